Source: an optimization exercise on an open RTL-to-GDS flow (aim: a short achievable clock period and few clock cycles). Production flows keep margins and buffers that such runs may drop. The RTL was checked by simulation tests, not by an equivalence proof against the original design. Order is by start time. A run may have started before the one above it ended, and the first run may already hold edits. The series may have gaps, and a smaller design here may also do less where the tests do not look. Power is estimated from default activity; no workload was simulated.

[flow/config.mk]
export PLATFORM = sky130hd
export DESIGN_NAME = mips_cpu
export DESIGN_NICKNAME = mips_cpu
export VERILOG_FILES = /design/flow/design.v
export SDC_FILE = /design/flow/constraint.sdc
export NUM_CORES = 8
export LEC_CHECK = 0
export CAP_MARGIN = 20
export CORE_MARGIN = 2
export CORE_UTILIZATION = 40
export SETUP_SLACK_MARGIN = 0.5
export SLEW_MARGIN = 20
[flow/run.sh]
#!/bin/bash
# synth_recipe.tcl (not shown) runs the flow's synth.tcl, then flattens the netlist and writes it again
# the make line also repeats each setting of config.mk as NAME=value (left out here)
make -C /OpenROAD-flow-scripts/flow DESIGN_CONFIG=/design/flow/config.mk WORK_HOME=/design/flow/orfs CLKGATE_MAP_FILE= SYNTH_SCRIPT=/design/flow/synth_recipe.tcl finish
[flow/constraint.sdc]
create_clock -name core_clock -period 12.0 [get_ports {clk}]
set_input_delay 2.4000 -clock core_clock [delete_from_list [all_inputs] [get_ports {clk}]]
set_output_delay 2.4000 -clock core_clock [all_outputs]
set_load 0.01 [all_outputs]
[flow/design.v]
module pc(rst, clk, newpc, pc);
input rst, clk;
input [31:0] newpc;
output reg [31:0] pc;
always@(negedge rst or posedge clk)
begin
if (!rst)
	pc <= 0 ;
else
	pc <= newpc ;
end
endmodule
module sign_extend(unextend,extended);
    input  [15:0] unextend;
    output [31:0] extended;
    assign extended = {{16{unextend[15]}}, unextend};
endmodule
module mux_32(m1,m2,sel,out);
    input [31:0] m1,m2;
    input sel;
    output [31:0] out;
    assign out=sel? m2 : m1;
endmodule 
module mux_5(rt,rd,sel,wrt_reg);
    input [4:0] rt,rd;
    input sel;
    output [4:0]wrt_reg;
    assign wrt_reg=sel? rd : rt;
endmodule 
module jump_concat(inst,pc,out_adr);
    input [25:0] inst;
    input [3:0] pc;
    output [31:0] out_adr;
    assign out_adr = {pc,inst <<2};
endmodule
module alu_mips(reg_data1, reg_data2,shamt, control, aluout, zero);
input [31:0] reg_data1,reg_data2;
input [4:0] shamt;
input [3:0] control;
output reg [31:0] aluout;
output zero;
always@(control, reg_data1, reg_data2, shamt)
begin
	case(control)
		4'b0010: aluout=reg_data1+reg_data2;
		4'b0110: aluout=reg_data1-reg_data2;
		4'b0000: aluout=reg_data1&reg_data2;
		4'b0001: aluout=reg_data1|reg_data2;
		4'b1001: aluout=reg_data1^reg_data2;
		4'b1010: aluout=reg_data2<<shamt;
		4'b1100: aluout=reg_data2>>shamt;
		4'b0111: aluout={31'b0, reg_data1<reg_data2};
		default: aluout=reg_data1+reg_data2;
	endcase
end
assign zero=aluout==0?1:0;
endmodule
module control(inst,func,RegWrite,RegDst,AluSrc,Branch,MemWrite,MemRead,MemtoReg,AluOp,jump);
input [5:0] inst;
input [5:0] func;
output RegWrite,RegDst,AluSrc,Branch,MemWrite,MemRead,MemtoReg,jump;
output [3:0] AluOp;
reg [11:0] out;
always@(inst,func)begin
    if(inst==6'b000000)begin  
        if(func==6'b100000) out=12'b110001000100; 
        else if(func==6'b000000)out=12'b110000010100; 
        else if(func==6'b000010)out=12'b110000011000; 
        else if(func==6'b100010)out=12'b110000001100; 
        else if(func==6'b100100)out=12'b110000000000; 
        else if(func==6'b100101)out=12'b110000000010; 
        else if(func==6'b101011)out=12'b110000001110; 
        else out=12'b000000000000;
    end
    else if(inst== 6'b100011) out=12'b101001100100; 
    else if(inst==6'b101011) out=12'b001010000100; 
    else if(inst==6'b000100) out=12'b000100001100; 
    else if (inst==6'b001000) out=12'b101000000100; 
    else if(inst==6'b001101) out=12'b101000000010; 
    else if(inst==6'b000010) out=12'b000000000101; 
    else out=12'b000000000000;
end
assign RegWrite=out[11];
assign RegDst=out[10];
assign AluSrc=out[9];
assign Branch=out[8];
assign MemWrite=out[7];
assign MemRead=out[6];
assign MemtoReg=out[5];
assign AluOp=out[4:1];
assign jump=out[0];
endmodule
module register_mips(rst,clk,regwrite,read_adr1,read_adr2,dst_adr,write_data,readout1,readout2);
    input rst,clk;  
    input regwrite;  
    input [4:0] read_adr1,read_adr2,dst_adr;  
    input [31:0] write_data;  
    output [31:0] readout1, readout2;  
    reg[31:0] register_memory [31:1];  
    parameter size=32;
    integer i;
    always @ (negedge rst or posedge clk)
    begin
        if (!rst) begin
            for (i = 1; i < size; i = i + 1)
                register_memory[i] <= 32'b0;
        end
        else if (regwrite == 1'b1 && dst_adr != 5'd0) begin
            register_memory[dst_adr] <= write_data;
        end
    end
    assign readout1 = (read_adr1 == 5'd0) ? 32'b0 : register_memory[read_adr1];
    assign readout2 = (read_adr2 == 5'd0) ? 32'b0 : register_memory[read_adr2];
endmodule
module mips_cpu(rst,clk,imem_addr,imem_rdata,dmem_addr,dmem_wdata,dmem_we,dmem_rdata);
    input rst,clk;
    output [31:0] imem_addr;    
    input  [31:0] imem_rdata;   
    output [31:0] dmem_addr;    
    output [31:0] dmem_wdata;   
    output        dmem_we;      
    input  [31:0] dmem_rdata;   
    wire[4:0] reg_wrtadr;
    wire [31:0] instruction,read_data1,read_data2,sign_extended,alu_scr2,alu_result,reg_wrtdata,mem_readdata;
    wire [31:0] new_pc,now_pc,next_pc,branced_pc,jump_pc,branch_selected;
    wire alu_zero,is_branced;
    wire RegWrite,RegDst,AluSrc,Branch,MemWrite,MemRead,MemtoReg,jump;
    wire [3:0] AluOp;
    pc p1(rst,clk,new_pc,now_pc);
    jump_concat jcon(instruction[25:0],next_pc[31:28],jump_pc);
    control c1(instruction[31:26],instruction[5:0],RegWrite,RegDst,AluSrc,Branch,MemWrite,MemRead,MemtoReg,AluOp,jump);
    assign imem_addr=now_pc;
    assign instruction=imem_rdata;
    mux_5 regmux(instruction[20:16],instruction[15:11],RegDst,reg_wrtadr);
    register_mips r1(rst,clk,RegWrite,instruction[25:21],instruction[20:16],reg_wrtadr,reg_wrtdata,read_data1,read_data2);
    sign_extend se(instruction[15:0],sign_extended);
    mux_32 alscr(read_data2,sign_extended,AluSrc,alu_scr2);
    alu_mips ALU(read_data1,alu_scr2,instruction[10:6],AluOp,alu_result,alu_zero);
    assign dmem_addr=alu_result;
    assign dmem_wdata=read_data2;
    assign dmem_we=MemWrite;
    assign mem_readdata=dmem_rdata;
    mux_32 memmux(alu_result,mem_readdata,MemtoReg,reg_wrtdata);
    mux_32 bmux(next_pc,branced_pc,is_branced,branch_selected);
    mux_32 jmux(branch_selected,jump_pc,jump,new_pc);
    assign next_pc=now_pc+4;
    assign is_branced=alu_zero&Branch;
    assign branced_pc=(sign_extended<<2)+next_pc;
endmodule
==> results of run 1 <==
worst min-delay path, stage by stage (launching register included):
cell,delay [ns]
dfrtp_1,0.36
nand2_1,0.05
o21ai_0,0.06
state kept, by name, indices dropped and copies added (netlist names):
signal / flops
r1.register_memory: 992
p1.pc: 30
layout by cell type (no fill, tap or decap), drive strengths merged, types with 76 or more instances in the layout:
cell,n
buf,647
a21oi,231
nand2,1262
ha,126
nor3,76
a22oi,362
nor2,364
clkbuf,162
clkdlybuf4s50,145
and3,464
a221oi,129
inv,127
nand4,106
o21ai,1140
dfrtp,1022
a2111oi,121
nand3,209
path summary, 6_finish.rpt:
check | cells after the start | slack [ns] | endpoint | start
max | 31 | 0.38 | dmem_addr[28] | imem_rdata[18]
min | 2 | 0.50 | r1.register_memory[8][12] | r1.register_memory[8][12]
max in group asynchronous | 3 | 8.03 | r1.register_memory[12][25] | rst
min reg2reg | 2 | 0.50 | r1.register_memory[8][12] | r1.register_memory[8][12]
min in group asynchronous | 1 | 1.59 | r1.register_memory[4][3] | rst
max reg2reg | 35 | 3.96 | p1.pc[6] | r1.register_memory[27][0]
power groups by stage:
stage / registers (mW) / clock network [mW] / logic, mW
after floorplan: 3.68 / 0 / 0.814
after global placement: 3.72 / 0 / 1.63
after detailed placement: 3.72 / 0 / 1.63
after CTS: 3.66 / 3.54 / 1.65
after global routing: 3.67 / 3.69 / 1.80
final: 3.67 / 3.55 / 1.72
kinds of logic (layout without fill, tap and decap cells):
group	Yosys count	in the layout
other	1	41
buffers and inverters	817	1131
DFF	1022	1022
and+or+nand+nor	2778	2778
AOI/OAI and AO/OA	2604	2604
adders and majority gates	130	130
muxes	67	67
xor gates and xnor gates	67	67
layout make-up:
type / instances / area, sq um
Antenna cell: 39 / 97.6
Fill cell: 15100 / 80300
Clock buffer: 162 / 3180
Multi-Input combinational cell: 5648 / 34300
Clock inverter: 42 / 524
Tap cell: 2044 / 2560
Inverter: 128 / 480
Timing Repair Buffer: 799 / 7020
Sequential cell: 1022 / 25600
through the flow:
stage	power, mW	worst slack (ns)	cells
3_5_place_dp	5.35	-0.437	9631
3_3_place_gp	5.34	-0.878	9630
4_1_cts	8.84	0.331	9840
5_1_grt	9.15	0.347	9847
6_report	8.93	0.382	9884
2_1_floorplan	4.50	1.62	7487
metal layers:
layer / wire length, um / GRT usage (%) / vias to the layer above / share of wire [%]
met5: 183 / 0.151 / - / 0.045
met1: 151000 / 63.5 / 34600 / 37
met4: 36200 / 35.3 / 26 / 8.8
met2: 165000 / 70.9 / 6407 / 40
met3: 58600 / 19.7 / 1869 / 14
li1: - / - / 28100 / -
repair_timing:
item / CTS / global route
buffers inserted: 5 / 3
hold endpoints to repair: 0 / 0
endpoints found under the setup margin: 13 / 14
pin swaps: 5 / 9
hold buffers: 0 / 0
resized for setup: 26 / 42
==> impl_metrics.env, run 1 <==
export IMPL_synth_xor_area_share_pct=0.946
export IMPL_stdcell_area_sq_um=73700
export IMPL_synth_simple_area_share_pct=21.4
export IMPL_synth_top_family_by_area="compound AO/OA/AOI/OAI gates"
export IMPL_placed_area_sq_um=69600
export IMPL_io_pins=163
export IMPL_avgSynthCellArea_sq_um=8.29
export IMPL_synthArstFlopShare_pct=100
export IMPL_hold_violations=0
export IMPL_final_antenna_net_count=0
export IMPL_synth_edf_count=0
export IMPL_gp_congestion=1.08
export IMPL_startpoint_type="input pin"
export IMPL_setup_viol=0
export IMPL_yosysSeqAreaShare_pct=41.2
export IMPL_cap_violations=0
export IMPL_p_sw_share_pct=32.1
export IMPL_vdd_drop_max_uv=117
export IMPL_critPathCaptureType="primary output"
export IMPL_path_max_fanout=20
export IMPL_drt_iter0_drc=12900
export IMPL_power_internal_mw=6.06
export IMPL_synthAdderAreaFrac_pct=2.65
export IMPL_cp_data_arrival_time_ns=9.22
export IMPL_crit_type="in -> out"
export IMPL_synth_cells=7486
export IMPL_critical_path_top_delay_family="buffers and inverters"
export IMPL_drive_above_1_share_pct=14.1
export IMPL_vias=71000
export IMPL_slew_headroom_pct=13.4
export IMPL_rows=144
export IMPL_worst_pin_slew_ns=1.29
export IMPL_grt_pass1_wl_um=555000
export IMPL_fin_setup_tns_ns=0
export IMPL_ys_flop_type="dfrtp_1"
export IMPL_worst_skew_pair_late_latency_ns=0.83
export IMPL_clockBufferDepth=3
export IMPL_sequentialPowerShare_pct=41.0
export IMPL_pwr_density_cell_nw_per_um2=121
export IMPL_dpl_hpwl_um=285000
export IMPL_synthesis_area_sq_um=62100
export IMPL_nets=7905
export IMPL_synth_seq_cells=1022
export IMPL_die_x_um=398
export IMPL_synth_compound_area_share_pct=27.4
export IMPL_yosysTopAreaCell="dfrtp_1"
export IMPL_coreArea_sq_um=154000
export IMPL_clkSinkCount=1022
export IMPL_cts_tree="done"
export IMPL_critPathMostFrequentCell="buf_4"
export IMPL_p_sw_mw=2.87
export IMPL_synth_most_common_cell="nand2_1"
export IMPL_min_period_over_period_pct=96.8
export IMPL_grt_overflow_total=0
export IMPL_final_util_pct=47.9
export IMPL_synth_area_top_cells="dfrtp_1 (41%), o21ai_0 (9.1%), nand2_1 (7.6%)"
export IMPL_period_needed_ns=11.62
export IMPL_totalWireLength_um=411000
export IMPL_clkPwrFrac_pct=39.7
export IMPL_finalMaxSlewViolations=0
export IMPL_grt_total_usage_pct=50.6
export IMPL_synthTopCellsByCount="nand2_1 (1262), o21ai_0 (1123), dfrtp_1 (1022), clkbuf_1 (607), and3_1 (464)"
export IMPL_cts_max_level=3
export IMPL_cts_made_buffers=111
export IMPL_cts_clk_slew_worst_paths_ns=0.06
export IMPL_min_path_type="reg -> reg"
export IMPL_fmax_mhz=86.1
export IMPL_start_util_pct=40.3
export IMPL_post_route_drc_count=0
export IMPL_muxShareOfSynthArea_pct=1.28
export IMPL_combinationalPowerShare_pct=19.3
export IMPL_synth_top_area_share_pct=41.2
export IMPL_cpPeakStageDelay_ns=0.57
export IMPL_drt_pre_antenna_iters=8
export IMPL_yosysWarnings=5
export IMPL_antenna_found_initial=42
export IMPL_root_buffer="clkbuf_16"
export IMPL_critPathBufInv=13
export IMPL_synthToLayoutAreaGrowth_pct=18.8
export IMPL_cp_slowest_cell="nor3b_4"
export IMPL_holdWs_ns=0.502
export IMPL_portBuffers=160
export IMPL_grt_pass1_vias=64900
export IMPL_synth_cell_types=105
export IMPL_clock_skew_ns=0.103
export IMPL_power_leakage_nw=33.1
export IMPL_via_per_inst=7.18
export IMPL_grt_start_max_net_pins=168
export IMPL_status="timing/DRC/antenna clean"
export IMPL_routedWlPerCell_um=41.6
export IMPL_cp_required_ns=9.60
export IMPL_rsz0062_at_grt="yes"
export IMPL_fp_dieArea_sq_um=158000
export IMPL_die_h_um=398
Testbench counts, summed over its fixed seeds: cycles 55,417.
==> inputs of run 2 (changes only) <==
--- a/flow/design.v
+++ b/flow/design.v
@@ -34,25 +34,36 @@
     assign out_adr = {pc,inst <<2};
 endmodule
-module alu_mips(reg_data1, reg_data2,shamt, control, aluout, zero);
-input [31:0] reg_data1,reg_data2;
-input [4:0] shamt;
-input [3:0] control;
-output reg [31:0] aluout;
-output zero;
-always@(control, reg_data1, reg_data2, shamt)
-begin
-	case(control)
-		4'b0010: aluout=reg_data1+reg_data2;
-		4'b0110: aluout=reg_data1-reg_data2;
-		4'b0000: aluout=reg_data1&reg_data2;
-		4'b0001: aluout=reg_data1|reg_data2;
-		4'b1001: aluout=reg_data1^reg_data2;
-		4'b1010: aluout=reg_data2<<shamt;
-		4'b1100: aluout=reg_data2>>shamt;
-		4'b0111: aluout={31'b0, reg_data1<reg_data2};
-		default: aluout=reg_data1+reg_data2;
-	endcase
-end
-assign zero=aluout==0?1:0;
+module ks_add #(parameter W = 32, parameter L = 5) (a, b, ci, s, co);
+    input  [W-1:0] a, b;
+    input          ci;
+    output [W-1:0] s;
+    output         co;
+    wire [W-1:0] g [0:L];
+    wire [W-1:0] p [0:L];
+    assign g[0] = (a & b);
+    assign p[0] = (a | b);
+    genvar i, k;
+    generate
+        for (k = 0; k < L; k = k + 1) begin : lvl
+            for (i = 0; i < W; i = i + 1) begin : bt
+                if (i >= (1 << k)) begin : comb
+                    assign g[k+1][i] = g[k][i] | (p[k][i] & g[k][i - (1 << k)]);
+                    assign p[k+1][i] = p[k][i] & p[k][i - (1 << k)];
+                end else begin : ps
+                    assign g[k+1][i] = g[k][i];
+                    assign p[k+1][i] = p[k][i];
+                end
+            end
+        end
+    endgenerate
+    wire [W:0] c;
+    assign c[0] = ci;
+    generate
+        for (i = 1; i <= W; i = i + 1) begin : cy
+            assign c[i] = g[L][i-1] | (p[L][i-1] & ci);
+        end
+    endgenerate
+    assign s  = (a ^ b) ^ c[W-1:0];
+    assign co = c[W];
 endmodule
 module control(inst,func,RegWrite,RegDst,AluSrc,Branch,MemWrite,MemRead,MemtoReg,AluOp,jump);
@@ -121,29 +132,190 @@
     output        dmem_we;      
     input  [31:0] dmem_rdata;   
-    wire[4:0] reg_wrtadr;
-    wire [31:0] instruction,read_data1,read_data2,sign_extended,alu_scr2,alu_result,reg_wrtdata,mem_readdata;
-    wire [31:0] new_pc,now_pc,next_pc,branced_pc,jump_pc,branch_selected;
-    wire alu_zero,is_branced;
-    wire RegWrite,RegDst,AluSrc,Branch,MemWrite,MemRead,MemtoReg,jump;
-    wire [3:0] AluOp;
-    pc p1(rst,clk,new_pc,now_pc);
-    jump_concat jcon(instruction[25:0],next_pc[31:28],jump_pc);
-    control c1(instruction[31:26],instruction[5:0],RegWrite,RegDst,AluSrc,Branch,MemWrite,MemRead,MemtoReg,AluOp,jump);
-    assign imem_addr=now_pc;
-    assign instruction=imem_rdata;
-    mux_5 regmux(instruction[20:16],instruction[15:11],RegDst,reg_wrtadr);
-    register_mips r1(rst,clk,RegWrite,instruction[25:21],instruction[20:16],reg_wrtadr,reg_wrtdata,read_data1,read_data2);
-    sign_extend se(instruction[15:0],sign_extended);
-    mux_32 alscr(read_data2,sign_extended,AluSrc,alu_scr2);
-    alu_mips ALU(read_data1,alu_scr2,instruction[10:6],AluOp,alu_result,alu_zero);
-    assign dmem_addr=alu_result;
-    assign dmem_wdata=read_data2;
-    assign dmem_we=MemWrite;
-    assign mem_readdata=dmem_rdata;
-    mux_32 memmux(alu_result,mem_readdata,MemtoReg,reg_wrtdata);
-    mux_32 bmux(next_pc,branced_pc,is_branced,branch_selected);
-    mux_32 jmux(branch_selected,jump_pc,jump,new_pc);
-    assign next_pc=now_pc+4;
-    assign is_branced=alu_zero&Branch;
-    assign branced_pc=(sign_extended<<2)+next_pc;
-endmodule
+    reg [29:0] pc;              
+    reg [29:0] pcn;             
+    reg        e_kill;          
+    reg        e_wen, e_lw, e_sw, e_beq, e_pred, e_fok, e_addi;
+    reg [31:0] e_nimm;          
+    reg [4:0]  e_rd;
+    reg [31:0] e_rsl, e_rsh, e_rtl, e_rth, e_bl, e_bh;
+    reg        e_rs4, e_rt4;
+    reg [15:0] e_imm;
+    reg [4:0]  e_sh;
+    reg        e_fb_l;
+    reg        s_add, s_sub, s_and, s_or, s_slt, s_sll, s_srl;
+    reg [29:0] e_npc;
+    reg        m_wen, m_lw;
+    reg [4:0]  m_rd;
+    reg [31:0] m_res;
+    reg [31:0] m_addr, m_wdata;
+    reg        m_we;
+    reg        w_wen;
+    reg [4:0]  w_rd;
+    reg [31:0] w_val;
+    reg [31:0] rf [1:31];
+    wire [31:0] ins = imem_rdata;
+    wire [5:0]  op = ins[31:26];
+    wire [5:0]  fn = ins[5:0];
+    wire [4:0]  rs = ins[25:21];
+    wire [4:0]  rt = ins[20:16];
+    wire [4:0]  rd = ins[15:11];
+    wire rtype  = (op == 6'h00);
+    wire f_add  = rtype & (fn == 6'h20);
+    wire f_sub  = rtype & (fn == 6'h22);
+    wire f_and  = rtype & (fn == 6'h24);
+    wire f_or   = rtype & (fn == 6'h25);
+    wire f_slt  = rtype & (fn == 6'h2B);
+    wire f_sll  = rtype & (fn == 6'h00);
+    wire f_srl  = rtype & (fn == 6'h02);
+    wire f_lw   = (op == 6'h23);
+    wire f_sw   = (op == 6'h2B);
+    wire f_beq  = (op == 6'h04);
+    wire f_addi = (op == 6'h08);
+    wire f_ori  = (op == 6'h0D);
+    wire f_j    = (op == 6'h02);
+    wire f_r3   = f_add | f_sub | f_and | f_or | f_slt;    
+    wire f_sh   = f_sll | f_srl;                            
+    wire f_ri   = f_addi | f_ori | f_lw;                    
+    wire [4:0] f_dst = f_ri ? rt : rd;
+    wire f_wen  = ((f_r3 | f_sh) & (rd != 5'd0)) | (f_ri & (rt != 5'd0));
+    wire use_rs = f_r3 | f_ri | f_sw | f_beq;
+    wire use_rt = f_r3 | f_sh | f_sw | f_beq;
+    wire [31:0] rsl = (rs[3:0] == 4'd0) ? 32'd0 : rf[{1'b0, rs[3:0]}];
+    wire [31:0] rsh = rf[{1'b1, rs[3:0]}];
+    wire [31:0] rtl = (rt[3:0] == 4'd0) ? 32'd0 : rf[{1'b0, rt[3:0]}];
+    wire [31:0] rth = rf[{1'b1, rt[3:0]}];
+    wire ev_wen = e_wen & ~e_kill;
+    wire ev_lw  = e_lw  & ~e_kill;
+    wire fa_m = ev_wen & (e_rd == rs);
+    wire fb_m = ev_wen & (e_rd == rt);
+    wire fa_w = m_wen & (m_rd == rs);
+    wire fb_w = m_wen & (m_rd == rt);
+    wire stall = ev_lw & (fa_m | (fb_m & ~op[5] & ~op[3]));
+    wire [29:0] pci = ~pcn;
+    wire [29:0] npc = pci + 30'd1;
+    wire [29:0] jt  = {2'b00, npc[29:26], ins[23:0]};
+    wire [10:0] bt_lo = {1'b0, npc[9:0]} + {1'b0, ins[9:0]};
+    wire [29:0] bt  = {npc[29:10], bt_lo[9:0]};
+    wire        fok = bt_lo[10] ? (ins[15:10] == 6'h3F) : (ins[15:10] == 6'h00);
+    wire e_az   = e_addi & ~e_kill & (e_rs4 ? (e_rsh == e_nimm) : (e_rsl == e_nimm));
+    wire zknown = e_addi & ~e_kill & (((rt == 5'd0) & fa_m) | ((rs == 5'd0) & fb_m));
+    wire f_pred = f_beq & (zknown ? e_az : ((rs == rt) | ins[15]));
+    wire        mispredict;
+    wire [29:0] redirect;
+    wire [31:0] res;
+    wire [31:0] a, bf, b;    
+    wire [31:0] wb;
+    wire [31:0] fva = fa_m ? res : wb;
+    wire [31:0] fvb = fb_m ? res : wb;
+    wire        fa  = fa_m | fa_w;
+    wire        fb  = fb_m | fb_w;
+    wire [31:0] imm32 = {{16{ins[15]}}, ins[15:0]};
+    wire        isrc  = f_ri | f_sw;
+    wire [29:0] pc_next = mispredict ? redirect :
+                          stall      ? pci :
+                          f_j        ? jt :
+                          f_pred     ? bt : npc;
+    always @(negedge rst or posedge clk) begin
+        if (!rst) begin
+            pc  <= 30'd0;
+            pcn <= {30{1'b1}};
+            e_kill <= 1'b0;
+            e_wen <= 1'b0; e_lw <= 1'b0; e_sw <= 1'b0; e_beq <= 1'b0;
+        end else begin
+            pc  <= pc_next;
+            pcn <= ~pc_next;
+            e_kill <= mispredict | stall;
+            e_wen  <= f_wen;
+            e_lw   <= f_lw;
+            e_sw   <= f_sw;
+            e_beq  <= f_beq & (ins[15:0] != 16'd0);
+        end
+    end
+    always @(posedge clk) begin
+        e_pred <= f_pred;
+        e_addi <= f_addi & f_wen;
+        e_nimm <= 32'd0 - {{16{ins[15]}}, ins[15:0]};
+        e_fok  <= fok;
+        e_rd   <= f_dst;
+        e_rs4  <= rs[4];
+        e_rt4  <= rt[4];
+        e_rsl  <= fa ? fva : rsl;
+        e_rsh  <= fa ? fva : rsh;
+        e_rtl  <= fb ? fvb : rtl;
+        e_rth  <= fb ? fvb : rth;
+        e_bl   <= isrc ? imm32 : fb ? fvb : rtl;
+        e_bh   <= isrc ? imm32 : fb ? fvb : rth;
+        e_imm  <= ins[15:0];
+        e_sh   <= ins[10:6];
+        e_fb_l <= fb_m & ev_lw;
+        s_add  <= f_add | f_addi | f_lw | f_sw;
+        s_sub  <= f_sub;
+        s_and  <= f_and;
+        s_or   <= f_or | f_ori;
+        s_slt  <= f_slt;
+        s_sll  <= f_sll;
+        s_srl  <= f_srl;
+        e_npc  <= npc;
+    end
+    assign a  = e_rs4 ? e_rsh : e_rsl;
+    assign bf = e_rt4 ? e_rth : e_rtl;
+    assign b  = e_rt4 ? e_bh : e_bl;
+    wire [31:0] sum, diff;
+    wire        nborrow;
+    ks_add #(32) add0 (.a(a), .b(b), .ci(1'b0), .s(sum), .co());
+    ks_add #(32) sub0 (.a(a), .b(~bf), .ci(1'b1), .s(diff), .co(nborrow));
+    assign res = ({32{s_add}} & sum)
+                    | ({32{s_sub}} & diff)
+                    | ({32{s_and}} & (a & bf))
+                    | ({32{s_or}}  & (a | b))
+                    | ({32{s_slt}} & {31'd0, ~nborrow})
+                    | ({32{s_sll}} & (bf << e_sh))
+                    | ({32{s_srl}} & (bf >> e_sh));
+    wire eq_ll = (e_rsl == e_rtl), eq_lh = (e_rsl == e_rth);
+    wire eq_hl = (e_rsh == e_rtl), eq_hh = (e_rsh == e_rth);
+    wire taken = e_rs4 ? (e_rt4 ? eq_hh : eq_hl) : (e_rt4 ? eq_lh : eq_ll);
+    wire ev_beq = e_beq & ~e_kill;
+    assign mispredict = ev_beq & (taken ? ~(e_pred & e_fok) : e_pred);
+    wire [29:0] e_bt = e_npc + {{14{e_imm[15]}}, e_imm};
+    assign redirect = taken ? e_bt : e_npc;
+    always @(negedge rst or posedge clk) begin
+        if (!rst) begin
+            m_wen <= 1'b0; m_lw <= 1'b0; m_we <= 1'b0;
+        end else begin
+            m_wen <= ev_wen;
+            m_lw  <= ev_lw;
+            m_we  <= e_sw & ~e_kill;
+        end
+    end
+    always @(posedge clk) begin
+        m_rd    <= e_rd;
+        m_res   <= res;
+        m_addr  <= sum;
+        m_wdata <= e_fb_l ? dmem_rdata : bf;
+    end
+    assign wb = m_lw ? dmem_rdata : m_res;
+    always @(negedge rst or posedge clk) begin
+        if (!rst) begin
+            w_wen <= 1'b0;
+        end else begin
+            w_wen <= m_wen;
+        end
+    end
+    always @(posedge clk) begin
+        w_rd  <= m_rd;
+        w_val <= wb;
+    end
+    integer i;
+    always @(negedge rst or posedge clk) begin
+        if (!rst) begin
+            for (i = 1; i < 32; i = i + 1)
+                rf[i] <= 32'd0;
+        end else if (m_wen) begin
+            rf[m_rd] <= wb;
+        end
+    end
+    assign imem_addr  = {pc, 2'b00};
+    assign dmem_addr  = m_addr;
+    assign dmem_wdata = m_wdata;
+    assign dmem_we    = m_we;
+endmodule
==> flow/flow/run.sh (new file) <==
#!/bin/bash
set -euo pipefail
bash standard.sh SETUP_SLACK_MARGIN=8.5 TNS_END_PERCENT=100 \
  "BUFFER_PORTS_ARGS=-buffer_cell sky130_fd_sc_hd__buf_8" finish > flow_make.log 2>&1
==> flow/standard.sh (new file) <==
#!/bin/bash
# synth_recipe.tcl (not shown) runs the flow's synth.tcl, then flattens the netlist and writes it again
# the make line also repeats each setting of config.mk as NAME=value (left out here)
make -C /OpenROAD-flow-scripts/flow DESIGN_CONFIG=/design/flow/config.mk WORK_HOME=/design/flow/orfs CLKGATE_MAP_FILE= SYNTH_SCRIPT=/design/flow/synth_recipe.tcl "${@:-finish}"
--- a/flow/config.mk
+++ b/flow/config.mk
@@ -6,7 +6,7 @@
 export NUM_CORES = 8
 export LEC_CHECK = 0
+export ABC_CLOCK_PERIOD_IN_PS = 3000
 export CAP_MARGIN = 20
 export CORE_MARGIN = 2
 export CORE_UTILIZATION = 40
-export SETUP_SLACK_MARGIN = 0.5
 export SLEW_MARGIN = 20
removed: flow/run.sh
==> impl_metrics.env, run 2 <==
export IMPL_min_period_over_period_pct=34.6
export IMPL_final_common_cell="dfrtp_1"
export IMPL_drt_pre_antenna_iters=14
export IMPL_grt_pass1_wl_um=576000
export IMPL_fmax_mhz=241
export IMPL_rows=160
export IMPL_ys_flop_type="dfrtp_1"
export IMPL_hold_end="m_rd[0]"
export IMPL_power_internal_mw=10.7
export IMPL_p_sw_share_pct=34.9
export IMPL_synth_xor_area_share_pct=1.89
export IMPL_dpl_hpwl_um=225000
export IMPL_portBuffers=160
export IMPL_largest_reg_flops=992
export IMPL_place_inst=10400
export IMPL_layout_cells_non_filler=11500
export IMPL_synth_simple_area_share_pct=13.3
export IMPL_worst_skew_pair_late_latency_ns=0.86
export IMPL_min_path_type="reg -> reg"
export IMPL_muxShareOfSynthArea_pct=6.83
export IMPL_grt_pass1_vias=73500
export IMPL_critical_path_top_delay_family="compound AO/OA/AOI/OAI gates"
export IMPL_cpPeakStageDelay_ns=0.48
export IMPL_synth_seq_cells=1433
export IMPL_timing_rr_end="e_bl[26]"
export IMPL_die_x_um=440
export IMPL_crit_type="reg -> reg"
export IMPL_yosysTopAreaCell="dfrtp_1"
export IMPL_synth_compound_area_share_pct=25.1
export IMPL_hold_violations=0
export IMPL_io_pins=163
export IMPL_start_util_pct=40.1
export IMPL_combinationalPowerShare_pct=30.9
export IMPL_dp_slack_ns=6.06
export IMPL_synth_most_common_cell="dfrtp_1"
export IMPL_critPathCaptureType="flop"
export IMPL_final_cell_mix="dfrtp_1 (1028), nor2_1 (868), a21oi_1 (788), nand2_1 (593), buf_4 (448)"
export IMPL_synthToLayoutAreaGrowth_pct=37.3
export IMPL_period_needed_ns=4.15
export IMPL_yosysWarnings=3
export IMPL_p_sw_mw=5.72
export IMPL_synth_top_family_by_area="compound AO/OA/AOI/OAI gates"
export IMPL_vias=79400
export IMPL_cp_data_arrival_time_ns=4.89
export IMPL_cts_made_buffers=157
export IMPL_fin_ws_ns=7.85
export IMPL_cp_slowest_cell="a221o_2"
export IMPL_path_max_fanout=6
export IMPL_fp_dieArea_sq_um=194000
export IMPL_sequentialPowerShare_pct=37.2
export IMPL_totalWireLength_um=430000
export IMPL_regMostFlops="rf"
export IMPL_nets=9107
export IMPL_synth_cell_types=102
export IMPL_post_route_drc_count=0
export IMPL_final_util_pct=55.1
export IMPL_routedWlPerCell_um=37.5
export IMPL_synthesis_area_sq_um=76200
export IMPL_grt_start_max_net_pins=165
export IMPL_die_h_um=440
export IMPL_worstRegToRegCells=17
export IMPL_setup_viol=0
export IMPL_synth_edf_count=0
export IMPL_antenna_found_initial=30
export IMPL_power_mw=16.4
export IMPL_cap_violations=0
export IMPL_synth_cells=8262
export IMPL_clock_skew_ns=0.0384
export IMPL_root_buffer="clkbuf_16"
export IMPL_slew_headroom_pct=14.0
export IMPL_clkPwrFrac_pct=31.8
export IMPL_pwr_density_cell_nw_per_um2=157
export IMPL_synth_area_top_cells="dfrtp_1 (34%), dfxtp_1 (9.8%), a21oi_1 (5.6%)"
export IMPL_hold_buffers=0
export IMPL_hold_path_depth=0
export IMPL_clockBufferDepth=3
export IMPL_cp_required_ns=12.74
export IMPL_power_leakage_nw=41.6
export IMPL_synthAdderAreaFrac_pct=3.59
export IMPL_rrSetupSlack_ns=7.85
export IMPL_cts_clk_slew_worst_paths_ns=0.06
export IMPL_critPathBufInv=6
export IMPL_cts_max_level=4
export IMPL_synthTopCellsByCount="dfrtp_1 (1030), nor2_1 (952), a21oi_1 (854), nand2_1 (635), clkbuf_1 (596)"
export IMPL_stdcell_area_sq_um=105000
export IMPL_critPathMostFrequentCell="buf_12"
export IMPL_grt_total_usage_pct=41.8
export IMPL_seqCellArea_sq_um=34100
export IMPL_synth_top_area_share_pct=33.8
export IMPL_fin_setup_tns_ns=0
export IMPL_rsz0062_at_grt="yes"
export IMPL_startpoint_type="flop"
export IMPL_r2r_start="e_rs4"
export IMPL_cts_tree="done"
export IMPL_finalMaxSlewViolations=0
export IMPL_synthArstFlopShare_pct=74.0
export IMPL_gp_congestion=1.03
export IMPL_avgSynthCellArea_sq_um=9.22
export IMPL_num_fill_cells=16100
export IMPL_status="timing/DRC/antenna clean"
export IMPL_drive_above_1_share_pct=28.8
export IMPL_grt_overflow_total=0
export IMPL_via_per_inst=6.91
export IMPL_final_antenna_net_count=0
export IMPL_worstPathCellList="buf_12 -> mux2i_1 -> buf_4 -> inv_4 -> ha_4 -> inv_2 -> fa_2 -> or3_4 -> a311oi_4 -> a2111o_2 -> a31oi_4 -> o31ai_4 -> buf_12 -> buf_8 -> o22ai_4 -> a221o_2 -> a221o_1"
export IMPL_min_from="e_rd[0]"
export IMPL_clkSinkCount=1433
export IMPL_drt_iter0_drc=13800
export IMPL_holdWs_ns=0.403
export IMPL_coreArea_sq_um=190000
export IMPL_placed_area_sq_um=82300
export IMPL_worst_pin_slew_ns=1.28
export IMPL_vdd_drop_max_uv=162
export IMPL_multiInputGateArea_sq_um=45300
export IMPL_yosysSeqAreaShare_pct=44.7
[run 2: cell count changes after synthesis, moves of 81 or more]
cell	delta
nand2_1	-627
a221oi_1	+121
a21oi_1	+624
o21ai_0	-608
a22o_1	+156
a22oi_1	+103
nor2_1	+588
a2111oi_0	-110
mux2i_1	+143
and3_1	-414
ha_1	+88
dfxtp_1	+373
mux4_2	+81
mux2_2	+96
[run 2: final cells by class]
class                           instances  area share, %
Clock buffer                          217           4.26
Inverter                              206          0.768
Tap cell                             2511           3.00
Sequential cell                      1433           32.6
Antenna cell                           22         0.0526
Timing Repair Buffer                 1089           15.0
Multi-Input combinational cell       5937           43.3
Clock inverter                         71          0.953
[run 2: worst max-delay path by stage]
| stage | startpoint | to | slack, ns | cells past startpoint |
|---|---|---|---|---|
| 4_1_cts | e_rs4 | e_bl[30] | 7.92 | 17 |
| 3_5_place_dp | imem_rdata[17] | e_bh[8] | 6.06 | 13 |
| 6_report | e_rs4 | e_bl[26] | 7.85 | 17 |
| 3_3_place_gp | imem_rdata[17] | e_bh[8] | 6.01 | 13 |
| 2_1_floorplan | e_rt4 | e_bl[30] | 7.24 | 23 |
| 5_1_grt | e_rs4 | e_bl[26] | 7.84 | 13 |
[run 2: cells by family (layout without fill, tap and decap cells)]
family                     Yosys count  after routing
other                                1             24
AOI/OAI and AO/OA                 2871           2871
adders and majority gates          217            217
and+or+nand+nor                   2287           2290
buffers and inverters              896           1583
xor gates and xnor gates           164            164
muxes                              393            393
DFF                               1433           1433
[run 2: power by group through the flow]
stage	sequential (mW)	combinational (mW)	clock, mW
2_1_floorplan	5.86	2.26	0
3_3_place_gp	6.08	3.74	0
3_5_place_dp	6.09	3.77	0
4_1_cts	6.04	4.57	5.20
5_1_grt	6.13	5.29	5.42
6_report	6.10	5.07	5.22
[run 2: per-layer routing]
layer	routed length (um)	GRT usage, %	vias to the layer above
li1	-	-	31700
met1	146000	48.8	38500
met2	179000	60.5	6829
met3	59100	16.0	2324
met4	45600	35.1	24
met5	422	0.546	-
[run 2: timing repair]
action                                  in CTS  in global routing
endpoints found under the setup margin     901                525
endpoints found under the hold margin        0                  0
gates cloned                               111                 23
pin swaps                                  308                347
setup buffers                              385                223
gates resized for setup                   1125                465
Testbench counts for the RTL of run 2, summed over its fixed seeds: cycles 56,620.
==> inputs of run 3 (changes only) <==
--- a/flow/design.v
+++ b/flow/design.v
@@ -140,4 +140,5 @@
     reg [31:0] e_rsl, e_rsh, e_rtl, e_rth, e_bl, e_bh;
     reg        e_rs4, e_rt4;
+    reg        e_rs4n, e_rt4n;   
     reg [15:0] e_imm;
     reg [4:0]  e_sh;
@@ -206,8 +207,4 @@
     wire [31:0] a, bf, b;    
     wire [31:0] wb;
-    wire [31:0] fva = fa_m ? res : wb;
-    wire [31:0] fvb = fb_m ? res : wb;
-    wire        fa  = fa_m | fa_w;
-    wire        fb  = fb_m | fb_w;
     wire [31:0] imm32 = {{16{ins[15]}}, ins[15:0]};
     wire        isrc  = f_ri | f_sw;
@@ -240,10 +237,12 @@
         e_rs4  <= rs[4];
         e_rt4  <= rt[4];
-        e_rsl  <= fa ? fva : rsl;
-        e_rsh  <= fa ? fva : rsh;
-        e_rtl  <= fb ? fvb : rtl;
-        e_rth  <= fb ? fvb : rth;
-        e_bl   <= isrc ? imm32 : fb ? fvb : rtl;
-        e_bh   <= isrc ? imm32 : fb ? fvb : rth;
+        e_rs4n <= ~rs[4];
+        e_rt4n <= ~rt[4];
+        e_rsl  <= fa_m ? res : fa_w ? wb : rsl;
+        e_rsh  <= fa_m ? res : fa_w ? wb : rsh;
+        e_rtl  <= fb_m ? res : fb_w ? wb : rtl;
+        e_rth  <= fb_m ? res : fb_w ? wb : rth;
+        e_bl   <= (fb_m & ~isrc) ? res : isrc ? imm32 : fb_w ? wb : rtl;
+        e_bh   <= (fb_m & ~isrc) ? res : isrc ? imm32 : fb_w ? wb : rth;
         e_imm  <= ins[15:0];
         e_sh   <= ins[10:6];
@@ -258,7 +257,7 @@
         e_npc  <= npc;
     end
-    assign a  = e_rs4 ? e_rsh : e_rsl;
+    assign a  = {e_rs4n ? e_rsl[31:16] : e_rsh[31:16], e_rs4 ? e_rsh[15:0] : e_rsl[15:0]};
     assign bf = e_rt4 ? e_rth : e_rtl;
-    assign b  = e_rt4 ? e_bh : e_bl;
+    assign b  = e_rt4n ? e_bl : e_bh;
     wire [31:0] sum, diff;
     wire        nborrow;
==> flow/flow/run.sh (replaced) <==
#!/bin/bash
set -euo pipefail
here=$(cd "$(dirname "$0")" && pwd)
plat=$(sed -n '/^export DONT_USE_CELLS/,/^#/p' "$FLOW_HOME/platforms/sky130hd/config.mk" \
       | grep -o 'sky130_fd_sc_hd__[a-z0-9_]*' | tr '\n' ' ')
extra=$(tr '\n' ' ' < "$here/extra_dont_use.txt")
bash standard.sh SETUP_SLACK_MARGIN=8.5 TNS_END_PERCENT=100 \
  "BUFFER_PORTS_ARGS=-buffer_cell sky130_fd_sc_hd__buf_8" \
  "DONT_USE_CELLS=$plat $extra" finish > flow_make.log 2>&1
==> flow/flow/extra_dont_use.txt (new file) <==
sky130_fd_sc_hd__a2111o_1 sky130_fd_sc_hd__a2111o_2 sky130_fd_sc_hd__a2111o_4 sky130_fd_sc_hd__a2111oi_0 sky130_fd_sc_hd__a2111oi_1 sky130_fd_sc_hd__a2111oi_2 sky130_fd_sc_hd__a2111oi_4 sky130_fd_sc_hd__a41o_1 sky130_fd_sc_hd__a41o_2 sky130_fd_sc_hd__a41o_4 sky130_fd_sc_hd__a41oi_1 sky130_fd_sc_hd__a41oi_2 sky130_fd_sc_hd__a41oi_4 sky130_fd_sc_hd__nor4_1 sky130_fd_sc_hd__nor4_2 sky130_fd_sc_hd__nor4_4 sky130_fd_sc_hd__nor4b_1 sky130_fd_sc_hd__nor4b_2 sky130_fd_sc_hd__nor4b_4 sky130_fd_sc_hd__nor4bb_1 sky130_fd_sc_hd__nor4bb_2 sky130_fd_sc_hd__nor4bb_4 sky130_fd_sc_hd__o2111a_1 sky130_fd_sc_hd__o2111a_2 sky130_fd_sc_hd__o2111a_4 sky130_fd_sc_hd__o2111ai_1 sky130_fd_sc_hd__o2111ai_2 sky130_fd_sc_hd__o2111ai_4 sky130_fd_sc_hd__o41a_1 sky130_fd_sc_hd__o41a_2 sky130_fd_sc_hd__o41a_4 sky130_fd_sc_hd__o41ai_1 sky130_fd_sc_hd__o41ai_2 sky130_fd_sc_hd__o41ai_4 sky130_fd_sc_hd__or4_1 sky130_fd_sc_hd__or4_2 sky130_fd_sc_hd__or4_4 sky130_fd_sc_hd__or4b_1 sky130_fd_sc_hd__or4b_2 sky130_fd_sc_hd__or4b_4 sky130_fd_sc_hd__or4bb_1 sky130_fd_sc_hd__or4bb_2 sky130_fd_sc_hd__or4bb_4 
==> impl_metrics.env, run 3 <==
export IMPL_met1_length_um=142000
export IMPL_yosysWarnings=3
export IMPL_ys_flop_type="dfrtp_1"
export IMPL_synthToLayoutAreaGrowth_pct=35.6
export IMPL_die_h_um=439
export IMPL_cap_violations=1
export IMPL_fin_setup_tns_ns=0
export IMPL_synthArstFlopShare_pct=73.9
export IMPL_worst_skew_pair_late_latency_ns=0.84
export IMPL_clockBufferDepth=3
export IMPL_combinationalPowerShare_pct=31.1
export IMPL_min_period_over_period_pct=34.3
export IMPL_regMostFlops="rf"
export IMPL_fmax_mhz=243
export IMPL_dp_slack_ns=6.24
export IMPL_synth_seq_cells=1435
export IMPL_synth_area_top_cells="dfrtp_1 (34%), dfxtp_1 (9.9%), a22oi_1 (8.6%)"
export IMPL_critPathCaptureType="flop"
export IMPL_min_from="e_rd[2]"
export IMPL_worst_pin_slew_ns=1.62
export IMPL_synth_cells=8318
export IMPL_crit_type="in -> reg"
export IMPL_io_pins=163
export IMPL_portBuffers=160
export IMPL_avgSynthCellArea_sq_um=9.11
export IMPL_clkPwrFrac_pct=31.5
export IMPL_clock_skew_ns=0.0380
export IMPL_largest_reg_flops=992
export IMPL_dpl_hpwl_um=214000
export IMPL_via_per_inst=6.93
export IMPL_p_sw_share_pct=34.3
export IMPL_yosysSeqAreaShare_pct=45.0
export IMPL_startpoint_type="input pin"
export IMPL_cts_max_level=4
export IMPL_p_sw_mw=5.56
export IMPL_worstRegToRegCells=13
export IMPL_nets=9111
export IMPL_post_route_drc_count=0
export IMPL_power_leakage_nw=39.3
export IMPL_drt_iter0_drc=15200
export IMPL_rsz0062_at_grt="yes"
export IMPL_totalWireLength_um=417000
export IMPL_status="failed layout checks"
export IMPL_hold_buffers=0
export IMPL_gp_congestion=1.01
export IMPL_r2r_start="e_rs4"
export IMPL_die_x_um=439
export IMPL_fin_ws_ns=7.89
export IMPL_final_cell_mix="nor2_1 (1122), dfrtp_1 (1027), a21oi_1 (1019), a22oi_1 (766), buf_4 (393)"
export IMPL_grt_overflow_total=0
export IMPL_yosysTopAreaCell="dfrtp_1"
export IMPL_finalMaxSlewViolations=14
export IMPL_final_common_cell="nor2_1"
export IMPL_rows=159
export IMPL_drt_pre_antenna_iters=15
export IMPL_final_util_pct=54.7
export IMPL_timing_rr_end="pcn[9]"
export IMPL_synthesis_area_sq_um=75800
export IMPL_start_util_pct=40.3
export IMPL_vdd_drop_max_uv=117
export IMPL_power_internal_mw=10.6
export IMPL_grt_pass1_vias=72900
export IMPL_antenna_found_initial=31
export IMPL_drive_above_1_share_pct=28.0
export IMPL_clkSinkCount=1435
export IMPL_cts_made_buffers=156
export IMPL_holdWs_ns=0.419
export IMPL_grt_start_max_net_pins=151
export IMPL_violations="capacitance limit, slew limit"
export IMPL_slew_headroom_pct=-8.33
export IMPL_fp_dieArea_sq_um=193000
export IMPL_vias=79500
export IMPL_path_max_fanout=12
export IMPL_cts_tree="done"
export IMPL_wl_met2_um=168000
export IMPL_coreArea_sq_um=188000
export IMPL_cts_clk_slew_worst_paths_ns=0.06
export IMPL_grt_total_usage_pct=39.5
export IMPL_rrSetupSlack_ns=7.98
export IMPL_final_antenna_net_count=0
export IMPL_min_path_type="reg -> reg"
export IMPL_top_layer="met5"
export IMPL_setup_viol=0
export IMPL_hold_end="m_rd[2]"
export IMPL_hold_violations=0
export IMPL_routedWlPerCell_um=36.3
export IMPL_root_buffer="clkbuf_16"
export IMPL_hold_path_depth=0
export IMPL_sequentialPowerShare_pct=37.3
export IMPL_synth_top_area_share_pct=34.0
export IMPL_synth_edf_count=0
export IMPL_period_needed_ns=4.11
export IMPL_grt_pass1_wl_um=549000
export IMPL_wl_met3_um=63600
export IMPL_pwr_density_cell_nw_per_um2=158
export IMPL_synth_most_common_cell="nor2_1"
export IMPL_synth_cell_types=91
export IMPL_cp_required_ns=12.69
export IMPL_synthTopCellsByCount="nor2_1 (1195), a21oi_1 (1070), dfrtp_1 (1030), a22oi_1 (867), clkbuf_1 (582)"
export IMPL_cp_data_arrival_time_ns=4.81
[run 3: changes by cell type after synthesis, sizes merged, moves of 40 or more]
cell / delta
a21oi: +216
a221oi: -203
a22o: -204
a22oi: +402
inv: +44
nand2: -255
nand3: -40
nand4: +127
nor2: +244
nor3: +71
o21ai: -183
[run 3: kinds of logic (layout without fill, tap and decap cells)]
family	Yosys count	count (layout)	synth area share (%)
compound gates	2849	2856	24.2
xor+xnor	176	176	2.03
fa+ha+maj	215	215	3.58
buf+inv	925	1553	4.85
flops	1435	1435	45.0
mux	387	388	6.67
other cells	1	31	0.00495
simple gates	2330	2333	13.7
[run 3: layout make-up]
type	instances	area, sq um
inverters	249	961
clock buffers	247	4820
flip-flops and latches	1435	34200
repair buffers	1018	14300
diodes	29	72.6
clock inverters	39	514
well taps	2495	3120
multi-input cells	5970	44800
fillers	15900	85200
[run 3: critical path, cell delays in order]
cell	delay, ns
buf_12	0.12
xnor2_1	0.20
nand4_1	0.23
nor3_4	0.24
buf_12	0.23
a32oi_4	0.09
o311ai_4	0.42
buf_6	0.22
mux2i_1	0.19
a21oi_1	0.10
a221o_1	0.36
[run 3: worst max path at each step]
stage	start	to	slack, ns	cells after the start
final	imem_rdata[21]	pc[8]	7.89	11
after global routing	imem_rdata[21]	pc[0]	7.84	11
after CTS	imem_rdata[20]	pc[8]	8.02	12
after detailed placement	e_rt4	e_bl[23]	6.24	13
after global placement	imem_rdata[19]	e_bh[28]	6.23	10
after floorplan	imem_rdata[16]	pc[8]	7.41	11
[run 3: timing repair]
| action | CTS | global route |
|---|---|---|
| buffers inserted | 324 | 247 |
| setup endpoints to repair | 1077 | 814 |
| pin swaps | 242 | 385 |
| cloned | 80 | 39 |
| gates resized for setup | 1100 | 588 |
[run 3: power by group through the flow]
stage,clock network [mW],logic (mW),registers [mW]
2_1_floorplan,0,2.29,5.87
3_3_place_gp,0,3.76,6.03
3_5_place_dp,0,3.78,6.04
4_1_cts,5.09,4.47,6.00
5_1_grt,5.29,5.28,6.09
6_report,5.11,5.04,6.05
[run 3: per-stage QoR]
stage | cells | power (mW) | cell area (sq um)
2_1_floorplan | 8319 | 8.16 | 77000
3_3_place_gp | 10500 | 9.79 | 81400
3_5_place_dp | 10500 | 9.82 | 81400
4_1_cts | 11200 | 15.6 | 97100
5_1_grt | 11500 | 16.7 | 103000
6_report | 11500 | 16.2 | 103000
[run 3: routing by layer]
layer	up-vias	GRT usage, %
met4	24	29.8
met3	2416	15.3
met2	7305	56.6
li1	31600	-
met5	-	0.298
met1	38200	47.9
Testbench counts for the RTL of run 3, summed over its fixed seeds: cycles 56,620.
==> inputs of run 4 (changes only) <==
==> flow/flow/extra_dont_use.txt (replaced) <==
sky130_fd_sc_hd__a2111o_1
sky130_fd_sc_hd__a2111o_2
sky130_fd_sc_hd__a2111o_4
sky130_fd_sc_hd__a2111oi_0
sky130_fd_sc_hd__a2111oi_1
sky130_fd_sc_hd__a2111oi_2
sky130_fd_sc_hd__a2111oi_4
sky130_fd_sc_hd__a41o_1
sky130_fd_sc_hd__a41o_2
sky130_fd_sc_hd__a41o_4
sky130_fd_sc_hd__a41oi_1
sky130_fd_sc_hd__a41oi_2
sky130_fd_sc_hd__a41oi_4
sky130_fd_sc_hd__nor4_1
sky130_fd_sc_hd__nor4_2
sky130_fd_sc_hd__nor4_4
sky130_fd_sc_hd__nor4b_1
sky130_fd_sc_hd__nor4b_2
sky130_fd_sc_hd__nor4b_4
sky130_fd_sc_hd__nor4bb_1
sky130_fd_sc_hd__nor4bb_2
sky130_fd_sc_hd__nor4bb_4
sky130_fd_sc_hd__o2111a_1
sky130_fd_sc_hd__o2111a_2
sky130_fd_sc_hd__o2111a_4
sky130_fd_sc_hd__o2111ai_1
sky130_fd_sc_hd__o2111ai_2
sky130_fd_sc_hd__o2111ai_4
sky130_fd_sc_hd__o41a_1
sky130_fd_sc_hd__o41a_2
sky130_fd_sc_hd__o41a_4
sky130_fd_sc_hd__o41ai_1
sky130_fd_sc_hd__o41ai_2
sky130_fd_sc_hd__o41ai_4
sky130_fd_sc_hd__or4_1
sky130_fd_sc_hd__or4_2
sky130_fd_sc_hd__or4_4
sky130_fd_sc_hd__or4b_1
sky130_fd_sc_hd__or4b_2
sky130_fd_sc_hd__or4b_4
sky130_fd_sc_hd__or4bb_1
sky130_fd_sc_hd__or4bb_2
sky130_fd_sc_hd__or4bb_4
sky130_fd_sc_hd__a311o_1
sky130_fd_sc_hd__a311o_2
sky130_fd_sc_hd__a311o_4
sky130_fd_sc_hd__a311oi_1
sky130_fd_sc_hd__a311oi_2
sky130_fd_sc_hd__a311oi_4
sky130_fd_sc_hd__nor3_1
sky130_fd_sc_hd__nor3_2
sky130_fd_sc_hd__nor3_4
sky130_fd_sc_hd__nor3b_1
sky130_fd_sc_hd__nor3b_2
sky130_fd_sc_hd__nor3b_4
sky130_fd_sc_hd__o311a_1
sky130_fd_sc_hd__o311a_2
sky130_fd_sc_hd__o311a_4
sky130_fd_sc_hd__o311ai_0
sky130_fd_sc_hd__o311ai_1
sky130_fd_sc_hd__o311ai_2
sky130_fd_sc_hd__o311ai_4
sky130_fd_sc_hd__o31a_1
sky130_fd_sc_hd__o31a_2
sky130_fd_sc_hd__o31a_4
sky130_fd_sc_hd__o31ai_1
sky130_fd_sc_hd__o31ai_2
sky130_fd_sc_hd__o31ai_4
sky130_fd_sc_hd__o32a_1
sky130_fd_sc_hd__o32a_2
sky130_fd_sc_hd__o32a_4
sky130_fd_sc_hd__o32ai_1
sky130_fd_sc_hd__o32ai_2
sky130_fd_sc_hd__o32ai_4
sky130_fd_sc_hd__or3_1
sky130_fd_sc_hd__or3_2
sky130_fd_sc_hd__or3_4
sky130_fd_sc_hd__or3b_1
sky130_fd_sc_hd__or3b_2
sky130_fd_sc_hd__or3b_4
==> impl_metrics.env, run 4 <==
export IMPL_vias=79600
export IMPL_nets=9139
export IMPL_synth_cells=8336
export IMPL_coreArea_sq_um=188000
export IMPL_drive_above_1_share_pct=27.4
export IMPL_p_sw_share_pct=34.3
export IMPL_path_max_fanout=8
export IMPL_critical_path_top_delay_family="simple AND/OR/NAND/NOR gates"
export IMPL_r2r_start="e_rt4n"
export IMPL_met1_length_um=140000
export IMPL_die_x_um=440
export IMPL_synthToLayoutAreaGrowth_pct=33.5
export IMPL_cts_max_level=4
export IMPL_synthTopCellsByCount="nor2_1 (1293), a21oi_1 (1075), dfrtp_1 (1030), a22oi_1 (793), clkbuf_1 (585)"
export IMPL_synth_compound_area_share_pct=24.0
export IMPL_min_period_over_period_pct=33.3
export IMPL_gp_congestion=0.984
export IMPL_yosysWarnings=3
export IMPL_avgSynthCellArea_sq_um=9.12
export IMPL_fmax_mhz=251
export IMPL_ys_flop_type="dfrtp_1"
export IMPL_synth_edf_count=0
export IMPL_regMostFlops="rf"
export IMPL_yosysTopAreaCell="dfrtp_1"
export IMPL_worst_pin_slew_ns=1.32
export IMPL_via_per_inst=6.92
export IMPL_grt_start_max_net_pins=168
export IMPL_finalMaxSlewViolations=0
export IMPL_power_leakage_nw=39.3
export IMPL_sequentialPowerShare_pct=38.4
export IMPL_synth_area_top_cells="dfrtp_1 (34%), dfxtp_1 (9.9%), a22oi_1 (7.8%)"
export IMPL_clkSinkCount=1435
export IMPL_period_needed_ns=3.99
export IMPL_worst_skew_pair_late_latency_ns=0.84
export IMPL_power_mw=15.7
export IMPL_totalWireLength_um=421000
export IMPL_final_antenna_net_count=0
export IMPL_fin_setup_tns_ns=0
export IMPL_slew_headroom_pct=12.2
export IMPL_top_layer="met5"
export IMPL_muxShareOfSynthArea_pct=7.12
export IMPL_synthArstFlopShare_pct=73.9
export IMPL_drt_iter0_drc=15500
export IMPL_synthesis_area_sq_um=76000
export IMPL_synth_top_family_by_area="compound AO/OA/AOI/OAI gates"
export IMPL_synth_most_common_cell="nor2_1"
export IMPL_pwr_density_cell_nw_per_um2=155
export IMPL_synth_cell_types=73
export IMPL_crit_type="in -> reg"
export IMPL_final_util_pct=53.9
export IMPL_cp_data_arrival_time_ns=4.76
export IMPL_timing_critical_path_from="imem_rdata[17]"
export IMPL_grt_pass1_wl_um=537000
export IMPL_routedWlPerCell_um=36.6
export IMPL_clkPwrFrac_pct=31.2
export IMPL_grt_overflow_total=0
export IMPL_cap_violations=0
export IMPL_cts_made_buffers=153
export IMPL_drt_pre_antenna_iters=14
export IMPL_synth_top_area_share_pct=33.9
export IMPL_grt_total_usage_pct=38.6
export IMPL_wl_met3_um=64400
export IMPL_critPathMostFrequentCell="buf_12"
export IMPL_dp_slack_ns=6.09
export IMPL_rows=159
export IMPL_largest_reg_flops=992
export IMPL_wl_met2_um=168000
export IMPL_power_internal_mw=10.3
export IMPL_die_h_um=440
export IMPL_cts_clk_slew_worst_paths_ns=0.06
export IMPL_synthAdderAreaFrac_pct=3.57
export IMPL_final_common_cell="nor2_1"
export IMPL_critPathCaptureType="flop"
export IMPL_fin_ws_ns=8.01
export IMPL_fp_dieArea_sq_um=193000
export IMPL_critPathBufInv=4
export IMPL_combinationalPowerShare_pct=30.4
export IMPL_synth_simple_area_share_pct=13.6
export IMPL_final_cell_mix="nor2_1 (1142), a21oi_1 (1029), dfrtp_1 (1025), a22oi_1 (649), buf_4 (464)"
export IMPL_min_path_type="reg -> reg"
export IMPL_yosysSeqAreaShare_pct=44.8
export IMPL_post_route_drc_count=0
export IMPL_start_util_pct=40.4
export IMPL_dpl_hpwl_um=217000
export IMPL_grt_pass1_vias=72200
export IMPL_io_pins=163
export IMPL_clockBufferDepth=3
export IMPL_rsz0062_at_grt="yes"
export IMPL_holdWs_ns=0.404
export IMPL_setup_viol=0
export IMPL_synth_xor_area_share_pct=2.07
export IMPL_portBuffers=160
export IMPL_cpPeakStageDelay_ns=0.60
export IMPL_vdd_drop_max_uv=105
export IMPL_cp_required_ns=12.77
export IMPL_startpoint_type="input pin"
export IMPL_p_sw_mw=5.40
export IMPL_hold_violations=0
export IMPL_min_from="e_rd[4]"
export IMPL_root_buffer="clkbuf_16"
export IMPL_synth_seq_cells=1435
export IMPL_hold_buffers=0
export IMPL_clock_skew_ns=0.0329
export IMPL_status="timing/DRC/antenna clean"
export IMPL_antenna_found_initial=26
export IMPL_cp_slowest_cell="nor2_4"
export IMPL_worstPathCellList="buf_12 -> buf_6 -> nand2b_4 -> nor2_4 -> buf_12 -> buf_16 -> a22oi_1 -> and3_1 -> a31oi_4 -> a21oi_1 -> o21ai_2"
export IMPL_num_fill_cells=16200
export IMPL_cts_tree="done"
[run 4: changes by cell type after synthesis, sizes merged, moves of 40 or more]
cell	delta
nor2	+99
nand3	-45
a22oi	-73
a22o	+40
a221oi	+42
nor3	-177
[run 4: path summary, 6_finish.rpt]
kind,to,slack [ns],cells past startpoint
max,e_bl[29],8.01,11
min,m_rd[4],0.40,0
max reg2reg,m_res[30],8.15,16
min reg2reg,m_rd[4],0.40,0
max in group asynchronous,rf[11][26],8.69,3
min in group asynchronous,pc[13],1.57,1
[run 4: repair_timing]
item / in CTS / in global routing
cloned: 69 / 62
pin swaps: 207 / 371
endpoints found under the hold margin: 0 / 0
gates resized for setup: 899 / 509
endpoints found under the setup margin: 1072 / 775
buffers inserted: 284 / 284
[run 4: worst reg2reg max path, delay by kind of cell, from the launching register on]
family	cells	cell delay, ns
compound gates	4	1.19
buf+inv	6	0.79
mux	2	0.63
simple gates	3	0.42
flops	1	0.37
fa+ha+maj	1	0.36
[run 4: cell families after synthesis]
| logic type | count (synthesis) |
|---|---|
| AO/OA/AOI/OAI | 2834 |
| multiplexers | 422 |
| XOR/XNOR | 180 |
| other | 1 |
| adder cells (fa/ha/maj) | 215 |
| buffers and inverters | 925 |
| flip-flops | 1435 |
| AND/OR/NAND/NOR | 2324 |
[run 4: through the flow]
stage | instance area, sq um | cells
floorplan | 78000 | 8337
global placement | 81900 | 10500
detailed placement | 81900 | 10500
CTS | 95400 | 11100
global route | 101000 | 11500
finish | 101000 | 11500
[run 4: per-layer routing]
layer / up-vias / track usage, %
li1: 31500 / -
met1: 38100 / 45.7
met2: 7286 / 56.4
met3: 2683 / 15.4
met4: 38 / 28.5
met5: - / 0.273
[run 4: area by class of cell]
type / instances / area (sq um) / area share [%]
Antenna cell: 26 / 65.1 / 0.0641
Sequential cell: 1435 / 34200 / 33.7
Multi-Input combinational cell: 5986 / 44000 / 43.3
Tap cell: 2495 / 3120 / 3.08
Inverter: 258 / 972 / 0.958
Clock buffer: 237 / 4560 / 4.49
Clock inverter: 41 / 487 / 0.480
Timing Repair Buffer: 1024 / 14100 / 13.9
[run 4: power by group through the flow]
stage               combinational [mW]  sequential (mW)  clock, mW
floorplan                         2.28             5.85          0
finish                            4.78             6.03       4.91
CTS                               4.27             5.98       4.88
global placement                  3.65             6.02          0
detailed placement                3.70             6.03          0
global route                      5.01             6.07       5.09
==> inputs of run 5 (changes only) <==
--- a/flow/flow/run.sh
+++ b/flow/flow/run.sh
@@ -7,3 +7,3 @@
 bash standard.sh SETUP_SLACK_MARGIN=8.5 TNS_END_PERCENT=100 \
   "BUFFER_PORTS_ARGS=-buffer_cell sky130_fd_sc_hd__buf_8" \
-  "DONT_USE_CELLS=$plat $extra" finish > flow_make.log 2>&1
+  "DONT_USE_CELLS=$plat $extra" "POST_GLOBAL_ROUTE_TCL=$here/post_grt.tcl" finish > flow_make.log 2>&1
==> flow/flow/post_grt.tcl (new file) <==
# After the global-route timing repair: repair any max slew / max capacitance
# violations its moves (cloning, resizing) left, with global-route parasitics,
# then legalize and update the global routes of the changed nets.
log_cmd estimate_parasitics -global_routing
log_cmd global_route -start_incremental
repair_design_helper
log_cmd detailed_placement
log_cmd global_route -end_incremental
log_cmd estimate_parasitics -global_routing
==> impl_metrics.env, run 5 <==
export IMPL_cap_violations=0
export IMPL_synth_edf_count=0
export IMPL_via_per_inst=6.92
export IMPL_final_cell_mix="nor2_1 (1142), a21oi_1 (1029), dfrtp_1 (1025), a22oi_1 (649), buf_4 (464)"
export IMPL_avgSynthCellArea_sq_um=9.12
export IMPL_portBuffers=160
export IMPL_totalWireLength_um=421000
export IMPL_start_util_pct=40.4
export IMPL_die_x_um=440
export IMPL_clockBufferDepth=3
export IMPL_timing_rr_end="m_res[30]"
export IMPL_hold_buffers=0
export IMPL_grt_total_usage_pct=38.6
export IMPL_final_antenna_net_count=0
export IMPL_root_buffer="clkbuf_16"
export IMPL_cts_made_buffers=153
export IMPL_status="timing/DRC/antenna clean"
export IMPL_clock_skew_ns=0.0329
export IMPL_yosysSeqAreaShare_pct=44.8
export IMPL_cts_resized_gates=899
export IMPL_synthesis_area_sq_um=76000
export IMPL_pwr_density_cell_nw_per_um2=155
export IMPL_fmax_mhz=251
export IMPL_hold_end="m_rd[4]"
export IMPL_hold_violations=0
export IMPL_met1_length_um=140000
export IMPL_period_needed_ns=3.99
export IMPL_min_path_type="reg -> reg"
export IMPL_cts_clk_slew_worst_paths_ns=0.06
export IMPL_layout_cells_non_filler=11500
export IMPL_seqCellArea_sq_um=34200
export IMPL_yosysTopAreaCell="dfrtp_1"
export IMPL_clkSinkCount=1435
export IMPL_synth_seq_cells=1435
export IMPL_grt_pass1_vias=72200
export IMPL_final_common_cell="nor2_1"
export IMPL_wl_met3_um=64400
export IMPL_nets=9139
export IMPL_place_inst=10500
export IMPL_synth_most_common_cell="nor2_1"
export IMPL_synthArstFlopShare_pct=73.9
export IMPL_setup_viol=0
export IMPL_cts_max_level=4
export IMPL_r2r_start="e_rt4n"
export IMPL_crit_type="in -> reg"
export IMPL_routedWlPerCell_um=36.6
export IMPL_min_from="e_rd[4]"
export IMPL_wl_met2_um=168000
export IMPL_drive_above_1_share_pct=27.4
export IMPL_slew_headroom_pct=12.2
export IMPL_cp_required_ns=12.77
export IMPL_rrSetupSlack_ns=8.15
export IMPL_cts_tree="done"
export IMPL_worstRegToRegCells=16
export IMPL_drt_iter0_drc=15500
export IMPL_critPathCaptureType="flop"
export IMPL_antenna_found_initial=26
export IMPL_dpl_hpwl_um=217000
export IMPL_post_route_drc_count=0
export IMPL_top_layer="met5"
export IMPL_vdd_drop_max_uv=105
export IMPL_die_h_um=440
export IMPL_startpoint_type="input pin"
export IMPL_coreArea_sq_um=188000
export IMPL_power_leakage_nw=39.3
export IMPL_synthToLayoutAreaGrowth_pct=33.5
export IMPL_vias=79600
export IMPL_path_max_fanout=8
export IMPL_post_cts_buffers=284
export IMPL_fin_setup_tns_ns=0
export IMPL_synth_area_top_cells="dfrtp_1 (34%), dfxtp_1 (9.9%), a22oi_1 (7.8%)"
export IMPL_num_fill_cells=16200
export IMPL_finalMaxSlewViolations=0
export IMPL_regMostFlops="rf"
export IMPL_fp_dieArea_sq_um=193000
export IMPL_multiInputGateArea_sq_um=44000
export IMPL_min_period_over_period_pct=33.3
export IMPL_synth_cell_types=73
export IMPL_largest_reg_flops=992
export IMPL_grt_pass1_wl_um=537000
export IMPL_synth_cells=8336
export IMPL_drt_pre_antenna_iters=14
export IMPL_final_util_pct=53.9
export IMPL_hold_path_depth=0
export IMPL_io_pins=163
export IMPL_power_mw=15.7
export IMPL_grt_overflow_total=0
export IMPL_yosysWarnings=3
export IMPL_ys_flop_type="dfrtp_1"
export IMPL_gp_congestion=0.984
export IMPL_rows=159
export IMPL_synth_top_area_share_pct=33.9
export IMPL_synthTopCellsByCount="nor2_1 (1293), a21oi_1 (1075), dfrtp_1 (1030), a22oi_1 (793), clkbuf_1 (585)"
export IMPL_cp_data_arrival_time_ns=4.76
export IMPL_worst_skew_pair_late_latency_ns=0.84
export IMPL_worst_pin_slew_ns=1.32
export IMPL_grt_start_max_net_pins=168
-- run 5: cell counts after synthesis --
Identical to the previous run, type by type.
-- run 5: logic make-up after synthesis --
logic type               after synthesis  share of synthesized area (%)
AO/OA/AOI/OAI                       2834                           24.0
XOR/XNOR                             180                           2.07
adder cells (fa/ha/maj)              215                           3.57
buffers and inverters                925                           4.76
flip-flops                          1435                           44.8
multiplexers                         422                           7.12
other                                  1                        0.00493
AND/OR/NAND/NOR                     2324                           13.6
-- run 5: stage by stage --
step | hold WS, ns | worst slack (ns) | instance area, sq um
after floorplan | 0.375 | 7.46 | 78000
after global placement | 0.397 | 6.08 | 81900
after detailed placement | 0.395 | 6.09 | 81900
after CTS | 0.405 | 8.14 | 95400
final | 0.404 | 8.01 | 101000
-- run 5: final cells by class --
| cell class | count | share of cell area [%] |
|---|---|---|
| antenna | 26 | 0.0641 |
| clock buffer | 237 | 4.49 |
| clock inverter | 41 | 0.480 |
| inverter | 258 | 0.958 |
| multi-input combinational | 5986 | 43.3 |
| sequential | 1435 | 33.7 |
| tap | 2495 | 3.08 |
| timing repair buffer | 1024 | 13.9 |
-- run 5: how the worst max path moves through the flow --
stage                               from            end
final                     imem_rdata[17]       e_bl[29]
after floorplan           imem_rdata[16]          pc[1]
after detailed placement  imem_rdata[17]       e_bh[16]
after global placement    imem_rdata[17]       e_bh[16]
after CTS                          pc[9]  imem_addr[11]
-- run 5: where the power goes --
group          switching (mW)  internal (mW)  total [mW]
clock                    2.12           2.79        4.91
sequential              0.597           5.44        6.03
combinational            2.68           2.10        4.78
total                    5.40           10.3        15.7
-- run 5: critical path: stages --
cell and delay, ns:
buf_12 0.11, buf_6 0.13, nand2b_4 0.18, nor2_4 0.60, buf_12 0.25, buf_16 0.19
a22oi_1 0.11, and3_1 0.22, a31oi_4 0.34, a21oi_1 0.14, o21ai_2 0.06
-- run 5: per-layer routing --
layer  up-vias  GRT usage (%)
met3      2683           15.4
li1      31500              -
met2      7286           56.4
met4        38           28.5
met1     38100           45.7
met5         -          0.273
==> inputs of run 6 (changes only) <==
--- a/flow/config.mk
+++ b/flow/config.mk
@@ -10,3 +10,4 @@
 export CORE_MARGIN = 2
 export CORE_UTILIZATION = 40
+export PLACE_DENSITY = 0.55
 export SLEW_MARGIN = 20
==> impl_metrics.env, run 6 <==
export IMPL_dpl_hpwl_um=230000
export IMPL_antenna_found_initial=20
export IMPL_worst_skew_pair_late_latency_ns=0.84
export IMPL_cts_tree="done"
export IMPL_synth_top_area_share_pct=33.9
export IMPL_cts_max_level=4
export IMPL_synth_area_top_cells="dfrtp_1 (34%), dfxtp_1 (9.9%), a22oi_1 (7.8%)"
export IMPL_cts_made_buffers=157
export IMPL_worst_pin_slew_ns=1.30
export IMPL_post_route_drc_count=0
export IMPL_power_mw=16.1
export IMPL_die_h_um=440
export IMPL_startpoint_type="input pin"
export IMPL_cp_slowest_cell="or2_4"
export IMPL_clock_skew_ns=0.0445
export IMPL_grt_start_max_net_pins=94
export IMPL_critPathCaptureType="flop"
export IMPL_synth_edf_count=0
export IMPL_synthTopCellsByCount="nor2_1 (1293), a21oi_1 (1075), dfrtp_1 (1030), a22oi_1 (793), clkbuf_1 (585)"
export IMPL_avgSynthCellArea_sq_um=9.12
export IMPL_cpPeakStageDelay_ns=0.26
export IMPL_root_buffer="clkbuf_16"
export IMPL_grt_pass1_wl_um=552000
export IMPL_clockBufferDepth=3
export IMPL_drive_above_1_share_pct=28.8
export IMPL_cap_violations=0
export IMPL_io_pins=163
export IMPL_grt_pass1_vias=70900
export IMPL_hold_violations=0
export IMPL_synth_seq_cells=1435
export IMPL_crit_type="in -> reg"
export IMPL_layout_cells_non_filler=11500
export IMPL_via_per_inst=6.78
export IMPL_largest_reg_flops=992
export IMPL_synth_cells=8336
export IMPL_yosysTopAreaCell="dfrtp_1"
export IMPL_power_leakage_nw=39.9
export IMPL_clkSinkCount=1435
export IMPL_yosysSeqAreaShare_pct=44.8
export IMPL_vias=78100
export IMPL_cts_clk_slew_worst_paths_ns=0.06
export IMPL_regMostFlops="rf"
export IMPL_fin_setup_tns_ns=0
export IMPL_synth_most_common_cell="nor2_1"
export IMPL_placed_area_sq_um=82000
export IMPL_min_period_over_period_pct=32.7
export IMPL_stdcell_area_sq_um=103000
export IMPL_hold_buffers=0
export IMPL_routedWlPerCell_um=36.9
export IMPL_vdd_drop_max_uv=170
export IMPL_yosysWarnings=3
export IMPL_place_inst=10500
export IMPL_nets=9170
export IMPL_fmax_mhz=255
export IMPL_worstPathCellList="buf_12 -> or2_4 -> buf_12 -> buf_6 -> buf_6 -> nor2_4 -> buf_12 -> buf_12 -> buf_12 -> buf_6 -> a22oi_2 -> nand4_1 -> o221ai_4 -> a31oi_1"
export IMPL_synth_cell_types=73
export IMPL_rows=159
export IMPL_final_cell_mix="nor2_1 (1135), dfrtp_1 (1023), a21oi_1 (1011), a22oi_1 (628), buf_4 (458)"
export IMPL_cts_resized_gates=1000
export IMPL_status="timing/DRC/antenna clean"
export IMPL_pwr_density_cell_nw_per_um2=156
export IMPL_drt_pre_antenna_iters=14
export IMPL_grt_overflow_total=0
export IMPL_post_cts_buffers=292
export IMPL_final_antenna_net_count=0
export IMPL_synthesis_area_sq_um=76000
export IMPL_cp_required_ns=12.74
export IMPL_setup_viol=0
export IMPL_coreArea_sq_um=188000
export IMPL_path_max_fanout=7
export IMPL_min_path_type="reg -> reg"
export IMPL_die_x_um=440
export IMPL_drt_iter0_drc=13300
export IMPL_fp_dieArea_sq_um=193000
export IMPL_start_util_pct=40.4
export IMPL_slew_headroom_pct=13.3
export IMPL_final_common_cell="nor2_1"
export IMPL_critPathMostFrequentCell="buf_12"
export IMPL_totalWireLength_um=425000
export IMPL_portBuffers=160
export IMPL_gp_congestion=0.986
export IMPL_synthArstFlopShare_pct=73.9
export IMPL_finalMaxSlewViolations=0
export IMPL_grt_total_usage_pct=40.1
export IMPL_synthToLayoutAreaGrowth_pct=35.7
export IMPL_period_needed_ns=3.92
export IMPL_cp_data_arrival_time_ns=4.66
export IMPL_ys_flop_type="dfrtp_1"
[run 6: cell counts after synthesis]
Identical to the previous run, type by type.
[run 6: worst max-delay path: cells and delay by family]
kind,cells,cell delay (ns)
AOI/OAI and AO/OA,3,0.49
buffers and inverters,8,1.05
and+or+nand+nor,3,0.69
[run 6: kinds of logic after synthesis]
group / synth area share, %
AOI/OAI and AO/OA: 24.0
and+or+nand+nor: 13.6
DFF: 44.8
buffers and inverters: 4.76
muxes: 7.12
adders and majority gates: 3.57
xor gates and xnor gates: 2.07
other: 0.00493
[run 6: final cells by class]
| class | count | area [sq um] |
|---|---|---|
| Fill cell | 16400 | 85100 |
| Inverter | 258 | 987 |
| Antenna cell | 13 | 32.5 |
| Tap cell | 2495 | 3120 |
| Clock buffer | 229 | 4660 |
| Sequential cell | 1435 | 34200 |
| Multi-Input combinational cell | 5984 | 44700 |
| Clock inverter | 55 | 722 |
| Timing Repair Buffer | 1053 | 14700 |
[run 6: worst paths after layout]
kind                           startpoint         end  slack (ns)  depth (start not counted)
max                        imem_rdata[16]     e_bl[0]        8.08                         14
min                               e_rd[1]     m_rd[1]        0.40                          0
max reg2reg                         e_rs4      pcn[0]        8.13                         13
min reg2reg                       e_rd[1]     m_rd[1]        0.40                          0
max in group asynchronous             rst       pc[1]        8.79                          3
min in group asynchronous             rst  rf[23][23]        1.50                          1
[run 6: where the power goes]
part	total (mW)	internal (mW)	switching (mW)
Clock	5.16	3.00	2.16
Combinational	4.89	2.18	2.71
Sequential	6.04	5.44	0.606
Total	16.1	10.6	5.48
[run 6: layer usage]
layer  vias to the layer above  global-route usage [%]  part of all wire, %
li1                      31600                       -                    -
met1                     37800                    49.0                   35
met2                      6590                    59.4                   41
met3                      2064                    13.7                   14
met4                        14                    27.8                   10
met5                         -                       0                0.046
[run 6: metrics by stage]
step / worst slack [ns] / util [%] / hold WS [ns]
6_report: 8.08 / 54.8 / 0.405
4_1_cts: 8.14 / 51.5 / 0.396
3_5_place_dp: 5.98 / 43.6 / 0.388
3_3_place_gp: 6.05 / 43.5 / 0.386
2_1_floorplan: 7.46 / - / 0.375
==> inputs of run 7 (changes only) <==
--- a/flow/design.v
+++ b/flow/design.v
@@ -209,4 +209,7 @@
     wire [31:0] imm32 = {{16{ins[15]}}, ins[15:0]};
     wire        isrc  = f_ri | f_sw;
+    wire ra_m = fa_m, ra_w = ~fa_m & fa_w, ra_r = ~fa_m & ~fa_w;
+    wire rb_m = fb_m, rb_w = ~fb_m & fb_w, rb_r = ~fb_m & ~fb_w;
+    wire bb_m = rb_m & ~isrc, bb_w = rb_w & ~isrc, bb_r = rb_r & ~isrc;
     wire [29:0] pc_next = mispredict ? redirect :
                           stall      ? pci :
@@ -239,10 +242,10 @@
         e_rs4n <= ~rs[4];
         e_rt4n <= ~rt[4];
-        e_rsl  <= fa_m ? res : fa_w ? wb : rsl;
-        e_rsh  <= fa_m ? res : fa_w ? wb : rsh;
-        e_rtl  <= fb_m ? res : fb_w ? wb : rtl;
-        e_rth  <= fb_m ? res : fb_w ? wb : rth;
-        e_bl   <= (fb_m & ~isrc) ? res : isrc ? imm32 : fb_w ? wb : rtl;
-        e_bh   <= (fb_m & ~isrc) ? res : isrc ? imm32 : fb_w ? wb : rth;
+        e_rsl  <= ({32{ra_m}} & res) | ({32{ra_w}} & wb) | ({32{ra_r}} & rsl);
+        e_rsh  <= ({32{ra_m}} & res) | ({32{ra_w}} & wb) | ({32{ra_r}} & rsh);
+        e_rtl  <= ({32{rb_m}} & res) | ({32{rb_w}} & wb) | ({32{rb_r}} & rtl);
+        e_rth  <= ({32{rb_m}} & res) | ({32{rb_w}} & wb) | ({32{rb_r}} & rth);
+        e_bl   <= ({32{bb_m}} & res) | ({32{bb_w}} & wb) | ({32{bb_r}} & rtl) | ({32{isrc}} & imm32);
+        e_bh   <= ({32{bb_m}} & res) | ({32{bb_w}} & wb) | ({32{bb_r}} & rth) | ({32{isrc}} & imm32);
         e_imm  <= ins[15:0];
         e_sh   <= ins[10:6];
==> impl_metrics.env, run 7 <==
export IMPL_vdd_drop_max_uv=158
export IMPL_regMostFlops="rf"
export IMPL_power_internal_mw=10.6
export IMPL_totalWireLength_um=412000
export IMPL_avgSynthCellArea_sq_um=9.07
export IMPL_worstRegToRegCells=18
export IMPL_synthToLayoutAreaGrowth_pct=36.7
export IMPL_nets=9080
export IMPL_setup_viol=0
export IMPL_power_leakage_nw=39.8
export IMPL_synth_area_top_cells="dfrtp_1 (34%), dfxtp_1 (10%), a21oi_1 (7.5%)"
export IMPL_rows=158
export IMPL_top_usage_layer="met2"
export IMPL_use_met3_pct=14.1
export IMPL_sequentialPowerShare_pct=37.4
export IMPL_clkPwrFrac_pct=31.7
export IMPL_dpl_hpwl_um=218000
export IMPL_coreArea_sq_um=186000
export IMPL_grt_pass1_vias=71400
export IMPL_gp_congestion=1.02
export IMPL_synth_top_area_share_pct=34.4
export IMPL_critPathCaptureType="flop"
export IMPL_cts_tree="done"
export IMPL_pwr_density_cell_nw_per_um2=157
export IMPL_drive_above_1_share_pct=28.7
export IMPL_largest_reg_flops=992
export IMPL_final_cell_mix="nor2_1 (1208), a21oi_1 (1065), dfrtp_1 (1029), a22oi_1 (488), buf_4 (383)"
export IMPL_grt_pass1_wl_um=558000
export IMPL_routedWlPerCell_um=36.1
export IMPL_use_met2_pct=59.3
export IMPL_synth_cell_types=82
export IMPL_status="timing/DRC/antenna clean"
export IMPL_combinationalPowerShare_pct=30.9
export IMPL_p_sw_share_pct=34.1
export IMPL_drt_iter0_drc=12900
export IMPL_ys_flop_type="dfrtp_1"
export IMPL_startpoint_type="input pin"
export IMPL_yosysTopAreaCell="dfrtp_1"
export IMPL_final_util_pct=55.1
export IMPL_clockBufferDepth=3
export IMPL_io_pins=163
export IMPL_cts_made_buffers=158
export IMPL_period_needed_ns=4.05
export IMPL_clkSinkCount=1435
export IMPL_final_common_cell="nor2_1"
export IMPL_synthTopCellsByCount="nor2_1 (1330), a21oi_1 (1121), dfrtp_1 (1030), a22oi_1 (643), clkbuf_1 (587)"
export IMPL_die_x_um=437
export IMPL_synth_most_common_cell="nor2_1"
export IMPL_synthesis_area_sq_um=75000
export IMPL_portBuffers=160
export IMPL_grt_util_met1_pct=49.6
export IMPL_fin_setup_tns_ns=0
export IMPL_dp_slack_ns=6.03
export IMPL_cts_resized_gates=1110
export IMPL_grt_total_usage_pct=41.1
export IMPL_cts_clk_slew_worst_paths_ns=0.06
export IMPL_worst_skew_pair_late_latency_ns=0.85
export IMPL_grt_start_max_net_pins=162
export IMPL_via_per_inst=6.68
export IMPL_drt_pre_antenna_iters=10
export IMPL_post_cts_buffers=376
export IMPL_die_h_um=437
export IMPL_cp_data_arrival_time_ns=4.76
export IMPL_post_route_drc_count=0
export IMPL_hold_path_depth=0
export IMPL_min_period_over_period_pct=33.8
export IMPL_fmax_mhz=247
export IMPL_synth_edf_count=0
export IMPL_hold_buffers=0
export IMPL_stdcell_area_sq_um=102000
export IMPL_synth_cells=8267
export IMPL_root_buffer="clkbuf_16"
export IMPL_yosysSeqAreaShare_pct=45.4
export IMPL_yosysWarnings=3
export IMPL_crit_type="in -> reg"
export IMPL_hold_violations=0
export IMPL_num_fill_cells=16000
export IMPL_start_util_pct=40.3
export IMPL_grt_overflow_total=0
export IMPL_fin_ws_ns=7.95
export IMPL_worst_pin_slew_ns=1.14
export IMPL_slew_headroom_pct=24.2
export IMPL_cp_required_ns=12.71
export IMPL_fp_dieArea_sq_um=191000
export IMPL_final_antenna_net_count=0
export IMPL_placed_area_sq_um=81700
export IMPL_clock_skew_ns=0.0489
export IMPL_min_path_type="reg -> reg"
export IMPL_antenna_found_initial=22
export IMPL_cts_max_level=4
export IMPL_vias=76300
export IMPL_finalMaxSlewViolations=0
export IMPL_synthArstFlopShare_pct=73.9
export IMPL_path_max_fanout=8
export IMPL_p_sw_mw=5.48
export IMPL_synth_seq_cells=1435
export IMPL_cap_violations=0
-- run 7: cell types whose count changed after synthesis, sizes merged, moves of 50 or more --
cell,delta
a21oi,+51
a221oi,+68
a22o,+74
a22oi,-149
nand4,-59
o21ai,+50
-- run 7: critical path: stages --
cell and delay (ns):
buf_12 0.09, or2_4 0.14, buf_6 0.11, buf_6 0.12, nor2_4 0.04, buf_12 0.14
buf_6 0.11, buf_12 0.15, a22o_1 0.23, a221oi_2 0.17, nand4_1 0.58, o21ai_2 0.38
nand2_1 0.09
-- run 7: layout make-up --
type / count / area [sq um] / area share [%]
multi-input combinational: 5934 / 44000 / 43.0
sequential: 1435 / 34200 / 33.4
timing repair buffer: 1022 / 14900 / 14.5
clock buffer: 233 / 4610 / 4.50
tap: 2480 / 3100 / 3.03
inverter: 248 / 960 / 0.937
clock inverter: 54 / 696 / 0.679
antenna: 11 / 27.5 / 0.0269
-- run 7: cell families (layout without fill, tap and decap cells) --
family / after synthesis / in the layout / synth area share (%)
AOI/OAI and AO/OA: 2865 / 2866 / 24.6
and+or+nand+nor: 2303 / 2311 / 13.4
DFF: 1435 / 1435 / 45.4
buffers and inverters: 908 / 1557 / 4.72
muxes: 353 / 353 / 5.97
adders and majority gates: 215 / 215 / 3.62
xor gates and xnor gates: 187 / 187 / 2.18
other: 1 / 13 / 0.00500
-- run 7: worst paths after layout --
path | from | endpoint | slack [ns]
setup / recovery | imem_rdata[21] | e_rsh[20] | 7.95
hold / removal | e_rd[0] | m_rd[0] | 0.41
setup reg to reg | e_rs4 | pc[13] | 8.06
hold reg to reg | e_rd[0] | m_rd[0] | 0.41
max in group asynchronous | rst | rf[4][20] | 8.75
min in group asynchronous | rst | rf[23][5] | 1.58
-- run 7: per-layer routing --
metal | vias to the layer above | share of wire, %
li1 | 31200 | -
met1 | 37300 | 36
met2 | 5845 | 42
met3 | 1886 | 13
met4 | 26 | 9.9
met5 | - | 0.13
-- run 7: power by group through the flow --
stage	registers (mW)	logic [mW]	clock network, mW
after floorplan	5.86	2.27	0
after global placement	6.02	3.66	0
after detailed placement	6.02	3.71	0
after CTS	5.97	4.50	5.09
final	6.01	4.96	5.08
-- run 7: per-stage QoR --
stage	power (mW)	hold slack [ns]	std cells
3_3_place_gp	9.69	0.391	10400
3_5_place_dp	9.73	0.385	10400
2_1_floorplan	8.13	0.363	8268
6_report	16.1	0.414	11400
4_1_cts	15.6	0.402	11200
Testbench counts for the RTL of run 7, summed over its fixed seeds: cycles 56,620.
==> inputs of run 8 (changes only) <==
--- a/flow/design.v
+++ b/flow/design.v
@@ -209,7 +209,4 @@
     wire [31:0] imm32 = {{16{ins[15]}}, ins[15:0]};
     wire        isrc  = f_ri | f_sw;
-    wire ra_m = fa_m, ra_w = ~fa_m & fa_w, ra_r = ~fa_m & ~fa_w;
-    wire rb_m = fb_m, rb_w = ~fb_m & fb_w, rb_r = ~fb_m & ~fb_w;
-    wire bb_m = rb_m & ~isrc, bb_w = rb_w & ~isrc, bb_r = rb_r & ~isrc;
     wire [29:0] pc_next = mispredict ? redirect :
                           stall      ? pci :
@@ -242,10 +239,10 @@
         e_rs4n <= ~rs[4];
         e_rt4n <= ~rt[4];
-        e_rsl  <= ({32{ra_m}} & res) | ({32{ra_w}} & wb) | ({32{ra_r}} & rsl);
-        e_rsh  <= ({32{ra_m}} & res) | ({32{ra_w}} & wb) | ({32{ra_r}} & rsh);
-        e_rtl  <= ({32{rb_m}} & res) | ({32{rb_w}} & wb) | ({32{rb_r}} & rtl);
-        e_rth  <= ({32{rb_m}} & res) | ({32{rb_w}} & wb) | ({32{rb_r}} & rth);
-        e_bl   <= ({32{bb_m}} & res) | ({32{bb_w}} & wb) | ({32{bb_r}} & rtl) | ({32{isrc}} & imm32);
-        e_bh   <= ({32{bb_m}} & res) | ({32{bb_w}} & wb) | ({32{bb_r}} & rth) | ({32{isrc}} & imm32);
+        e_rsl  <= fa_m ? res : fa_w ? wb : rsl;
+        e_rsh  <= fa_m ? res : fa_w ? wb : rsh;
+        e_rtl  <= fb_m ? res : fb_w ? wb : rtl;
+        e_rth  <= fb_m ? res : fb_w ? wb : rth;
+        e_bl   <= (fb_m & ~isrc) ? res : isrc ? imm32 : fb_w ? wb : rtl;
+        e_bh   <= (fb_m & ~isrc) ? res : isrc ? imm32 : fb_w ? wb : rth;
         e_imm  <= ins[15:0];
         e_sh   <= ins[10:6];
--- a/flow/config.mk
+++ b/flow/config.mk
@@ -9,5 +9,5 @@
 export CAP_MARGIN = 20
 export CORE_MARGIN = 2
-export CORE_UTILIZATION = 40
-export PLACE_DENSITY = 0.55
+export CORE_UTILIZATION = 50
+export PLACE_DENSITY = 0.6
 export SLEW_MARGIN = 20
==> impl_metrics.env, run 8 <==
export IMPL_status="timing/DRC/antenna clean"
export IMPL_synthToLayoutAreaGrowth_pct=32.9
export IMPL_vias=78700
export IMPL_cts_clk_slew_worst_paths_ns=0.06
export IMPL_cp_required_ns=12.68
export IMPL_synth_top_area_share_pct=33.9
export IMPL_regMostFlops="rf"
export IMPL_cts_resized_gates=1038
export IMPL_die_x_um=394
export IMPL_synthesis_area_sq_um=76000
export IMPL_num_fill_cells=11800
export IMPL_path_max_fanout=15
export IMPL_avgSynthCellArea_sq_um=9.12
export IMPL_placed_area_sq_um=81400
export IMPL_clockBufferDepth=3
export IMPL_cts_max_level=4
export IMPL_post_cts_buffers=341
export IMPL_nets=9022
export IMPL_fp_dieArea_sq_um=155000
export IMPL_start_util_pct=50.2
export IMPL_holdWs_ns=0.442
export IMPL_post_route_drc_count=0
export IMPL_rrSetupSlack_ns=7.99
export IMPL_synth_most_common_cell="nor2_1"
export IMPL_cts_made_buffers=160
export IMPL_finalMaxSlewViolations=0
export IMPL_hold_violations=0
export IMPL_synth_area_top_cells="dfrtp_1 (34%), dfxtp_1 (9.9%), a22oi_1 (7.8%)"
export IMPL_root_buffer="clkbuf_16"
export IMPL_yosysSeqAreaShare_pct=44.8
export IMPL_final_common_cell="nor2_1"
export IMPL_power_mw=16.2
export IMPL_ys_flop_type="dfrtp_1"
export IMPL_drt_pre_antenna_iters=14
export IMPL_die_h_um=394
export IMPL_cts_tree="done"
export IMPL_hold_buffers=0
export IMPL_drive_above_1_share_pct=27.0
export IMPL_startpoint_type="flop"
export IMPL_grt_total_usage_pct=50.6
export IMPL_synth_cells=8336
export IMPL_worst_skew_pair_late_latency_ns=0.84
export IMPL_dp_slack_ns=6.09
export IMPL_grt_start_max_net_pins=150
export IMPL_min_path_type="reg -> reg"
export IMPL_worstPathCellList="buf_12 -> buf_16 -> mux2i_2 -> inv_1 -> ha_4 -> o211ai_1 -> nand2_1 -> a221o_2 -> and3_4 -> buf_4 -> mux2i_4 -> nor2_4 -> a211oi_4 -> buf_4 -> inv_2 -> a21o_1"
export IMPL_synthArstFlopShare_pct=73.9
export IMPL_final_cell_mix="nor2_1 (1160), dfrtp_1 (1026), a21oi_1 (1017), a22oi_1 (652), nand2_1 (364)"
export IMPL_grt_overflow_total=0
export IMPL_yosysTopAreaCell="dfrtp_1"
export IMPL_rows=143
export IMPL_synth_edf_count=0
export IMPL_period_needed_ns=4.01
export IMPL_fmax_mhz=249
export IMPL_grt_pass1_wl_um=561000
export IMPL_antenna_found_initial=19
export IMPL_clkSinkCount=1435
export IMPL_fin_ws_ns=7.99
export IMPL_cpPeakStageDelay_ns=0.54
export IMPL_fin_setup_tns_ns=0
export IMPL_cp_data_arrival_time_ns=4.69
export IMPL_critPathMostFrequentCell="buf_4"
export IMPL_stdcell_area_sq_um=101000
export IMPL_clock_skew_ns=0.0546
export IMPL_vdd_drop_max_uv=143
export IMPL_slew_headroom_pct=12.9
export IMPL_dpl_hpwl_um=224000
export IMPL_via_per_inst=7.21
export IMPL_routedWlPerCell_um=37.8
export IMPL_synth_cell_types=73
export IMPL_min_period_over_period_pct=33.4
export IMPL_totalWireLength_um=413000
export IMPL_pwr_density_cell_nw_per_um2=161
export IMPL_coreArea_sq_um=151000
export IMPL_cp_slowest_cell="mux2i_2"
export IMPL_worst_pin_slew_ns=1.31
export IMPL_gp_congestion=1.05
export IMPL_grt_pass1_vias=73400
export IMPL_synthTopCellsByCount="nor2_1 (1293), a21oi_1 (1075), dfrtp_1 (1030), a22oi_1 (793), clkbuf_1 (585)"
export IMPL_io_pins=163
export IMPL_critPathBufInv=6
export IMPL_portBuffers=160
export IMPL_drt_iter0_drc=14500
export IMPL_largest_reg_flops=992
export IMPL_power_leakage_nw=39.1
export IMPL_synth_seq_cells=1435
export IMPL_crit_type="reg -> reg"
export IMPL_critical_path_top_delay_family="compound AO/OA/AOI/OAI gates"
export IMPL_cap_violations=0
export IMPL_yosysWarnings=3
export IMPL_final_antenna_net_count=0
export IMPL_setup_viol=0
export IMPL_critPathCaptureType="flop"
==> run 8: changes by cell type in the layout (fill, tap and decap cells not counted), sizes merged, moves of 43 or more <==
| cell | change |
|---|---|
| a22oi | +149 |
| buf | -84 |
| a221oi | -68 |
| nand4 | +59 |
| a22o | -74 |
| a21oi | -51 |
| nand3 | -43 |
| o21ai | -50 |
==> run 8: power by group <==
part	total (mW)	switching [mW]	internal (mW)
Clock	5.22	2.18	3.03
Combinational	4.95	2.72	2.23
Sequential	6.06	0.622	5.44
Total	16.2	5.53	10.7
==> run 8: metrics by stage <==
stage / util [%] / std cells
2_1_floorplan: - / 8337
4_1_cts: 64.3 / 10700
3_3_place_gp: 53.8 / 10000
6_report: 66.7 / 10900
3_5_place_dp: 53.8 / 10000
==> run 8: cell type report <==
cell class / instances / area [sq um] / area share (%)
antenna: 20 / 50.0 / 0.0496
timing repair buffer: 904 / 13200 / 13.0
clock inverter: 52 / 776 / 0.768
tap: 2030 / 2540 / 2.52
multi-input combinational: 5982 / 44500 / 44.1
inverter: 258 / 993 / 0.984
clock buffer: 244 / 4760 / 4.71
sequential: 1435 / 34200 / 33.9
==> run 8: final timing paths <==
check	depth (start not counted)	end	from
worst max-delay path	16	e_rtl[22]	e_rt4n
worst min-delay path	0	m_rd[4]	e_rd[4]
worst max register to register	16	e_rtl[22]	e_rt4n
worst min register to register	0	m_rd[4]	e_rd[4]
max in group asynchronous	3	rf[5][17]	rst
min in group asynchronous	1	rf[10][23]	rst
==> run 8: worst reg2reg max path, cell delays in order (launching register included) <==
cell and delay (ns):
dfxtp_4 0.43, buf_12 0.15, buf_16 0.20, mux2i_2 0.55, inv_1 0.17, ha_4 0.21, o211ai_1 0.24, nand2_1 0.11
a221o_2 0.45, and3_4 0.22, buf_4 0.14, mux2i_4 0.16, nor2_4 0.08, a211oi_4 0.39, buf_4 0.18, inv_2 0.04
a21o_1 0.15
==> run 8: layer usage <==
| layer | track usage, % | wire, um | up-vias |
|---|---|---|---|
| li1 | - | - | 31300 |
| met1 | 61.4 | 142000 | 37900 |
| met3 | 22.4 | 64800 | 2259 |
| met4 | 39.2 | 40100 | 28 |
| met5 | 1.85 | 835 | - |
| met2 | 69.9 | 165000 | 7263 |
==> run 8: kinds of logic (layout without fill, tap and decap cells) <==
family / Yosys count / count (layout) / share of synthesized area (%)
mux: 422 / 423 / 7.12
flops: 1435 / 1435 / 44.8
buf+inv: 925 / 1458 / 4.76
fa+ha+maj: 215 / 215 / 3.57
simple gates: 2324 / 2327 / 13.6
other cells: 1 / 22 / 0.00493
xor+xnor: 180 / 180 / 2.07
compound gates: 2834 / 2835 / 24.0
Testbench counts for the RTL of run 8, summed over its fixed seeds: cycles 56,620.
==> inputs of run 9 (changes only) <==
--- a/flow/design.v
+++ b/flow/design.v
@@ -138,5 +138,7 @@
     reg [31:0] e_nimm;          
     reg [4:0]  e_rd;
-    reg [31:0] e_rsl, e_rsh, e_rtl, e_rth, e_bl, e_bh;
+    reg [31:0] e_rsl, e_rsh, e_rtl, e_rth;
+    reg        e_isrc;          
+    reg [31:0] e_imm32;
     reg        e_rs4, e_rt4;
     reg        e_rs4n, e_rt4n;   
@@ -243,6 +245,6 @@
         e_rtl  <= fb_m ? res : fb_w ? wb : rtl;
         e_rth  <= fb_m ? res : fb_w ? wb : rth;
-        e_bl   <= (fb_m & ~isrc) ? res : isrc ? imm32 : fb_w ? wb : rtl;
-        e_bh   <= (fb_m & ~isrc) ? res : isrc ? imm32 : fb_w ? wb : rth;
+        e_isrc <= isrc;
+        e_imm32 <= imm32;
         e_imm  <= ins[15:0];
         e_sh   <= ins[10:6];
@@ -258,6 +260,6 @@
     end
     assign a  = {e_rs4n ? e_rsl[31:16] : e_rsh[31:16], e_rs4 ? e_rsh[15:0] : e_rsl[15:0]};
-    assign bf = e_rt4 ? e_rth : e_rtl;
-    assign b  = e_rt4n ? e_bl : e_bh;
+    assign bf = {e_rt4n ? e_rtl[31:16] : e_rth[31:16], e_rt4 ? e_rth[15:0] : e_rtl[15:0]};
+    assign b  = e_isrc ? e_imm32 : bf;
     wire [31:0] sum, diff;
     wire        nborrow;
--- a/flow/config.mk
+++ b/flow/config.mk
@@ -9,5 +9,5 @@
 export CAP_MARGIN = 20
 export CORE_MARGIN = 2
-export CORE_UTILIZATION = 50
-export PLACE_DENSITY = 0.6
+export CORE_UTILIZATION = 40
+export PLACE_DENSITY = 0.55
 export SLEW_MARGIN = 20
==> impl_metrics.env, run 9 <==
export IMPL_nets=8695
export IMPL_stdcell_area_sq_um=94700
export IMPL_synth_area_top_cells="dfrtp_1 (35%), dfxtp_1 (8.5%), a22oi_1 (8.1%)"
export IMPL_cap_violations=0
export IMPL_synth_cell_types=77
export IMPL_vdd_drop_max_uv=164
export IMPL_fin_setup_tns_ns=0
export IMPL_rows=157
export IMPL_ys_flop_type="dfrtp_1"
export IMPL_die_x_um=432
export IMPL_synth_cells=8121
export IMPL_yosysWarnings=3
export IMPL_worst_pin_slew_ns=1.26
export IMPL_synthToLayoutAreaGrowth_pct=29.1
export IMPL_grt_pass1_vias=69000
export IMPL_crit_type="in -> reg"
export IMPL_regMostFlops="rf"
export IMPL_top_usage_layer="met2"
export IMPL_use_met3_pct=13.1
export IMPL_power_leakage_nw=36.6
export IMPL_grt_pass1_wl_um=530000
export IMPL_post_cts_buffers=201
export IMPL_via_per_inst=6.84
export IMPL_slew_headroom_pct=16.3
export IMPL_drive_above_1_share_pct=23.9
export IMPL_critPathCaptureType="flop"
export IMPL_synth_most_common_cell="nor2_1"
export IMPL_clock_skew_ns=0.0341
export IMPL_hold_buffers=0
export IMPL_placed_area_sq_um=79200
export IMPL_cts_max_level=4
export IMPL_synth_top_area_share_pct=35.1
export IMPL_drt_pre_antenna_iters=10
export IMPL_place_inst=10200
export IMPL_worst_skew_pair_late_latency_ns=0.84
export IMPL_yosysTopAreaCell="dfrtp_1"
export IMPL_cp_data_arrival_time_ns=4.77
export IMPL_use_met2_pct=58.1
export IMPL_clockBufferDepth=3
export IMPL_totalWireLength_um=401000
export IMPL_startpoint_type="input pin"
export IMPL_layout_cells_non_filler=10900
export IMPL_final_antenna_net_count=0
export IMPL_period_needed_ns=4.08
export IMPL_cts_clk_slew_worst_paths_ns=0.06
export IMPL_pwr_density_cell_nw_per_um2=161
export IMPL_fmax_mhz=245
export IMPL_routedWlPerCell_um=36.7
export IMPL_post_route_drc_count=0
export IMPL_clkSinkCount=1372
export IMPL_grt_overflow_total=0
export IMPL_seqCellArea_sq_um=32900
export IMPL_cp_required_ns=12.69
export IMPL_fp_dieArea_sq_um=187000
export IMPL_gp_congestion=0.996
export IMPL_avgSynthCellArea_sq_um=9.03
export IMPL_vias=74900
export IMPL_final_common_cell="nor2_1"
export IMPL_portBuffers=160
export IMPL_yosysSeqAreaShare_pct=44.7
export IMPL_setup_viol=0
export IMPL_io_pins=163
export IMPL_cts_resized_gates=704
export IMPL_power_mw=15.2
export IMPL_grt_util_met1_pct=49.9
export IMPL_synth_seq_cells=1372
export IMPL_die_h_um=432
export IMPL_final_cell_mix="nor2_1 (1177), dfrtp_1 (1028), a21oi_1 (1004), a22oi_1 (706), buf_4 (302)"
export IMPL_dpl_hpwl_um=216000
export IMPL_start_util_pct=40.1
export IMPL_root_buffer="clkbuf_16"
export IMPL_num_fill_cells=16300
export IMPL_drt_iter0_drc=13500
export IMPL_synthTopCellsByCount="nor2_1 (1303), a21oi_1 (1039), dfrtp_1 (1030), a22oi_1 (791), clkbuf_1 (586)"
export IMPL_multiInputGateArea_sq_um=41500
export IMPL_synthArstFlopShare_pct=77.3
export IMPL_hold_violations=0
export IMPL_path_max_fanout=46
export IMPL_largest_reg_flops=992
export IMPL_coreArea_sq_um=183000
export IMPL_cts_tree="done"
export IMPL_cts_made_buffers=150
export IMPL_synth_edf_count=0
export IMPL_min_period_over_period_pct=34.0
export IMPL_min_path_type="reg -> reg"
export IMPL_grt_start_max_net_pins=151
export IMPL_synthesis_area_sq_um=73300
export IMPL_dp_slack_ns=6.45
export IMPL_fin_ws_ns=7.92
export IMPL_finalMaxSlewViolations=0
export IMPL_status="timing/DRC/antenna clean"
export IMPL_antenna_found_initial=25
export IMPL_grt_total_usage_pct=39.7
## run 9: final timing paths
path,startpoint,endpoint,slack [ns],depth (start not counted)
max reg2reg,e_rt4,e_rth[26],8.06,19
max in group asynchronous,rst,pc[29],8.74,3
max,imem_rdata[16],e_rth[28],7.92,12
min reg2reg,e_rd[2],m_rd[2],0.41,0
min,e_rd[2],m_rd[2],0.41,0
min in group asynchronous,rst,rf[1][24],1.56,1
## run 9: where the power goes
part | total, mW | switching (mW) | internal [mW]
clock network | 4.85 | 2.07 | 2.78
logic | 4.56 | 2.54 | 2.02
registers | 5.81 | 0.616 | 5.20
## run 9: area by class of cell
cell class | instances | share of cell area (%)
Tap cell | 2385 | 3.15
Sequential cell | 1372 | 34.8
Multi-Input combinational cell | 5837 | 43.8
Antenna cell | 16 | 0.0423
Timing Repair Buffer | 785 | 11.7
Clock buffer | 220 | 4.74
Inverter | 268 | 1.08
Clock inverter | 61 | 0.633
## run 9: routing by layer
metal,wire (um),up-vias
li1,-,30300
met1,144000,36300
met2,165000,6441
met3,56400,1825
met4,35700,18
met5,164,-
## run 9: logic make-up after synthesis
family	after synthesis	share of synthesized area [%]
AOI/OAI and AO/OA	2790	24.4
and+or+nand+nor	2252	13.8
DFF	1372	44.7
buffers and inverters	921	4.86
muxes	396	6.49
adders and majority gates	215	3.70
xor gates and xnor gates	174	2.08
other	1	0.00511
## run 9: through the flow
step	hold WS, ns	utilization, %
after detailed placement	0.396	43.4
after global placement	0.395	43.3
after floorplan	0.375	-
after CTS	0.407	49.6
final	0.411	51.8
## run 9: worst max-delay path, cell delays in order
cell	delay, ns
buf_12	0.11
buf_4	0.13
buf_8	0.12
buf_6	0.11
nand2b_4	0.12
nor2_4	0.09
buf_12	0.18
a22o_1	0.40
a221oi_1	0.25
nand4_1	0.13
nor2_1	0.36
o22ai_2	0.11
Testbench counts for the RTL of run 9, summed over its fixed seeds: cycles 56,620.
==> inputs of run 10 (changes only) <==
--- a/flow/design.v
+++ b/flow/design.v
@@ -138,7 +138,5 @@
     reg [31:0] e_nimm;          
     reg [4:0]  e_rd;
-    reg [31:0] e_rsl, e_rsh, e_rtl, e_rth;
-    reg        e_isrc;          
-    reg [31:0] e_imm32;
+    reg [31:0] e_rsl, e_rsh, e_rtl, e_rth, e_bl, e_bh;
     reg        e_rs4, e_rt4;
     reg        e_rs4n, e_rt4n;   
@@ -245,6 +243,6 @@
         e_rtl  <= fb_m ? res : fb_w ? wb : rtl;
         e_rth  <= fb_m ? res : fb_w ? wb : rth;
-        e_isrc <= isrc;
-        e_imm32 <= imm32;
+        e_bl   <= (fb_m & ~isrc) ? res : isrc ? imm32 : fb_w ? wb : rtl;
+        e_bh   <= (fb_m & ~isrc) ? res : isrc ? imm32 : fb_w ? wb : rth;
         e_imm  <= ins[15:0];
         e_sh   <= ins[10:6];
@@ -260,6 +258,6 @@
     end
     assign a  = {e_rs4n ? e_rsl[31:16] : e_rsh[31:16], e_rs4 ? e_rsh[15:0] : e_rsl[15:0]};
-    assign bf = {e_rt4n ? e_rtl[31:16] : e_rth[31:16], e_rt4 ? e_rth[15:0] : e_rtl[15:0]};
-    assign b  = e_isrc ? e_imm32 : bf;
+    assign bf = e_rt4 ? e_rth : e_rtl;
+    assign b  = e_rt4n ? e_bl : e_bh;
     wire [31:0] sum, diff;
     wire        nborrow;
--- a/flow/config.mk
+++ b/flow/config.mk
@@ -10,4 +10,5 @@
 export CORE_MARGIN = 2
 export CORE_UTILIZATION = 40
+export GPL_ROUTABILITY_DRIVEN = 0
 export PLACE_DENSITY = 0.55
 export SLEW_MARGIN = 20
==> impl_metrics.env, run 10 <==
export IMPL_coreArea_sq_um=188000
export IMPL_synthTopCellsByCount="nor2_1 (1293), a21oi_1 (1075), dfrtp_1 (1030), a22oi_1 (793), clkbuf_1 (585)"
export IMPL_dpl_hpwl_um=222000
export IMPL_root_buffer="clkbuf_16"
export IMPL_antenna_found_initial=24
export IMPL_final_antenna_net_count=0
export IMPL_post_cts_buffers=329
export IMPL_cts_resized_gates=1019
export IMPL_hold_violations=0
export IMPL_totalWireLength_um=433000
export IMPL_vias=79500
export IMPL_cp_slowest_cell="or2_4"
export IMPL_startpoint_type="input pin"
export IMPL_final_util_pct=55.3
export IMPL_clockBufferDepth=3
export IMPL_min_period_over_period_pct=32.8
export IMPL_vdd_drop_max_uv=126
export IMPL_critPathCaptureType="flop"
export IMPL_yosysWarnings=3
export IMPL_setup_viol=0
export IMPL_synth_seq_cells=1435
export IMPL_die_h_um=440
export IMPL_synth_top_family_by_area="compound AO/OA/AOI/OAI gates"
export IMPL_portBuffers=160
export IMPL_yosysTopAreaCell="dfrtp_1"
export IMPL_cp_data_arrival_time_ns=4.71
export IMPL_synth_edf_count=0
export IMPL_yosysSeqAreaShare_pct=44.8
export IMPL_cts_made_buffers=159
export IMPL_grt_pass1_wl_um=561000
export IMPL_cts_clk_slew_worst_paths_ns=0.06
export IMPL_crit_type="in -> reg"
export IMPL_grt_pass1_vias=72000
export IMPL_drive_above_1_share_pct=28.9
export IMPL_muxShareOfSynthArea_pct=7.12
export IMPL_ys_flop_type="dfrtp_1"
export IMPL_grt_start_max_net_pins=163
export IMPL_die_x_um=440
export IMPL_start_util_pct=40.4
export IMPL_drt_iter0_drc=14600
export IMPL_final_cell_mix="nor2_1 (1134), dfrtp_1 (1028), a21oi_1 (1020), a22oi_1 (631), buf_4 (443)"
export IMPL_critPathBufInv=9
export IMPL_finalMaxSlewViolations=0
export IMPL_final_common_cell="nor2_1"
export IMPL_fp_dieArea_sq_um=193000
export IMPL_synth_area_top_cells="dfrtp_1 (34%), dfxtp_1 (9.9%), a22oi_1 (7.8%)"
export IMPL_period_needed_ns=3.94
export IMPL_min_path_type="reg -> reg"
export IMPL_pwr_density_cell_nw_per_um2=154
export IMPL_clock_skew_ns=0.0468
export IMPL_io_pins=163
export IMPL_synthesis_area_sq_um=76000
export IMPL_cts_max_level=4
export IMPL_synthToLayoutAreaGrowth_pct=36.9
export IMPL_path_max_fanout=7
export IMPL_regMostFlops="rf"
export IMPL_cp_required_ns=12.77
export IMPL_cts_tree="done"
export IMPL_cap_violations=0
export IMPL_fmax_mhz=254
export IMPL_hold_buffers=0
export IMPL_worst_pin_slew_ns=1.26
export IMPL_grt_overflow_total=0
export IMPL_nets=9219
export IMPL_fin_setup_tns_ns=0
export IMPL_synth_most_common_cell="nor2_1"
export IMPL_power_leakage_nw=40.3
export IMPL_synthAdderAreaFrac_pct=3.57
export IMPL_synth_simple_area_share_pct=13.6
export IMPL_largest_reg_flops=992
export IMPL_synth_top_area_share_pct=33.9
export IMPL_synth_xor_area_share_pct=2.07
export IMPL_grt_total_usage_pct=40.8
export IMPL_worstPathCellList="buf_12 -> or2_4 -> buf_4 -> buf_6 -> nor2_4 -> buf_12 -> buf_12 -> buf_16 -> buf_6 -> buf_16 -> buf_12 -> a22oi_1 -> nand4_1 -> o221ai_4 -> o221ai_2"
export IMPL_critPathMostFrequentCell="buf_12"
export IMPL_synth_cells=8336
export IMPL_via_per_inst=6.87
export IMPL_worst_skew_pair_late_latency_ns=0.86
export IMPL_synth_cell_types=73
export IMPL_critical_path_top_delay_family="buffers and inverters"
export IMPL_synth_compound_area_share_pct=24.0
export IMPL_slew_headroom_pct=16.3
export IMPL_routedWlPerCell_um=37.4
export IMPL_cpPeakStageDelay_ns=0.26
export IMPL_status="timing/DRC/antenna clean"
export IMPL_post_route_drc_count=0
export IMPL_synthArstFlopShare_pct=73.9
export IMPL_clkSinkCount=1435
export IMPL_avgSynthCellArea_sq_um=9.12
export IMPL_rows=159
export IMPL_drt_pre_antenna_iters=12
run 10: logic make-up after synthesis:
logic type               count (synthesis)
adder cells (fa/ha/maj)                215
flip-flops                            1435
AO/OA/AOI/OAI                         2834
AND/OR/NAND/NOR                       2324
XOR/XNOR                               180
buffers and inverters                  925
other                                    1
multiplexers                           422
run 10: metrics by stage:
| stage | power (mW) | setup WS [ns] | std cells | instance area (sq um) | hold WS, ns |
|---|---|---|---|---|---|
| 3_5_place_dp | 9.74 | 6.20 | 10500 | 82100 | 0.385 |
| 4_1_cts | 15.4 | 8.14 | 11200 | 97600 | 0.386 |
| 3_3_place_gp | 9.70 | 6.21 | 10500 | 81900 | 0.389 |
| 2_1_floorplan | 8.13 | 7.46 | 8337 | 78000 | 0.375 |
| 6_report | 16.0 | 8.06 | 11600 | 104000 | 0.398 |
run 10: where the power goes:
| group | internal [mW] | total, mW | switching [mW] |
|---|---|---|---|
| sequential | 5.44 | 6.05 | 0.617 |
| combinational | 2.16 | 4.87 | 2.71 |
| clock | 2.91 | 5.11 | 2.19 |
| total | 10.5 | 16.0 | 5.52 |
run 10: area by class of cell:
cell class,count,area [sq um]
clock inverter,55,664
multi-input combinational,5986,44500
timing repair buffer,1098,15800
inverter,258,983
fill,16100,84200
clock buffer,233,4640
antenna,17,42.5
sequential,1435,34200
tap,2495,3120
run 10: final timing paths:
path,from,to,slack [ns],cells after the start
max,imem_rdata[17],e_bl[31],8.06,15
min,e_rd[4],m_rd[4],0.40,0
max reg2reg,e_rs4,pcn[0],8.15,14
min reg2reg,e_rd[4],m_rd[4],0.40,0
max in group asynchronous,rst,pcn[10],8.73,3
min in group asynchronous,rst,rf[22][23],1.50,1
run 10: layer usage:
layer | GRT usage, % | vias up | wire (um)
li1 | - | 31700 | -
met1 | 48.9 | 38400 | 146000
met2 | 58.5 | 7017 | 172000
met3 | 16.6 | 2409 | 66400
met4 | 30.6 | 21 | 47500
met5 | 0.0496 | - | 402
Testbench counts for the RTL of run 10, summed over its fixed seeds: cycles 56,620.

re-timing with driven ports:
No port has a modelled driver above. Below, the same layouts with a new extraction and two added sets of constraints. Step 1 (the two cells are an assumption about what drives the block):
set clk [get_ports {clk}]
set_driving_cell -lib_cell sky130_fd_sc_hd__clkbuf_16 $clk
set_driving_cell -lib_cell sky130_fd_sc_hd__buf_2 [delete_from_list [all_inputs] $clk]
Step 2 adds t to the input delays and takes it off the output delays; t is the mean of the earliest and latest rising clock arrival at the registers after step 1. Input paths then give back, and output paths get back, about the clock's delay inside the block. Three values: ideal, step 1, step 2; two values: the first two.
| run | t, ns | setup WS [ns] | hold slack, ns | clock arrival spread, ns | worst data-port slew with drivers (ns) |
|---|---|---|---|---|---|
| run 1 | 0.869 | 0.382 / 0.308 / 0.308 | 0.502 / 0.502 / 0.502 | 0.102 / 0.103 | 0.17 |
| run 2 | 0.934 | 7.848 / 7.848 / 6.947 | 0.403 / 0.403 / 0.403 | 0.042 / 0.042 | 0.11 |
| run 3 | 0.915 | 7.887 / 7.927 / 7.012 | 0.419 / 0.419 / 0.419 | 0.044 / 0.045 | 0.10 |
| run 4 | 0.917 | 8.009 / 8.047 / 7.130 | 0.404 / 0.404 / 0.404 | 0.040 / 0.040 | 0.13 |
| run 5 | 0.917 | 8.009 / 8.047 / 7.130 | 0.404 / 0.404 / 0.404 | 0.040 / 0.040 | 0.13 |
| run 6 | 0.911 | 8.078 / 8.089 / 7.208 | 0.405 / 0.405 / 0.405 | 0.044 / 0.045 | 0.17 |
| run 7 | 0.922 | 7.946 / 7.952 / 7.030 | 0.414 / 0.414 / 0.414 | 0.050 / 0.050 | 0.15 |
| run 8 | 0.897 | 7.987 / 7.987 / 7.131 | 0.442 / 0.442 / 0.442 | 0.055 / 0.055 | 0.18 |
| run 9 | 0.907 | 7.921 / 7.961 / 7.054 | 0.411 / 0.411 / 0.411 | 0.039 / 0.039 | 0.15 |
| run 10 | 0.931 | 8.062 / 8.091 / 7.176 | 0.398 / 0.398 / 0.398 | 0.047 / 0.047 | 0.13 |
For run 7, which loses most, drivers alone change the setup slack by +0.006 ns; drivers and shift together by -0.916 ns.
